From an optimization exercise on the open Yosys and OpenROAD flow, aimed at small area; shortcuts taken in it are not production practice. At most, simulation tests tie the RTL to the original design; equivalence was not proved. Runs are listed by start time; runs that overlapped did not see each other's results, and the first one shown may already differ from the original design. The series may have gaps, and a smaller design here may also do less where the tests do not look. No functional check of the RTL was part of runs 1, 3 and 4. The clock port is modelled as an ideal driver; clocking choices that lean on that would not hold on a real chip.

===== run.sh =====
#!/bin/bash
# synth_recipe.tcl (not shown) runs the flow's synth.tcl, then flattens the netlist and writes it again
# the make line also repeats each setting of config.mk as NAME=value (left out here)
make -C /OpenROAD-flow-scripts/flow DESIGN_CONFIG=/design/flow/config.mk WORK_HOME=/design/flow/orfs CLKGATE_MAP_FILE= SYNTH_SCRIPT=/design/flow/synth_recipe.tcl finish

===== config.mk =====
export PLATFORM = sky130hd
export DESIGN_NAME = main
export DESIGN_NICKNAME = main
export VERILOG_FILES = /design/flow/design.v
export SDC_FILE = /design/flow/constraint.sdc
export NUM_CORES = 4
export LEC_CHECK = 0
export CAP_MARGIN = 20
export CORE_MARGIN = 2
export CORE_UTILIZATION = 40
export SLEW_MARGIN = 20

===== constraint.sdc =====
create_clock -name core_clock -period 13.0 [get_ports {clk}]
set_input_delay 2.6000 -clock core_clock [delete_from_list [all_inputs] [get_ports {clk}]]
set_output_delay 2.6000 -clock core_clock [all_outputs]
set_load 0.01 [all_outputs]

===== design.v =====
module decot(numero0,leds);
    output reg [6:0]leds;      
    input [3:0]numero0;
    always@(*)begin
        case(numero0)
            14'd0 : leds = 7'b1000000;
            14'd1 : leds = 7'b1111001;
            14'd2 : leds = 7'b0100100;
            14'd3 : leds = 7'b0110000;
            14'd4 : leds = 7'b0011001;
            14'd5 : leds = 7'b0010010;
            14'd6 : leds = 7'b0000010;
            14'd7 : leds = 7'b1111000;
            14'd8 : leds = 7'b0000000;
            14'd9 : leds = 7'b0010000;
            default : leds = 7'b1111111;
        endcase
    end  
endmodule
module separa( numero , numero0 , numero1 , numero2 , numero3);  
    input [13:0]numero;      
    output reg [3:0]numero0;
    output reg [3:0]numero1;
    output reg [3:0]numero2;
    output reg [3:0]numero3;
    reg [13:0]aux;
    always@(*)begin
        numero3 = numero/1000;
        aux = numero%1000;
        numero2 = aux/100;
        aux = aux%100;
        numero1 = aux/10;
        aux= aux%10;
        numero0 = aux;
    end
endmodule
module tecladinho(clk,rst,memlinha,memcoluna,num2,num);
    output reg [1:4]memcoluna;
    input [1:4]memlinha;
    output reg [13:0]num;
    output reg [13:0]num2;
    input clk;
    input rst;
    reg clk2;
    reg [1:0] count;
    parameter SCAN_HALF = 2'd3;
    wire scan = (count==SCAN_HALF) && !clk2;
    always@(posedge clk)begin
        if(rst)begin
            clk2<=1'b0;
            count<=2'd0;
        end
        else if(count==SCAN_HALF)begin
            clk2<=~clk2;
            count<=2'd0;
        end
        else begin
            count<=count+1'b1;
        end
    end
    always@(posedge clk)begin
        if(rst)
            memcoluna<=4'b0111;
        else if(scan)begin
            if(memcoluna==4'b0111)
                memcoluna<=4'b1011;
            else if(memcoluna==4'b1011)
                memcoluna<=4'b1101;
            else if(memcoluna==4'b1101)
                memcoluna<=4'b0111;
        end
    end
    always@(posedge clk)begin
        if(rst)begin
            num<=14'd0;
            num2<=14'd0;
        end
        else if(scan)begin
            if(memcoluna==4'b0111)begin
                if(memlinha==4'b0111)begin
                    num<=(num*10+1)%10000;
                end
                else if(memlinha==4'b1011)begin
                    num<=(num*10+4)%10000;
                end
                else if(memlinha==4'b1101)begin
                    num<=(num*10+7)%10000;
                end
            end
            else if(memcoluna==4'b1011)begin
                if(memlinha==4'b0111)begin
                    num<=(num*10+2)%10000;
                end
                else if(memlinha==4'b1011)begin
                    num<=(num*10+5)%10000;
                end
                else if(memlinha==4'b1101)begin
                    num<=(num*10+8)%10000;
                end
                else if(memlinha==4'b1110)begin
                    num<=(num*10)%10000;
                end
            end
            else if(memcoluna==4'b1101)begin
                if(memlinha==4'b0111)begin
                    num<=(num*10+3)%10000;
                end
                else if(memlinha==4'b1011)begin
                    num<=(num*10+6)%10000;
                end
                else if(memlinha==4'b1101)begin
                    num<=(num*10+9)%10000;
                end
                else if(memlinha==4'b1110)begin
                    num2<=num;
                end
            end
        end
    end
endmodule
module main( clk , rst , enable , funcao , reset , para , filete1 , filete2 , filete3 , filete4 , membpeg ,membsai,fio1,fio2,fio3,fio4);
    input clk;  
    input rst;  
    input funcao;  
    input enable;  
    input reset;  
    input para;  
    input [1:4]membpeg;  
    parameter CONF = 4'b0000, CRON = 4'b0001, TEMP = 4'b0010, PARAR = 4'b0011;
    parameter PULSE_MAX = 7'd99;
    output  [6:0]filete1;
    output  [6:0]filete2;
    output  [6:0]filete3;
    output  [6:0]filete4;
    output  [6:0]fio1;
    output  [6:0]fio2;
    output  [6:0]fio3;
    output  [6:0]fio4;
    output  [1:4]membsai;
    reg [3:0]estado;
    reg [13:0]counter,counterAux;
    reg [6:0] pulsos,pulsosAux;
    reg [13:0]numero;
    wire [13:0]pegui;
    wire [3:0]n0;
    wire [3:0]n1;
    wire [3:0]n2;
    wire [3:0]n3;
    wire [3:0]mempegfilt;
    reg flag;
    reg flag2;
    wire [13:0]pegui2;
    wire [3:0]m0,m1,m2,m3;
	tecladinho tec(clk,rst,membpeg,membsai,pegui,pegui2);
	separa princ(counter,n0,n1,n2,n3);
	separa dois(pegui2,m0,m1,m2,m3);
	decot dois0(m0,fio1);
	decot dois1(m1,fio2);
	decot dois2(m2,fio3);
	decot dois3(m3,fio4);
	decot dig0(n0,filete1);
	decot dig1(n1,filete2);
	decot dig2(n2,filete3);
	decot dig3(n3,filete4);
    always@ (posedge clk) begin
      if (rst) begin
        estado <= CONF;
        flag2 <= 1'b1;
      end else begin
				if(reset == 0)begin
					if( (estado == CRON) || (estado == PARAR && funcao == 0))begin
						if(estado == PARAR)
							estado <= CRON;
					end
					else if( (estado == TEMP) || (estado == PARAR && funcao == 1))begin
						if(estado == PARAR)
							estado <= TEMP;              
					end  
				end
        if (!para && flag2) begin  
            if(  (estado == CRON) || (estado == TEMP) )begin
                estado <= PARAR;
            end
            else if(estado == PARAR) begin
                estado <= funcao + 1'd1;  
            end			
        end
       if(!para && flag2)
		flag2<=0;
		else if(para && !flag2)
			flag2<=1;
        case(estado)
            CONF: begin
                if( enable==1 && funcao == 0)begin
                    estado <= CRON;
                end
                else if(enable == 1 && funcao == 1 )begin
                    estado <= TEMP;
                end
            end
            TEMP:begin
                if(enable==1'd0) begin
                    estado <= CONF;
                end
            end
            CRON:begin
                if(enable==1'd0)begin
                    estado<=CONF;
                end
            end
            PARAR:begin
                if(enable==1'd0)begin
                    estado<=CONF;
                end
            end 
        endcase
      end
    end
    always@ (posedge clk ) begin
      if (rst) begin
        counter <= 14'd0;
        pulsos <= 7'd0;
        counterAux <= 14'd0;
        flag <= 1'b1;
        pulsosAux <= 7'd0;
      end else begin
        if(!reset)begin
            if( (estado == CRON) || (estado == PARAR && funcao == 0))begin
                pulsos <= 7'd0;
                counter <= 14'd0;
                pulsosAux <= 7'd0;
                counterAux <= 14'd0;
            end
            else if( (estado == TEMP) || (estado == PARAR && funcao == 1))begin        
                pulsos <= 7'd0;
                counter <= pegui;
                pulsosAux <= 7'd0;
                counterAux <= 14'd0;      
            end  
        end
        if (!para && flag) begin
            if(  (estado == CRON) || (estado == TEMP) )begin
                counterAux <= counter;
                pulsosAux <= pulsos;
            end
            else if(estado == PARAR) begin
                counter <= counterAux;
                pulsos <= pulsosAux;
            end
        end
   	if(!para && flag)
		flag<=0;
		else if(para && !flag)
			flag<=1;
        case(estado)
            CONF: begin
				counter <=pegui;
                if(enable==1'd1 && funcao==1'd1)begin
                    counter <= pegui;
                    pulsos <= 7'd0;
                end
                else if(enable==1'd1 && funcao==1'd0)begin
                    counter <= 14'd0;
                    pulsos <= 7'd0;
                end
            end
            TEMP:begin
				if(counter != 0)begin
					if(pulsos == PULSE_MAX) begin
						pulsos <= 7'd0;
						if(counter > 0)begin
							counter <= counter - 1'd1;
						end
					end
					else
						pulsos <= pulsos + 1'd1;
				end
            end
            CRON: begin
				if(counter != pegui) begin
					if(pulsos == PULSE_MAX) begin
							pulsos <= 7'd0;
							if(counter < pegui )begin
								counter <= counter+1'd1;
							end
					end
					else
						pulsos <= pulsos + 1'd1;
				end
            end
            PARAR:begin
                if(funcao == 0 && counterAux != pegui) begin
                    if(pulsosAux == PULSE_MAX) begin
                        pulsosAux <= 7'd0;
                        if(counterAux < pegui)begin
                            counterAux <= counterAux +1'd1;
                        end
                    end
                    else
                        pulsosAux <= pulsosAux + 1'd1;
                end
                if(funcao == 1 && counterAux != 0) begin  
                    if(pulsosAux == PULSE_MAX) begin
                        pulsosAux <= 7'd0;
                        if(counterAux > 0)begin
                            counterAux <= counterAux - 1'd1;
                        end
                    end
                        else
                            pulsosAux <= pulsosAux + 1'd1;    
                end
            end
        endcase
      end
    end
    endmodule

==> results by group, run 1 <==
Clock tree
  • Clock latency on the worst-skew pair: between 0.3 and 0.4 ns
  • CTS sink cnt: 82
  • CTS tree: done
  • Maximum buffer depth of the clock tree: 2
  • H-Tree Level Count: 3
  • Cts hold-fix bufs: 0
  • CTS Buf Count: 9
  • Root buffer cell: clkbuf_16
  • Reg clk slew, reported paths: 0.07 ns

Drt
  • Vias: roughly 20,000
  • Post-DRT Antenna Nets: 0
  • Post-DR wirelength/cell: around 18 µm
  • DRC: 0
  • Initial detailed-routing violation count: 1,520
  • Routed WL: between 50 and 60 mm
  • Via density: 6.27
  • First drt pass iteration count: 8

Timing
  • Final WS setup: 0.445 ns
  • Slew @ Worst Pin: 1.10 ns
  • Fmax: 79.7 MHz
  • Max-slew headroom: ~26%
  • Min cycle time layout: about 13 ns
  • Fin crit share: 96.6%
  • Final setup viols: 0
  • Setup_tns: 0 ns
  • Final count of hold timing violations: 0
  • Final Skew: between 0.009 and 0.01 ns
  • Max-slew violation count: 0

Critical path
  • Reg-to-reg slack, setup: 2.13 ns
  • Startpoint types: flip-flop
  • CP Capture Type: output port
  • Crit path from: counter[8]
  • CP Class: reg2out
  • Reg2reg start: tec.num[0]
  • Max FO, Critical Path: 9
  • WP data arrival: a little under 10 ns
  • CP required: around 10 ns
  • Most frequent CP cell: nor2_1
  • CP max stage delay: 0.60 ns
  • Slowest CP cell: or4b_4

Layout
  • Nets: ~2,700
  • # fillers: ~4,300
  • Area Growth Syn to Fin: 13.5%
  • # diodes: 0
  • Most common cell after layout, fill and taps aside: nor2_1
  • Fraction of layout cells with a size suffix above 1: about 12%
  • Non-Filler Instances: 3,133
  • Most frequent cells in the layout: nor2_1 (259), nand2_1 (223), a21oi_1 (163)

Global route
  • First-pass GRT wire length: roughly 91 mm
  • GRT Total Usage: about a quarter
  • Met1 usage: ~33%
  • Initial antenna violation count: 0
  • Vias in the first global route: 17,800
  • Met3 usage: 1.97%
  • Top Usage Layer GRT: met2
  • Grt total ovfl: 0
  • Largest net degree at the start of global routing: 84
  • Met2 global-route usage: between 30 and 40%

Die
  • # rows: 76
  • IO Count: 70
  • Initial cell density of the core: about two fifths
  • Die Y-Extent: 212 µm
  • Die area: roughly 0.045 mm²
  • Die width: ~210 µm
  • Core area: around 0.043 mm²

Yosys
  • Total of warnings raised by yosys: 4
  • Number of synthesized flops with an enable pin: 0
  • Sequential area share after synthesis: approximately a tenth
  • Avg Cell Area, Syn: between 6 and 7 µm²
  • Post-synth cell types: 127
  • Most used DFF post-synth: dfxtp_1
  • Largest family of logic cells by synthesized area: compound AO/OA/AOI/OAI gates
  • Syn nets: 2,638
  • Post-Synth Adder-Cell Area: under 10%
  • Compound-Gate Fraction of Synth Area: between 30 and 40%
  • Synth Cell Area: ~0.017 mm²
  • Cells after synthesis: 2,515
  • Proportion of synthesized area in mux cells: 5.28%
  • Synth Area in XOR/XNOR: just over 6%
  • Post-Synth Simple-Gate Area: 28.5%
  • Post-synth ARST share: 0%
  • Seq cells post-synth: 82

Placed design
  • Pre-CTS WS: -0.104 ns
  • Inst Count DP: 3,096
  • Routability-driven placement congestion ratio: approximately 0.93
  • Port bufs: 68
  • Post-detail-place hpwl: about 42 mm

Min path
  • Hold Crit Start: tec.count[0]
  • Worst min path class: reg2reg

Run status
  • Outcome: no timing/DRC/antenna violations

Run
  • Maximum capacitance violations: 0
## final timing paths
path | endpoint | cells after the start
worst max register to register | tec.num[7] | 33
worst min-delay path | tec.count[0] | 1
worst min register to register | tec.count[0] | 1
worst max-delay path | filete1[0] | 36
## synth_stat cells (12+ instances only)
cell type	number	share of area (%)
a21oi_1	165	4.8
nand3_1	77	2.2
or4_1	12	0.52
nor3_1	96	2.8
and3_1	30	1.1
o21a_1	21	0.91
xor2_1	29	1.5
a21o_1	34	1.5
o211ai_1	40	1.7
buf_2	12	0.35
and2_1	34	1.2
nand2_1	226	4.9
xnor2_1	83	4.2
o21ai_0	130	3.8
a221oi_1	24	1.2
a211oi_1	57	2.5
nand2b_1	23	0.83
nand4_1	33	1.2
mux2i_1	75	4.3
nor2_1	263	5.7
dfxtp_1	82	9.5
ha_1	112	8.1
o22ai_1	34	1.2
nor2b_1	24	0.87
a211o_1	13	0.66
o21ai_1	28	0.81
clkbuf_1	123	2.7
mux2_2	13	0.85
o221ai_1	16	0.81
o31ai_1	22	0.96
or2_2	18	0.65
inv_1	93	2.0
nor4_1	38	1.4
a31oi_1	57	2.1
or3_1	29	1.1
a22oi_1	33	1.4
nor3b_1	12	0.52
## per-layer routing
layer  wire (µm)  vias up  share of wire (%)
met2       25700      629                 46
li1            -     9621                  -
met1       26000     9304                 47
met4        1130        0                2.0
met3        2850       80                5.1
met5           0        -                  0
## critical path: cells and delay by family, from the launching register on
family	cells	cell delay (ns)
buf+inv	3	0.75
fa+ha+maj	2	0.53
compound gates	15	3.64
mux	1	0.26
xor+xnor	2	0.39
flops	1	0.31
simple gates	13	3.70
## what timing repair did
action / CTS / global route
buffers inserted: 6 / 13
cloned: 0 / 2
gates resized for setup: 23 / 76
hold endpoints to repair: 0 / 0
pin swaps: 3 / 16
endpoints found under the setup margin: 19 / 28
## stage by stage
step	util [%]	instance area [µm²]	hold WS, ns
2_1_floorplan	-	17300	0.404
6_report	45.7	19600	0.426
5_1_grt	45.7	19600	0.468
3_3_place_gp	43.5	18700	0.412
3_5_place_dp	43.5	18700	0.424
4_1_cts	44.6	19100	0.433
## sequential cells by signal (all words and copies together), names as in the netlist
register / flops
counterAux: 14
counter: 14
tec.num2: 14
tec.num: 14
pulsosAux: 7
pulsos: 7
estado: 4
tec.memcoluna: 3
tec.count: 2
flag: 1
flag2: 1
tec.clk2: 1
## kinds of logic after synthesis
| family | count (synthesis) |
|---|---|
| buffers and inverters | 256 |
| muxes | 89 |
| AOI/OAI and AO/OA | 871 |
| xor gates and xnor gates | 116 |
| adders and majority gates | 119 |
| other | 1 |
| DFF | 82 |
| and+or+nand+nor | 981 |
## area by class of cell
class | instances | area [µm²] | share of cell area (%)
sequential | 82 | 1650 | 8.40
clock inverter | 4 | 50.0 | 0.255
clock buffer | 12 | 256 | 1.31
tap | 585 | 732 | 3.74
timing repair buffer | 166 | 1420 | 7.25
multi-input combinational | 2179 | 15100 | 77.0
inverter | 105 | 397 | 2.02
Power of run 1 is not shown: the default activity estimate is doubtful for this run.
==> run 2: changes to the inputs <==
==> design.v (replaced) <==
module decot(numero0, leds);
    input  [3:0] numero0;
    output [6:0] leds;
    wire [3:0] n = numero0;
    assign leds[0] = (~n[0] & ~n[1] & n[2]) | (n[0] & ~n[1] & ~n[2] & ~n[3]);
    assign leds[1] = (n[0] & ~n[1] & n[2]) | (~n[0] & n[1] & n[2]);
    assign leds[2] = ~n[0] & n[1] & ~n[2];
    assign leds[3] = (~n[0] & ~n[1] & n[2]) | (n[0] & n[1] & n[2]) | (n[0] & ~n[1] & ~n[2] & ~n[3]);
    assign leds[4] = n[0] | (~n[1] & n[2]);
    assign leds[5] = (n[0] & n[1]) | (n[1] & ~n[2]) | (n[0] & ~n[2] & ~n[3]);
    assign leds[6] = (n[0] & n[1] & n[2]) | (~n[1] & ~n[2] & ~n[3]);
endmodule
module separa(numero, up, passo);
    input  [15:0] numero;
    input         up;
    output [15:0] passo;
    wire [3:0] d0 = numero[3:0], d1 = numero[7:4], d2 = numero[11:8], d3 = numero[15:12];
    wire w0 = up ? (d0 == 4'd9) : (d0 == 4'd0);
    wire w1 = up ? (d1 == 4'd9) : (d1 == 4'd0);
    wire w2 = up ? (d2 == 4'd9) : (d2 == 4'd0);
    wire c1 = w0, c2 = w0 & w1, c3 = w0 & w1 & w2;
    function [3:0] dig(input [3:0] d, input u, input w);
        dig = w ? (u ? 4'd0 : 4'd9) : (u ? d + 4'd1 : d - 4'd1);
    endfunction
    assign passo[3:0]   = dig(d0, up, w0);
    assign passo[7:4]   = c1 ? dig(d1, up, w1) : d1;
    assign passo[11:8]  = c2 ? dig(d2, up, w2) : d2;
    assign passo[15:12] = c3 ? (up ? d3 + 4'd1 : d3 - 4'd1) : d3;
endmodule
module tecladinho(clk, rst, memlinha, memcoluna, num2, num);
    input clk;
    input rst;
    input [1:4] memlinha;
    output [1:4] memcoluna;
    output reg [15:0] num;
    output reg [15:0] num2;
    reg [2:0] count;
    wire scan = (count == 3'd3);
    always @(posedge clk) begin
        if (rst) count <= 3'd0;
        else     count <= count + 3'd1;
    end
    reg [1:3] col;
    assign memcoluna = {col, 1'b1};
    always @(posedge clk) begin
        if (rst)       col <= 3'b011;
        else if (scan) col <= {col[3], col[1:2]};
    end
    wire r1 = (memlinha == 4'b0111), r2 = (memlinha == 4'b1011);
    wire r3 = (memlinha == 4'b1101), r4 = (memlinha == 4'b1110);
    wire k1 = ~col[1], k2 = ~col[2], k3 = ~col[3];
    wire dig = (r1 | r2 | r3) | (r4 & k2);
    reg [3:0] d;
    always @(*) begin
        d = 4'd0;
        case (1'b1)
            r1: d = k1 ? 4'd1 : k2 ? 4'd2 : 4'd3;
            r2: d = k1 ? 4'd4 : k2 ? 4'd5 : 4'd6;
            r3: d = k1 ? 4'd7 : k2 ? 4'd8 : 4'd9;
            default: d = 4'd0;
        endcase
    end
    wire kin = scan & dig;
    wire latch = scan & k3 & r4;
    always @(posedge clk) begin
        if (rst) begin
            num  <= 16'd0;
            num2 <= 16'd0;
        end else begin
            if (kin)   num  <= {num[11:0], d};
            if (latch) num2 <= num;
        end
    end
endmodule
module main(clk, rst, enable, funcao, reset, para, filete1, filete2, filete3, filete4, membpeg, membsai, fio1, fio2, fio3, fio4);
    input clk;
    input rst;
    input funcao;
    input enable;
    input reset;
    input para;
    input [1:4] membpeg;
    output [6:0] filete1;
    output [6:0] filete2;
    output [6:0] filete3;
    output [6:0] filete4;
    output [6:0] fio1;
    output [6:0] fio2;
    output [6:0] fio3;
    output [6:0] fio4;
    output [1:4] membsai;
    localparam CONF = 2'd0, CRON = 2'd1, TEMP = 2'd2, PARAR = 2'd3;
    wire [15:0] num;    
    wire [15:0] tgt;    
    tecladinho tec(clk, rst, membpeg, membsai, tgt, num);
    reg  [1:0]  estado;
    reg         flag;     
    reg  [15:0] shown;    
    reg  [15:0] run;      
    reg  [6:0]  pulsos;   
    wire conf = (estado == CONF);
    wire cron = (estado == CRON);
    wire temp = (estado == TEMP);
    wire par  = (estado == PARAR);
    wire go   = cron | temp;
    wire press = ~para & flag;
    wire up    = cron | (par & ~funcao);
    wire eqt  = (run == tgt);
    wire ltt  = (run < tgt);
    wire zero = (run == 16'd0);
    wire active = up ? ~eqt : ~zero;
    wire tick   = (pulsos == 7'd99);
    wire stp    = tick & (up ? ltt : ~zero);
    wire [15:0] passo;
    separa st(run, up, passo);
    wire zsel = conf ? (enable & ~funcao) : up;
    wire [15:0] ld = zsel ? 16'd0 : tgt;
    wire [15:0] nat = stp ? passo : (~reset ? ld : run);
    wire [6:0]  pinc = tick ? 7'd0 : pulsos + 7'd1;
    always @(posedge clk) begin
        flag <= para;
        if (conf) begin
            run    <= ld;
            pulsos <= 7'd0;
        end else if (press) begin
            run    <= run;
            pulsos <= pulsos;
        end else if (go) begin
            run    <= nat;
            pulsos <= active ? pinc : (~reset ? 7'd0 : pulsos);
        end else begin
            run    <= ~reset ? ld : (stp ? passo : run);
            pulsos <= ~reset ? 7'd0 : (active ? pinc : pulsos);
        end
    end
    always @(posedge clk) begin
        if (rst) begin
            shown  <= 16'd0;
            estado <= CONF;
        end else begin
            if (conf)
                shown <= ld;
            else if (go)
                shown <= nat;
            else if (press)
                shown <= run;
            else if (~reset)
                shown <= ld;
            if (conf)
                estado <= enable ? (funcao ? TEMP : CRON) : CONF;
            else if (~enable)
                estado <= CONF;
            else if (go)
                estado <= press ? PARAR : estado;
            else if (~reset | press)
                estado <= funcao ? TEMP : CRON;
        end
    end
    decot dig0(shown[3:0],   filete1);
    decot dig1(shown[7:4],   filete2);
    decot dig2(shown[11:8],  filete3);
    decot dig3(shown[15:12], filete4);
    decot dois0(num[3:0],   fio1);
    decot dois1(num[7:4],   fio2);
    decot dois2(num[11:8],  fio3);
    decot dois3(num[15:12], fio4);
endmodule
==> run 2 against run 1 <==
Against the previous run:
- still clean
- sequential share of layout area is 15 points higher
- global-route usage is 1.8 points lower
- flip-flop and latch count is 2 lower
- clock skew is 0.0027 ns higher
- clock-buffer cell count is 1 lower
- final cell count is 66% lower
- synthesized cell count is 67% lower
- non-clock buffer count is 87 lower
- area after synthesis is 63% lower
- setup slack better by 6.6 ns
- die area is 62% lower
- largest cell class unchanged
==> results by group, run 2 <==
Yosys
  • Post-synth cell types: 78
  • Total of warnings raised by yosys: 3
  • Seq cells post-synth: 80
  • Number of synthesized flops with an enable pin: 16
  • Sequential area share after synthesis: roughly 28%
  • Avg Cell Area, Syn: between 7 and 8 µm²
  • Yosys top cell by area: dfxtp_1
  • Commonest cells in the netlist: nor2_1 (112), dfxtp_1 (64), nand2_1 (64)
  • Post-synth ARST share: 0%
  • Most used DFF post-synth: dfxtp_1
  • Syn nets: 864
  • Cells after synthesis: 820
  • Synth Cell Area: around 0.0063 mm²
  • Most frequent cell after synthesis: nor2_1
  • Share of the synthesized area in the top cell type: 20.2%
  • Synth area leaders: dfxtp_1 (20%), edfxtp_1 (7.6%), nor2_1 (6.6%)

Timing
  • Max-slew violation count: 0
  • Final Skew: approximately 0.012 ns
  • Fin crit share: 45.6%
  • Final count of hold timing violations: 0
  • Hold Worst Slack: ~0.43 ns
  • Final setup viols: 0
  • Slew @ Worst Pin: between 1 and 1.5 ns
  • Fmax: between 150 and 200 MHz
  • RSZ-0062 raised after global routing: false
  • Setup_tns: 0 ns
  • Max-slew headroom: 28.6%
  • Min cycle time layout: between 5 and 6 ns

Die
  • Die width: between 100 and 150 µm
  • Initial cell density of the core: 41.3%
  • Core area: between 0.015 and 0.02 mm²
  • IO Count: 70
  • Die Y-Extent: approximately 130 µm
  • # rows: between 40 and 50
  • Die area: about 0.017 mm²

Global route
  • Largest net degree at the start of global routing: 48
  • First-pass GRT wire length: between 20 and 30 mm
  • GRT Total Usage: approximately 22%
  • Vias in the first global route: roughly 5,800
  • Grt total ovfl: 0
  • Initial antenna violation count: 0

Layout
  • Area Growth Syn to Fin: 17.0%
  • # diodes: 0
  • Most common cell after layout, fill and taps aside: nor2_1
  • Fraction of layout cells with a size suffix above 1: 6.75%
  • Most frequent cells in the layout: nor2_1 (112), clkdlybuf4s50_1 (68), nand2_1 (64), dfxtp_1 (64), a21oi_1 (52)
  • Nets: approximately 880

Drt
  • Post-DRT Antenna Nets: 0
  • Vias: between 6,000 and 7,000
  • Post-DR wirelength/cell: ~17 µm
  • Initial detailed-routing violation count: 476
  • First drt pass iteration count: 5
  • Routed WL: around 18 mm
  • DRC: 0
  • Via density: 5.85

Placed design
  • Port bufs: roughly 70
  • Routability-driven placement congestion ratio: roughly 0.92
  • Post-detail-place hpwl: between 10 and 15 mm

Clock tree
  • H-Tree Level Count: 3
  • CTS tree: done
  • Maximum buffer depth of the clock tree: 2
  • Post-CTS sizing: 0
  • Reg clk slew, reported paths: ~0.06 ns
  • CTS Buf Count: 9
  • Cts hold-fix bufs: 0
  • Root buffer cell: clkbuf_16
  • Clock latency on the worst-skew pair: roughly 0.35 ns
  • CTS sink cnt: 80
  • Postcts setup bufs: 0

Critical path
  • WP data arrival: approximately 5.8 ns
  • CP Class: in2reg
  • CP required: ~13 ns
  • Startpoint types: primary input
  • CP Capture Type: flip-flop
  • R2R depth: 8
  • Max FO, Critical Path: 23

Min path
  • Worst min path class: reg2reg
  • WHS Path Cells: 1

Run
  • Maximum capacitance violations: 0

Run status
  • Outcome: no timing/DRC/antenna violations
## run 2: cell type report
class / count / area (µm²)
tap: 211 / 264
timing repair buffer: 79 / 767
clock inverter: 5 / 38.8
inverter: 36 / 135
multi-input combinational: 634 / 4180
fill: 1512 / 7910
clock buffer: 11 / 264
sequential: 80 / 1760
## run 2: through the flow
stage	cell area, µm²	setup WS (ns)	instances	utilization [%]
2_1_floorplan	6330	8.09	820	-
3_3_place_gp	7090	6.85	1039	46.3
3_5_place_dp	7090	6.71	1039	46.3
4_1_cts	7400	7.08	1055	48.3
5_1_grt	7410	6.72	1056	48.4
6_report	7410	7.07	1056	48.4
## run 2: worst paths after layout
| check | startpoint | endpoint | slack [ns] |
|---|---|---|---|
| worst min register to register | tec.count[0] | tec.count[0] | 0.43 |
| worst min-delay path | tec.count[0] | tec.count[0] | 0.43 |
| worst max register to register | run[13] | run[14] | 9.08 |
| worst max-delay path | funcao | run[14] | 7.07 |
## run 2: cells by family after synthesis
logic type               Yosys count  share of synthesized area, %
AND/OR/NAND/NOR                  303                          22.8
AO/OA/AOI/OAI                    230                          25.4
buffers and inverters            106                          6.60
flip-flops                        80                          27.8
multiplexers                      42                          6.76
adder cells (fa/ha/maj)           34                          7.19
XOR/XNOR                          24                          3.32
other                              1                        0.0592
## run 2: metal layers
layer | vias up | GRT usage (%) | part of all wire (%)
li1 | 3011 | - | -
met1 | 2916 | 30.7 | 46
met2 | 227 | 35.1 | 45
met3 | 24 | 3.49 | 7.5
met4 | 0 | 7.97 | 2.0
met5 | - | 0 | 0
## run 2: critical path: stages
cell             delay, ns
clkdlybuf4s50_1       0.49
or2b_1                0.31
nand2_2               0.24
inv_2                 0.24
o211ai_1              0.23
o31a_1                0.83
nand2_1               0.15
o21ai_0               0.18
nand2_1               0.53
Power of run 2 is not shown: the default activity estimate is doubtful for this run.
==> run 3: changes to the inputs <==
--- a/design.v
+++ b/design.v
@@ -2,30 +2,34 @@
     input  [3:0] numero0;
     output [6:0] leds;
     wire [3:0] n = numero0;
-    assign leds[0] = (~n[0] & ~n[1] & n[2]) | (n[0] & ~n[1] & ~n[2] & ~n[3]);
-    assign leds[1] = (n[0] & ~n[1] & n[2]) | (~n[0] & n[1] & n[2]);
-    assign leds[2] = ~n[0] & n[1] & ~n[2];
-    assign leds[3] = (~n[0] & ~n[1] & n[2]) | (n[0] & n[1] & n[2]) | (n[0] & ~n[1] & ~n[2] & ~n[3]);
-    assign leds[4] = n[0] | (~n[1] & n[2]);
-    assign leds[5] = (n[0] & n[1]) | (n[1] & ~n[2]) | (n[0] & ~n[2] & ~n[3]);
-    assign leds[6] = (n[0] & n[1] & n[2]) | (~n[1] & ~n[2] & ~n[3]);
+    assign leds[0] = ((n[0] & ~n[1] & ~n[3]));
+    assign leds[1] = ((n[1] & n[2]));
+    assign leds[2] = ((~n[0] & n[1] & ~n[2] & ~n[3]));
+    assign leds[3] = ((n[0] & ~n[1]));
+    assign leds[4] = ~((~n[0] & ~n[2]) | (n[0] & n[1] & n[2]));
+    assign leds[5] = ((n[0] & ~n[1] & ~n[2]) | (n[1] & ~n[2] & ~n[3]));
+    assign leds[6] = ((~n[1] & ~n[2]));
 endmodule
 module separa(numero, up, passo);
     input  [15:0] numero;
     input         up;
     output [15:0] passo;
-    wire [3:0] d0 = numero[3:0], d1 = numero[7:4], d2 = numero[11:8], d3 = numero[15:12];
-    wire w0 = up ? (d0 == 4'd9) : (d0 == 4'd0);
-    wire w1 = up ? (d1 == 4'd9) : (d1 == 4'd0);
-    wire w2 = up ? (d2 == 4'd9) : (d2 == 4'd0);
-    wire c1 = w0, c2 = w0 & w1, c3 = w0 & w1 & w2;
-    function [3:0] dig(input [3:0] d, input u, input w);
-        dig = w ? (u ? 4'd0 : 4'd9) : (u ? d + 4'd1 : d - 4'd1);
+    function [4:0] tg(input [3:0] d, input up);
+        begin
+            tg[0] = ~((~d[1] & d[2] & ~up) | (~d[1] & d[3] & ~up) | (d[0] & d[1] & ~d[3] & up));
+            tg[1] = ((~d[1] & d[2]) | (~d[1] & d[3]) | (~d[0] & ~up) | (d[0] & up));
+            tg[2] = ((~d[1] & d[2] & ~up) | (~d[1] & d[3] & ~up) | (d[0] & d[1] & ~d[3] & up));
+            tg[3] = ~((~d[0] & d[1]) | (~d[1] & d[2]) | (d[0] & ~d[2] & ~d[3]) | (d[1] & ~up) | (~d[1] & up));
+            tg[4] = ((~d[0] & ~d[1] & ~up) | (d[0] & d[1] & d[3] & up));
+        end
     endfunction
-    assign passo[3:0]   = dig(d0, up, w0);
-    assign passo[7:4]   = c1 ? dig(d1, up, w1) : d1;
-    assign passo[11:8]  = c2 ? dig(d2, up, w2) : d2;
-    assign passo[15:12] = c3 ? (up ? d3 + 4'd1 : d3 - 4'd1) : d3;
+    wire [4:0] t0 = tg(numero[3:0], up), t1 = tg(numero[7:4], up);
+    wire [4:0] t2 = tg(numero[11:8], up), t3 = tg(numero[15:12], up);
+    wire c1 = t0[4], c2 = c1 & t1[4], c3 = c2 & t2[4];
+    assign passo[3:0]   = numero[3:0]   ^ t0[3:0];
+    assign passo[7:4]   = numero[7:4]   ^ (t1[3:0] & {4{c1}});
+    assign passo[11:8]  = numero[11:8]  ^ (t2[3:0] & {4{c2}});
+    assign passo[15:12] = numero[15:12] ^ (t3[3:0] & {4{c3}});
 endmodule
 module tecladinho(clk, rst, memlinha, memcoluna, num2, num);
     input clk;
@@ -48,20 +52,10 @@
     end
     wire r1 = (memlinha == 4'b0111), r2 = (memlinha == 4'b1011);
     wire r3 = (memlinha == 4'b1101), r4 = (memlinha == 4'b1110);
-    wire k1 = ~col[1], k2 = ~col[2], k3 = ~col[3];
-    wire dig = (r1 | r2 | r3) | (r4 & k2);
-    reg [3:0] d;
-    always @(*) begin
-        d = 4'd0;
-        case (1'b1)
-            r1: d = k1 ? 4'd1 : k2 ? 4'd2 : 4'd3;
-            r2: d = k1 ? 4'd4 : k2 ? 4'd5 : 4'd6;
-            r3: d = k1 ? 4'd7 : k2 ? 4'd8 : 4'd9;
-            default: d = 4'd0;
-        endcase
-    end
+    wire dig = r1 | r2 | r3 | (r4 & ~col[2]);
+    wire [3:0] d = {r3, r2, col[1] & ~r4, col[2] & ~r4};
     wire kin = scan & dig;
-    wire latch = scan & k3 & r4;
+    wire latch = scan & ~col[3] & r4;
     always @(posedge clk) begin
         if (rst) begin
             num  <= 16'd0;
@@ -100,37 +94,44 @@
     reg  [6:0]  pulsos;   
     wire conf = (estado == CONF);
     wire cron = (estado == CRON);
-    wire temp = (estado == TEMP);
     wire par  = (estado == PARAR);
-    wire go   = cron | temp;
+    wire go   = ~conf & ~par;
     wire press = ~para & flag;
     wire up    = cron | (par & ~funcao);
-    wire eqt  = (run == tgt);
-    wire ltt  = (run < tgt);
-    wire zero = (run == 16'd0);
-    wire active = up ? ~eqt : ~zero;
-    wire tick   = (pulsos == 7'd99);
-    wire stp    = tick & (up ? ltt : ~zero);
+    wire [15:0] x = run ^ tgt;
+    wire [16:0] l;
+    assign l[0] = 1'b0;
+    genvar i;
+    generate for (i = 0; i < 16; i = i + 1) begin : cmp
+        assign l[i+1] = x[i] ? tgt[i] : l[i];
+    end endgenerate
+    wire ltt  = l[16];
+    wire neq  = |x;
+    wire nz   = |run;
+    wire active = up ? neq : nz;
+    localparam [6:0] P_START = 7'b0010001;
+    wire tick = pulsos[6] & ~pulsos[5] & pulsos[3] & ~pulsos[2] & ~pulsos[1];
+    wire [6:0] padv = tick ? P_START : {pulsos[5:0], pulsos[6] ^ pulsos[0]};
+    wire stp    = tick & (up ? ltt : nz);
     wire [15:0] passo;
     separa st(run, up, passo);
     wire zsel = conf ? (enable & ~funcao) : up;
     wire [15:0] ld = zsel ? 16'd0 : tgt;
     wire [15:0] nat = stp ? passo : (~reset ? ld : run);
-    wire [6:0]  pinc = tick ? 7'd0 : pulsos + 7'd1;
     always @(posedge clk) begin
         flag <= para;
         if (conf) begin
             run    <= ld;
-            pulsos <= 7'd0;
+            pulsos <= P_START;
         end else if (press) begin
             run    <= run;
             pulsos <= pulsos;
         end else if (go) begin
             run    <= nat;
-            pulsos <= active ? pinc : (~reset ? 7'd0 : pulsos);
+            pulsos <= active ? padv : (~reset ? P_START : pulsos);
         end else begin
             run    <= ~reset ? ld : (stp ? passo : run);
-            pulsos <= ~reset ? 7'd0 : (active ? pinc : pulsos);
+            pulsos <= ~reset ? P_START : (active ? padv : pulsos);
         end
     end
     always @(posedge clk) begin
--- a/config.mk
+++ b/config.mk
@@ -5,6 +5,7 @@
 export SDC_FILE = /design/flow/constraint.sdc
 export NUM_CORES = 4
 export LEC_CHECK = 0
+export ABC_AREA = 1
 export CAP_MARGIN = 20
 export CORE_MARGIN = 2
 export CORE_UTILIZATION = 40
==> run 3 against run 2 <==
Against the previous run:
- still clean on timing, DRC and antenna
- final cell count up 8.6%
- area after synthesis down 9.8%
- non-clock buffer count decreased by 4
- fmax increased by 6.5%
- via count fell by 3.1%
- flip-flop and latch count stayed put
- highest routed layer unchanged
==> results by group, run 3 <==
Yosys
  • Compound-Gate Fraction of Synth Area: 20.4%
  • Synth Area in XOR/XNOR: between 1.5 and 2%
  • Yosys top cell by area: dfxtp_1
  • Synth area leaders: dfxtp_1 (22%), nand2_1 (17%), edfxtp_1 (8.4%)
  • Share of the synthesized area in the top cell type: between 20% and 30%
  • Synth Cell Area: 0.00571 mm²
  • Total of warnings raised by yosys: 3
  • Post-synth ARST share: 0%
  • Post-Synth Simple-Gate Area: 32.3%
  • Seq cells post-synth: 80
  • Commonest cells in the netlist: nand2_1 (258), inv_1 (123), o21ai_0 (89)
  • Sequential area share after synthesis: just over 30%
  • Syn nets: a little over 900
  • Post-Synth Adder-Cell Area: between 1 and 1.5%
  • Most used DFF post-synth: dfxtp_1
  • Avg Cell Area, Syn: 6.23 µm²
  • Proportion of synthesized area in mux cells: 0%
  • Post-synth cell types: 42
  • Largest family of logic cells by synthesized area: simple AND/OR/NAND/NOR gates
  • Cells after synthesis: roughly 920
  • Most frequent cell after synthesis: nand2_1
  • Number of synthesized flops with an enable pin: 16

Timing
  • Max-slew headroom: 38.7%
  • Max-slew violation count: 0
  • Slew @ Worst Pin: approximately 0.9 ns
  • Fin crit share: 42.8%
  • Final Skew: ~0.0098 ns
  • Setup_tns: 0 ns
  • RSZ-0062 raised after global routing: false
  • Final setup viols: 0
  • Fmax: around 180 MHz
  • Final WS setup: 7.43 ns
  • Final count of hold timing violations: 0
  • Hold Worst Slack: 0.425 ns
  • Min cycle time layout: between 5 and 6 ns

Critical path
  • Max FO, Critical Path: 26
  • Cell Chain, Critical Path: clkdlybuf4s50_1 > clkinv_1 > nor2_1 > clkinv_1 > a21oi_1 > o21ai_1 > buf_4
  • Slowest CP cell: clkdlybuf4s50_1
  • Most frequent CP cell: clkinv_1
  • R2R depth: 13
  • Reg-to-reg slack, setup: about 9.9 ns
  • CP required: approximately 13 ns
  • Startpoint types: primary input
  • Reg2reg start: estado[0]
  • CP Capture Type: flip-flop
  • CP Class: in2reg
  • RR Endpoint: run[9]
  • CP max stage delay: 0.84 ns
  • WP data arrival: ~5.7 ns

Clock tree
  • CTS sink cnt: 80
  • CTS Buf Count: 9
  • CTS tree: done
  • Post-CTS sizing: 0
  • Maximum buffer depth of the clock tree: 2
  • Clock latency on the worst-skew pair: roughly 0.35 ns
  • Postcts setup bufs: 0
  • H-Tree Level Count: 3
  • Reg clk slew, reported paths: approximately 0.060 ns
  • Cts hold-fix bufs: 0
  • Root buffer cell: clkbuf_16

Global route
  • Vias in the first global route: about 5,400
  • Grt total ovfl: 0
  • Initial antenna violation count: 0
  • First-pass GRT wire length: around 28 mm
  • Largest net degree at the start of global routing: slightly below 50
  • GRT Total Usage: between 20% and 30%

Die
  • # rows: 43
  • Initial cell density of the core: between 40% and 50%
  • IO Count: 70
  • Die area: 0.0152 mm²
  • Die width: between 100 and 150 µm
  • Die Y-Extent: about 120 µm
  • Core area: roughly 0.014 mm²

Drt
  • Routed WL: 17.2 mm
  • Initial detailed-routing violation count: between 600 and 700
  • Post-DRT Antenna Nets: 0
  • First drt pass iteration count: 6
  • Post-DR wirelength/cell: 15.0 µm
  • DRC: 0
  • Via density: 5.22
  • Vias: between 5,000 and 6,000

Placed design
  • Routability-driven placement congestion ratio: between 0.9 and 1
  • Pre-CTS WS: 6.82 ns
  • Port bufs: 68
  • Post-detail-place hpwl: roughly 12 mm

Layout
  • # diodes: 0
  • Nets: approximately 980
  • Most common cell after layout, fill and taps aside: nand2_1
  • Area Growth Syn to Fin: 17.4%
  • Most frequent cells in the layout: nand2_1 (258), inv_1 (123), o21ai_0 (88), nor2_1 (88), clkdlybuf4s50_1 (68)
  • Footprint of the multi-input gates: about 0.0032 mm²
  • Fraction of layout cells with a size suffix above 1: 6.00%
  • # fillers: around 1,400
  • Sequential cell area: between 0.0015 and 0.002 mm²

Run status
  • Outcome: no timing/DRC/antenna violations

Run
  • Maximum capacitance violations: 0

Min path
  • WHS Path Cells: 1
  • Worst Hold End: tec.count[0]
  • Hold Crit Start: tec.count[0]
  • Worst min path class: reg2reg
==> run 3: cell types whose count changed after synthesis, moves of 12 or more <==
cell	before	now
and2_1	12	0
nand2_1	64	258
mux2i_1	39	0
nand2b_1	12	0
nor2_1	112	88
clkbuf_1	60	24
nand3_1	23	41
nor3_1	29	15
o21ai_0	41	89
a21oi_1	52	67
ha_1	30	6
a21o_1	13	0
inv_1	35	123
nand3_2	0	12
==> run 3: kinds of logic (layout without fill, tap and decap cells) <==
family | after synthesis | count (layout)
DFF | 80 | 80
xor gates and xnor gates | 11 | 11
adders and majority gates | 6 | 6
other | 1 | 1
and+or+nand+nor | 435 | 435
buffers and inverters | 177 | 227
AOI/OAI and AO/OA | 207 | 207
==> run 3: layout make-up <==
type	instances	share of cell area, %
Timing Repair Buffer	75	11.0
Tap cell	180	3.36
Inverter	136	7.69
Clock buffer	14	3.94
Clock inverter	2	0.205
Sequential cell	80	26.3
Multi-Input combinational cell	660	47.5
==> run 3: per-layer routing <==
layer  track usage (%)  wire [µm]  vias up  share of wire (%)
li1                  -          -     3052                  -
met1              32.1       7820     2663                 45
met2              36.7       7490      216                 44
met3              4.15       1150       56                6.7
met4              10.7        753        0                4.4
met5                 0          0        -                  0
==> run 3: metrics by stage <==
stage / utilization, % / instance area [µm²] / std cells
2_1_floorplan: - / 5710 / 917
3_3_place_gp: 46.0 / 6410 / 1130
3_5_place_dp: 46.0 / 6410 / 1130
4_1_cts: 48.0 / 6690 / 1146
5_1_grt: 48.1 / 6700 / 1147
6_report: 48.1 / 6700 / 1147
==> run 3: worst max-delay path by stage <==
stage	start	end	slack [ns]	cells past startpoint
2_1_floorplan	funcao	run[0]	7.81	12
3_3_place_gp	reset	shown[14]	6.95	6
3_5_place_dp	reset	shown[5]	6.82	6
4_1_cts	reset	shown[5]	7.18	6
5_1_grt	reset	run[7]	7.19	7
6_report	reset	run[7]	7.43	7
==> run 3: worst max-delay path: cells and delay by family <==
family / cells / cell delay (ns)
AOI/OAI and AO/OA: 2 / 0.38
buffers and inverters: 4 / 2.16
and+or+nand+nor: 1 / 0.49
Power of run 3 is not shown: the default activity estimate is doubtful for this run.
==> run 4: changes to the inputs <==
==> flow/run.sh (new file) <==
#!/bin/bash
# The standard layout (standard.sh, ORFS), with three settings changed through
# the environment: ports buffered with the smallest buffer, clock tree without
# dummy loads, and power recovery (downsizing off the critical paths) after global
# routing. make's full output goes to standard.log; each ORFS step logs under orfs/logs.
export BUFFER_PORTS_ARGS="-buffer_cell sky130_fd_sc_hd__buf_1"
export CTS_ARGS="-sink_clustering_enable -repair_clock_nets -dont_use_dummy_load -buf_list sky130_fd_sc_hd__clkbuf_8"
export RECOVER_POWER=100
bash standard.sh > standard.log 2>&1
==> standard.sh (new file) <==
#!/bin/bash
# synth_recipe.tcl (not shown) runs the flow's synth.tcl, then flattens the netlist and writes it again
# the make line also repeats each setting of config.mk as NAME=value (left out here)
make -C /OpenROAD-flow-scripts/flow DESIGN_CONFIG=/design/flow/config.mk WORK_HOME=/design/flow/orfs CLKGATE_MAP_FILE= SYNTH_SCRIPT=/design/flow/synth_recipe.tcl "${@:-finish}"
removed: run.sh
==> run 4 against run 3 <==
Against the previous run:
- the layout now fails its checks (max-capacitance violations, max-slew violations)
- first-iteration DRC count fell by 20%
- critical endpoint is now run[0]
- synthesized cell count did not move
- fmax fell by 5.0%
- hold slack got worse by 0.0015 ns
- flip-flop and latch count did not move
- sequential share of layout area rose by 2.8 points
- wire length fell by 2.8%
- final cell count fell by 0.61%
- core utilization fell by 4.7 points
- global-route usage fell by 1.3 points
==> results by group, run 4 <==
Placed design
  • Port bufs: 68
  • Inst Count DP: around 1,100
  • Post-detail-place hpwl: about 12 mm
  • Routability-driven placement congestion ratio: 0.972

Timing
  • Final Skew: ~0.026 ns
  • Setup_tns: 0 ns
  • Min cycle time layout: ~5.9 ns
  • Max-slew headroom: -11.7%
  • Fin crit share: 45.1%
  • Final setup viols: 0
  • RSZ-0062 raised after global routing: false
  • Max-slew violation count: 48
  • Final count of hold timing violations: 0
  • Slew @ Worst Pin: approximately 1.7 ns
  • Fmax: between 150 and 200 MHz

Drt
  • Initial detailed-routing violation count: 500
  • Routed WL: roughly 17 mm
  • First drt pass iteration count: 5
  • DRC: 0
  • Post-DR wirelength/cell: between 10 and 15 µm
  • Vias: between 5,000 and 6,000
  • Via density: slightly above 5
  • Post-DRT Antenna Nets: 0

Die
  • Die area: between 0.015 and 0.02 mm²
  • # rows: 43
  • IO Count: 70
  • Die width: around 120 µm
  • Core area: 0.0139 mm²
  • Initial cell density of the core: 41.0%
  • Die Y-Extent: around 120 µm

Yosys
  • Share of the synthesized area in the top cell type: ~22%
  • Synth area leaders: dfxtp_1 (22%), nand2_1 (17%), edfxtp_1 (8.4%)
  • Post-synth cell types: between 40 and 50
  • Synth Cell Area: around 0.0057 mm²
  • Syn nets: between 900 and 1,000
  • Cells after synthesis: about 920
  • Sequential area share after synthesis: 30.9%
  • Total of warnings raised by yosys: 3
  • Post-synth ARST share: 0%
  • Most frequent cell after synthesis: nand2_1
  • Seq cells post-synth: 80
  • Commonest cells in the netlist: nand2_1 (258), inv_1 (123), o21ai_0 (89)
  • Number of synthesized flops with an enable pin: 16
  • Most used DFF post-synth: dfxtp_1
  • Yosys top cell by area: dfxtp_1
  • Avg Cell Area, Syn: just over 6 µm²

Global route
  • Grt total ovfl: 0
  • Largest net degree at the start of global routing: 48
  • Met2 global-route usage: a little under two fifths
  • Initial antenna violation count: 0
  • Vias in the first global route: ~5,300
  • GRT Total Usage: 22.4%
  • Met3 usage: about 3.0%
  • Top Usage Layer GRT: met2
  • Met1 usage: between 20% and 30%
  • First-pass GRT wire length: 26.7 mm

Layout
  • # diodes: 0
  • Most frequent cells in the layout: nand2_1 (260), inv_1 (125), o21ai_0 (90)
  • Non-Filler Instances: around 1,100
  • Most common cell after layout, fill and taps aside: nand2_1
  • Area Growth Syn to Fin: 6.03%
  • Fraction of layout cells with a size suffix above 1: 3.96%
  • Nets: 978

Clock tree
  • Root buffer cell: clkbuf_8
  • CTS Buf Count: 9
  • Clock latency on the worst-skew pair: ~0.36 ns
  • H-Tree Level Count: 3
  • Reg clk slew, reported paths: approximately 0.06 ns
  • CTS tree: done
  • CTS sink cnt: 80
  • Maximum buffer depth of the clock tree: 2
  • Post-CTS sizing: 0
  • Cts hold-fix bufs: 0
  • Postcts setup bufs: 0

Run status
  • Outcome: failed layout checks
  • SO Faults: max-capacitance violations, max-slew violations

Min path
  • Worst min path class: reg2reg

Critical path
  • WP data arrival: 5.77 ns
  • CP Capture Type: flip-flop
  • Max FO, Critical Path: 26
  • CP required: approximately 13 ns
  • CP Class: in2reg
  • Startpoint types: primary input

Run
  • Maximum capacitance violations: 1
run 4: worst paths after layout:
| path | from | cells after the start | slack (ns) | end |
|---|---|---|---|---|
| setup / recovery | reset | 8 | 7.14 | run[0] |
| hold / removal | tec.count[0] | 1 | 0.42 | tec.count[0] |
| setup reg to reg | estado[1] | 13 | 9.00 | run[0] |
| hold reg to reg | tec.count[0] | 1 | 0.42 | tec.count[0] |
run 4: cell type report:
type / instances / area [µm²]
timing repair buffer: 75 / 297
multi-input combinational: 660 / 3130
clock buffer: 9 / 124
sequential: 80 / 1760
fill: 1530 / 7880
tap: 180 / 225
inverter: 136 / 515
run 4: critical path, cell delays in order:
cell and delay, ns:
buf_1 0.06, clkbuf_1 0.62, clkinv_1 0.74, nor2_1 0.53, clkinv_1 0.39, a21oi_1 0.20, o21ai_0 0.09, clkbuf_1 0.51
run 4: cell families after synthesis:
group | Yosys count | synth area share [%]
and+or+nand+nor | 435 | 32.3
AOI/OAI and AO/OA | 207 | 20.4
adders and majority gates | 6 | 1.31
DFF | 80 | 30.9
xor gates and xnor gates | 11 | 1.69
other | 1 | 0.0657
buffers and inverters | 177 | 13.4
run 4: metrics by stage:
step                instance area, µm²  worst slack, ns  util [%]  hold WS [ns]
floorplan                         5710             7.81         -         0.399
global placement                  6000             7.68      43.0         0.413
detailed placement                6000             7.53      43.0         0.418
CTS                               6120             7.90      43.9         0.427
global route                      6050             6.79      43.4         0.466
finish                            6050             7.14      43.4         0.424
run 4: layer usage:
metal | vias up | share of wire, %
met3 | 57 | 4.8
met2 | 184 | 45
met5 | - | 0
met4 | 0 | 4.1
li1 | 3047 | -
met1 | 2639 | 46
Power of run 4 is not shown: the default activity estimate is doubtful for this run.
==> run 5: changes to the inputs <==
--- a/design.v
+++ b/design.v
@@ -26,10 +26,7 @@
     wire [4:0] t0 = tg(numero[3:0], up), t1 = tg(numero[7:4], up);
     wire [4:0] t2 = tg(numero[11:8], up), t3 = tg(numero[15:12], up);
     wire c1 = t0[4], c2 = c1 & t1[4], c3 = c2 & t2[4];
-    assign passo[3:0]   = numero[3:0]   ^ t0[3:0];
-    assign passo[7:4]   = numero[7:4]   ^ (t1[3:0] & {4{c1}});
-    assign passo[11:8]  = numero[11:8]  ^ (t2[3:0] & {4{c2}});
-    assign passo[15:12] = numero[15:12] ^ (t3[3:0] & {4{c3}});
+    assign passo = numero ^ {t3[3:0] & {4{c3}}, t2[3:0] & {4{c2}}, t1[3:0] & {4{c1}}, t0[3:0]};
 endmodule
 module tecladinho(clk, rst, memlinha, memcoluna, num2, num);
     input clk;
@@ -54,16 +51,13 @@
     wire r3 = (memlinha == 4'b1101), r4 = (memlinha == 4'b1110);
     wire dig = r1 | r2 | r3 | (r4 & ~col[2]);
     wire [3:0] d = {r3, r2, col[1] & ~r4, col[2] & ~r4};
-    wire kin = scan & dig;
-    wire latch = scan & ~col[3] & r4;
+    wire kin   = ~rst & scan & dig;
+    wire latch = ~rst & scan & ~col[3] & r4;
+    wire hnum  = ~rst & ~kin;
+    wire htgt  = ~rst & ~latch;
     always @(posedge clk) begin
-        if (rst) begin
-            num  <= 16'd0;
-            num2 <= 16'd0;
-        end else begin
-            if (kin)   num  <= {num[11:0], d};
-            if (latch) num2 <= num;
-        end
+        num  <= ({16{kin}} & {num[11:0], d}) | ({16{hnum}} & num);
+        num2 <= ({16{latch}} & num) | ({16{htgt}} & num2);
     end
 endmodule
 module main(clk, rst, enable, funcao, reset, para, filete1, filete2, filete3, filete4, membpeg, membsai, fio1, fio2, fio3, fio4);
@@ -111,51 +105,40 @@
     wire active = up ? neq : nz;
     localparam [6:0] P_START = 7'b0010001;
     wire tick = pulsos[6] & ~pulsos[5] & pulsos[3] & ~pulsos[2] & ~pulsos[1];
-    wire [6:0] padv = tick ? P_START : {pulsos[5:0], pulsos[6] ^ pulsos[0]};
-    wire stp    = tick & (up ? ltt : nz);
+    wire stp  = tick & (up ? ltt : nz);
     wire [15:0] passo;
     separa st(run, up, passo);
     wire zsel = conf ? (enable & ~funcao) : up;
-    wire [15:0] ld = zsel ? 16'd0 : tgt;
-    wire [15:0] nat = stp ? passo : (~reset ? ld : run);
+    wire hp  = ~conf & press;             
+    wire rL  = conf | (~hp & ~reset & (par | ~stp));
+    wire rP  = ~conf & ~press & stp & (go | reset);
+    wire rR  = ~rL & ~rP;
+    wire sL  = ~rst & (conf | (~reset & (par ? ~press : ~stp)));
+    wire sP  = ~rst & go & stp;
+    wire sR  = ~rst & ((go & ~stp & reset) | (par & press));
+    wire sH  = ~rst & par & ~press & reset;
+    wire pA  = ~hp & ~conf & active & (go | reset);
+    wire pS  = conf | (~hp & ~reset & (par | ~active)) | (pA & tick);
+    wire pV  = pA & ~tick;
+    wire pH  = ~pS & ~pA;
+    wire [6:0] pshift = {pulsos[5:0], pulsos[6] ^ pulsos[0]};
     always @(posedge clk) begin
-        flag <= para;
-        if (conf) begin
-            run    <= ld;
-            pulsos <= P_START;
-        end else if (press) begin
-            run    <= run;
-            pulsos <= pulsos;
-        end else if (go) begin
-            run    <= nat;
-            pulsos <= active ? padv : (~reset ? P_START : pulsos);
-        end else begin
-            run    <= ~reset ? ld : (stp ? passo : run);
-            pulsos <= ~reset ? P_START : (active ? padv : pulsos);
-        end
+        flag   <= para;
+        run    <= ({16{rL & ~zsel}} & tgt) | ({16{rP}} & passo) | ({16{rR}} & run);
+        shown  <= ({16{sL & ~zsel}} & tgt) | ({16{sP}} & passo) | ({16{sR}} & run) | ({16{sH}} & shown);
+        pulsos <= ({7{pS}} & P_START) | ({7{pV}} & pshift) | ({7{pH}} & pulsos);
     end
     always @(posedge clk) begin
-        if (rst) begin
-            shown  <= 16'd0;
+        if (rst)
             estado <= CONF;
-        end else begin
-            if (conf)
-                shown <= ld;
-            else if (go)
-                shown <= nat;
-            else if (press)
-                shown <= run;
-            else if (~reset)
-                shown <= ld;
-            if (conf)
-                estado <= enable ? (funcao ? TEMP : CRON) : CONF;
-            else if (~enable)
-                estado <= CONF;
-            else if (go)
-                estado <= press ? PARAR : estado;
-            else if (~reset | press)
-                estado <= funcao ? TEMP : CRON;
-        end
+        else if (conf)
+            estado <= enable ? (funcao ? TEMP : CRON) : CONF;
+        else if (~enable)
+            estado <= CONF;
+        else if (go)
+            estado <= press ? PARAR : estado;
+        else if (~reset | press)
+            estado <= funcao ? TEMP : CRON;
     end
     decot dig0(shown[3:0],   filete1);
     decot dig1(shown[7:4],   filete2);
==> run.sh (new file) <==
#!/bin/bash
# synth_recipe.tcl (not shown) runs the flow's synth.tcl, then flattens the netlist and writes it again
# the make line also repeats each setting of config.mk as NAME=value (left out here)
make -C /OpenROAD-flow-scripts/flow DESIGN_CONFIG=/design/flow/config.mk WORK_HOME=/design/flow/orfs CLKGATE_MAP_FILE= SYNTH_SCRIPT=/design/flow/synth_recipe.tcl finish
removed: flow/run.sh
removed: standard.sh
==> run 5 against run 4 <==
Against the previous run:
- now clean on timing, DRC and antenna
- global-route usage is 1.0 points lower
- critical path depth grew 1
- hold slack got worse by 0.0053 ns
- highest routed layer unchanged
- critical endpoint is now shown[2]
- setup slack improved by 0.57 ns
- area after synthesis decreased by 13%
- wire length decreased by 20%
- non-clock buffer count fell by 4
- core utilization is 6.6 points higher
==> results by group, run 5 <==
Run status
  • Outcome: no timing/DRC/antenna violations

Drt
  • Via density: 5.14
  • Post-DR wirelength/cell: between 10 and 15 µm
  • Post-DRT Antenna Nets: 0
  • Initial detailed-routing violation count: roughly 270
  • Vias: slightly below 5,000
  • Routed WL: 13.4 mm
  • First drt pass iteration count: 5
  • DRC: 0

Critical path
  • WP data arrival: roughly 5.6 ns
  • Reg2reg start: estado[0]
  • CP required: about 13 ns
  • CP Class: in2reg
  • Reg-to-reg slack, setup: between 9 and 10 ns
  • R2R depth: 9
  • RR Endpoint: shown[2]
  • Max FO, Critical Path: 19
  • Startpoint types: primary input
  • CP Capture Type: flip-flop

Yosys
  • Synth area leaders: dfxtp_1 (32%), nand2_1 (10%), inv_1 (9.0%)
  • Total of warnings raised by yosys: 3
  • Synth Cell Area: just under 0.005 mm²
  • Most used DFF post-synth: dfxtp_1
  • Post-synth ARST share: 0%
  • Post-synth cell types: 41
  • Sequential area share after synthesis: 32.2%
  • Share of the synthesized area in the top cell type: 32.2%
  • Cells after synthesis: roughly 750
  • Avg Cell Area, Syn: between 6 and 7 µm²
  • Commonest cells in the netlist: nand2_1 (132), inv_1 (119), dfxtp_1 (80), nand3_1 (80), nor2_1 (79)
  • Most frequent cell after synthesis: nand2_1
  • Syn nets: ~760
  • Yosys top cell by area: dfxtp_1
  • Seq cells post-synth: 80
  • Number of synthesized flops with an enable pin: 0

Global route
  • GRT Total Usage: 21.3%
  • Vias in the first global route: approximately 5,000
  • Largest net degree at the start of global routing: 24
  • Initial antenna violation count: 0
  • First-pass GRT wire length: around 23 mm
  • Grt total ovfl: 0

Timing
  • Fmax: between 150 and 200 MHz
  • Final setup viols: 0
  • Final Skew: 0.00634 ns
  • Min cycle time layout: about 5.3 ns
  • Fin crit share: roughly two fifths
  • RSZ-0062 raised after global routing: false
  • Setup_tns: 0 ns
  • Max-slew headroom: between 30% and 40%
  • Slew @ Worst Pin: around 1.0 ns
  • Final count of hold timing violations: 0
  • Max-slew violation count: 0

Clock tree
  • Reg clk slew, reported paths: roughly 0.060 ns
  • CTS Buf Count: 9
  • H-Tree Level Count: 3
  • Cts hold-fix bufs: 0
  • Postcts setup bufs: 0
  • Post-CTS sizing: 0
  • Maximum buffer depth of the clock tree: 2
  • Clock latency on the worst-skew pair: 0.34 ns
  • CTS sink cnt: 80
  • Root buffer cell: clkbuf_16
  • CTS tree: done

Layout
  • Fraction of layout cells with a size suffix above 1: under 10%
  • Nets: between 800 and 900
  • # diodes: 0
  • Area Growth Syn to Fin: 21.6%
  • # fillers: around 1,300
  • Most common cell after layout, fill and taps aside: nand2_1
  • Util after Layout: around 50%
  • Most frequent cells in the layout: nand2_1 (132), inv_1 (119), nand3_1 (80), dfxtp_1 (80), nor2_1 (79)

Min path
  • Worst min path class: reg2reg
  • Worst Hold End: tec.count[0]
  • WHS Path Cells: 1
  • Hold Crit Start: tec.count[0]

Placed design
  • Routability-driven placement congestion ratio: slightly below 1
  • Post-detail-place hpwl: 10.1 mm
  • Port bufs: approximately 70

Die
  • IO Count: 70
  • Initial cell density of the core: between 40 and 50%
  • Core area: 0.0121 mm²
  • Die Y-Extent: 115 µm
  • Die area: 0.0133 mm²
  • Die width: 115 µm
  • # rows: 40

Run
  • Maximum capacitance violations: 0
## run 5: cell types whose count changed in the layout (fill, tap and decap cells not counted), sizes merged, moves of 49 or more
| cell | delta |
|---|---|
| nand2 | -120 |
| buf | -68 |
| clkdlybuf4s50 | +68 |
| a21oi | -59 |
| nand3 | +49 |
| o21ai | -49 |
## run 5: worst max path at each step
stage / from / to / slack [ns] / cells past startpoint
after floorplan: funcao / shown[10] / 8.96 / 9
after global placement: funcao / shown[0] / 7.45 / 9
after detailed placement: funcao / shown[11] / 7.39 / 9
after CTS: funcao / shown[2] / 7.75 / 9
after global routing: funcao / shown[12] / 7.41 / 9
final: funcao / shown[2] / 7.71 / 9
## run 5: kinds of logic (layout without fill, tap and decap cells)
| family | count (synthesis) | after routing | share of synthesized area, % |
|---|---|---|---|
| simple gates | 371 | 371 | 36.8 |
| buf+inv | 168 | 221 | 14.1 |
| compound gates | 107 | 107 | 12.8 |
| flops | 80 | 80 | 32.2 |
| xor+xnor | 14 | 14 | 2.47 |
| fa+ha+maj | 6 | 6 | 1.51 |
| other cells | 1 | 1 | 0.0755 |
## run 5: area by class of cell
class	instances	area [µm²]	share of cell area, %
multi-input combinational	499	2670	44.3
inverter	134	508	8.41
sequential	80	1600	26.5
clock inverter	7	119	1.97
timing repair buffer	71	703	11.6
clock buffer	9	225	3.73
tap	168	210	3.48
## run 5: worst max-delay path, cell delays in order
cell and delay, ns:
clkdlybuf4s50_1 0.51, inv_2 0.06, a21oi_4 0.29, inv_4 0.16
a21oi_2 0.84, inv_2 0.03, nor2_1 0.79, nand3_1 0.18
nand3_1 0.11
## run 5: stage by stage
step                cells  setup slack, ns  hold slack [ns]  cell area [µm²]
global placement      952             7.45            0.399             5700
global route          968             7.41            0.440             6040
CTS                   968             7.75            0.420             6040
finish                968             7.71            0.418             6040
detailed placement    952             7.39            0.407             5700
floorplan             747             8.96            0.390             4970
## run 5: layer usage
layer / vias to the layer above / global-route usage [%] / part of all wire [%]
met3: 24 / 4.08 / 6.4
met2: 168 / 33.7 / 44
li1: 2545 / - / -
met5: - / 0 / 0
met4: 0 / 7.87 / 1.8
met1: 2236 / 29.1 / 48
Power of run 5 is not shown: the default activity estimate is doubtful for this run.
==> run 6: changes to the inputs <==
==> flow/run.sh (new file) <==
#!/bin/bash
# The standard layout (standard.sh, ORFS) with two settings changed through
# the environment: ports buffered with the smallest buffer, and a clock tree of
# clkbuf_8 without dummy loads. make's full output goes to standard.log; each
# ORFS step writes its own log under orfs/logs.
export BUFFER_PORTS_ARGS="-buffer_cell sky130_fd_sc_hd__buf_1"
export CTS_ARGS="-sink_clustering_enable -repair_clock_nets -dont_use_dummy_load -buf_list sky130_fd_sc_hd__clkbuf_8"
bash standard.sh > standard.log 2>&1
==> standard.sh (new file) <==
#!/bin/bash
# synth_recipe.tcl (not shown) runs the flow's synth.tcl, then flattens the netlist and writes it again
# the make line also repeats each setting of config.mk as NAME=value (left out here)
make -C /OpenROAD-flow-scripts/flow DESIGN_CONFIG=/design/flow/config.mk WORK_HOME=/design/flow/orfs CLKGATE_MAP_FILE= SYNTH_SCRIPT=/design/flow/synth_recipe.tcl "${@:-finish}"
removed: run.sh
==> run 6 against run 5 <==
Against the previous run:
- fmax up 5.6%
- final area fell by 11%
- critical path depth unchanged
- clock-buffer cell count unchanged
- critical path type unchanged
==> results by group, run 6 <==
Run status
  • Outcome: no timing/DRC/antenna violations

Layout
  • Most common cell after layout, fill and taps aside: nand2_1
  • Fraction of layout cells with a size suffix above 1: 8.32%
  • # diodes: 0
  • # fillers: around 1,300
  • Most frequent cells in the layout: nand2_1 (132), inv_1 (119), nand3_1 (80), dfxtp_1 (80), nor2_1 (79)
  • Area Growth Syn to Fin: 8.56%
  • Nets: just over 800

Clock tree
  • Cts hold-fix bufs: 0
  • Maximum buffer depth of the clock tree: 2
  • H-Tree Level Count: 3
  • Clock latency on the worst-skew pair: between 0.3 and 0.4 ns
  • Root buffer cell: clkbuf_8
  • Reg clk slew, reported paths: 0.09 ns
  • Postcts setup bufs: 0
  • CTS sink cnt: 80
  • CTS tree: done
  • Post-CTS sizing: 0
  • CTS Buf Count: 9

Global route
  • GRT Total Usage: 19.7%
  • Grt total ovfl: 0
  • Vias in the first global route: roughly 4,500
  • Initial antenna violation count: 0
  • Largest net degree at the start of global routing: 24
  • First-pass GRT wire length: 21.3 mm

Critical path
  • R2R depth: 9
  • CP Capture Type: flip-flop
  • Delay-heaviest family, CP: compound AO/OA/AOI/OAI gates
  • CP max stage delay: 0.86 ns
  • WP data arrival: between 5 and 6 ns
  • CP Class: in2reg
  • Reg-to-reg slack, setup: 9.50 ns
  • Max FO, Critical Path: 19
  • RR Endpoint: shown[6]
  • Number of buffers and inverters on the critical path: 4
  • Slowest CP cell: a21oi_2
  • Reg2reg start: estado[0]
  • Cell Chain, Critical Path: buf_1 > inv_2 > a21oi_4 > inv_4 > a21oi_2 > inv_2 > nor2_1 > nand3_1 > nand3_1
  • CP required: about 13 ns
  • Startpoint types: primary input

Drt
  • Routed WL: between 10 and 15 mm
  • Post-DR wirelength/cell: between 10 and 15 µm
  • DRC: 0
  • Post-DRT Antenna Nets: 0
  • Initial detailed-routing violation count: roughly 300
  • Via density: around 5.1
  • First drt pass iteration count: 7
  • Vias: 4,883

Placed design
  • Routability-driven placement congestion ratio: about 0.92
  • Post-detail-place hpwl: 10.1 mm
  • Port bufs: a little under 70

Yosys
  • Cells after synthesis: approximately 750
  • Synth area leaders: dfxtp_1 (32%), nand2_1 (10%), inv_1 (9.0%)
  • Sequential area share after synthesis: between 30% and 40%
  • Total of warnings raised by yosys: 3
  • Yosys top cell by area: dfxtp_1
  • Post-synth ARST share: 0%
  • Avg Cell Area, Syn: ~6.7 µm²
  • Commonest cells in the netlist: nand2_1 (132), inv_1 (119), dfxtp_1 (80), nand3_1 (80), nor2_1 (79)
  • Most frequent cell after synthesis: nand2_1
  • Synth Cell Area: ~0.0050 mm²
  • Number of synthesized flops with an enable pin: 0
  • Syn nets: approximately 760
  • Post-synth cell types: 41
  • Seq cells post-synth: 80
  • Most used DFF post-synth: dfxtp_1
  • Share of the synthesized area in the top cell type: about a third

Min path
  • Worst Hold End: tec.count[0]
  • Worst min path class: reg2reg
  • WHS Path Cells: 1
  • Hold Crit Start: tec.count[0]

Timing
  • Final setup viols: 0
  • RSZ-0062 raised after global routing: false
  • Slew @ Worst Pin: 1.07 ns
  • Fin crit share: 38.5%
  • Fmax: around 200 MHz
  • Final count of hold timing violations: 0
  • Max-slew headroom: approximately 28%
  • Setup_tns: 0 ns
  • Min cycle time layout: ~5.0 ns
  • Final Skew: roughly 0.021 ns
  • Max-slew violation count: 0

Die
  • Initial cell density of the core: between 40% and 50%
  • IO Count: 70
  • Core area: about 0.012 mm²
  • Die width: approximately 120 µm
  • # rows: 40
  • Die area: ~0.013 mm²
  • Die Y-Extent: between 100 and 150 µm

Run
  • Maximum capacitance violations: 0
[run 6: cell counts after synthesis]
No cell type changed its count.
[run 6: cell families (layout without fill, tap and decap cells)]
| family | count (synthesis) | count (layout) | synth area share, % |
|---|---|---|---|
| AOI/OAI and AO/OA | 107 | 107 | 12.8 |
| other | 1 | 1 | 0.0755 |
| adders and majority gates | 6 | 6 | 1.51 |
| buffers and inverters | 168 | 214 | 14.1 |
| xor gates and xnor gates | 14 | 14 | 2.47 |
| and+or+nand+nor | 371 | 371 | 36.8 |
| DFF | 80 | 80 | 32.2 |
[run 6: routing by layer]
metal | GRT usage, % | wire length (µm) | vias up
li1 | - | - | 2530
met5 | 0 | 0 | -
met4 | 5.86 | 114 | 0
met1 | 28.2 | 6470 | 2192
met3 | 3.09 | 760 | 8
met2 | 30.7 | 5650 | 153
[run 6: metrics by stage]
stage / worst slack [ns] / hold slack (ns) / cell area, µm² / utilization [%] / instances
floorplan: 8.96 / 0.390 / 4970 / - / 747
global placement: 7.82 / 0.401 / 5270 / 43.7 / 952
detailed placement: 7.72 / 0.410 / 5270 / 43.7 / 952
CTS: 8.08 / 0.425 / 5400 / 44.7 / 961
global route: 7.75 / 0.446 / 5400 / 44.7 / 961
finish: 7.99 / 0.423 / 5400 / 44.7 / 961
[run 6: layout make-up]
type | instances | area [µm²] | share of cell area, %
clock buffer | 9 | 124 | 2.30
timing repair buffer | 71 | 278 | 5.15
inverter | 134 | 508 | 9.42
tap | 168 | 210 | 3.90
multi-input combinational | 499 | 2670 | 49.6
sequential | 80 | 1600 | 29.7
[run 6: how the worst max path moves through the flow]
stage,endpoint,startpoint,slack (ns),depth (start not counted)
after floorplan,shown[10],funcao,8.96,9
after global routing,shown[3],funcao,7.75,9
after CTS,shown[6],funcao,8.08,9
after detailed placement,shown[6],funcao,7.72,9
final,shown[6],funcao,7.99,9
after global placement,shown[11],funcao,7.82,9
Power of run 6 is not shown: the default activity estimate is doubtful for this run.
==> run 7: changes to the inputs <==
--- a/config.mk
+++ b/config.mk
@@ -5,7 +5,7 @@
 export SDC_FILE = /design/flow/constraint.sdc
 export NUM_CORES = 4
 export LEC_CHECK = 0
-export ABC_AREA = 1
+export ABC_AREA = 0
 export CAP_MARGIN = 20
 export CORE_MARGIN = 2
 export CORE_UTILIZATION = 40
==> run 7 against run 6 <==
Against the previous run:
- critical path type unchanged
- highest routed layer unchanged
- non-clock buffer count increased by 2
- core utilization up 0.094 points
- clock skew increased by 0.0065 ns
- die area is 0.54% higher
- global-route usage rose by 1.6 points
==> results by group, run 7 <==
Clock tree
  • Reg clk slew, reported paths: ~0.09 ns
  • Post-CTS sizing: 0
  • Root buffer cell: clkbuf_8
  • CTS Buf Count: 9
  • H-Tree Level Count: 3
  • CTS sink cnt: 80
  • Clock latency on the worst-skew pair: about 0.38 ns
  • CTS tree: done
  • Maximum buffer depth of the clock tree: 2
  • Cts hold-fix bufs: 0
  • Postcts setup bufs: 0

Yosys
  • Syn nets: about 650
  • Post-synth cell types: 68
  • Commonest cells in the netlist: dfxtp_1 (80), nand2_1 (59), nor2_1 (47)
  • Seq cells post-synth: 80
  • Synth Cell Area: roughly 0.0050 mm²
  • Most frequent cell after synthesis: dfxtp_1
  • Synth area leaders: dfxtp_1 (32%), a221o_1 (6.4%), nand2b_1 (4.8%)
  • Share of the synthesized area in the top cell type: about a third
  • Most used DFF post-synth: dfxtp_1
  • Yosys top cell by area: dfxtp_1
  • Cells after synthesis: 638
  • Total of warnings raised by yosys: 3
  • Post-synth ARST share: 0%
  • Avg Cell Area, Syn: between 7 and 8 µm²
  • Sequential area share after synthesis: about 32%
  • Number of synthesized flops with an enable pin: 0

Layout
  • # diodes: 0
  • Area Growth Syn to Fin: 8.64%
  • Most common cell after layout, fill and taps aside: dfxtp_1
  • Fraction of layout cells with a size suffix above 1: under 10%
  • Nets: just under 700
  • Most frequent cells in the layout: dfxtp_1 (80), buf_1 (68), nand2_1 (59)
  • # fillers: approximately 1,300

Min path
  • Worst Hold End: tec.count[0]
  • Worst min path class: reg2reg
  • WHS Path Cells: 1
  • Hold Crit Start: tec.count[0]

Drt
  • Routed length on met1: roughly 6.4 mm
  • Vias: just under 5,000
  • Via density: 5.79
  • First drt pass iteration count: 5
  • DRC: 0
  • Initial detailed-routing violation count: approximately 270
  • Top Metal Used: met4
  • Post-DRT Antenna Nets: 0
  • Routed WL: between 10 and 15 mm
  • Post-DR wirelength/cell: 16.2 µm
  • Routed length on met3: approximately 750 µm
  • Met2 WL: a little over 6 mm

Global route
  • Vias in the first global route: ~4,500
  • Largest net degree at the start of global routing: 47
  • First-pass GRT wire length: approximately 23 mm
  • Initial antenna violation count: 0
  • Grt total ovfl: 0
  • GRT Total Usage: 21.3%

Timing
  • Fin crit share: roughly two fifths
  • RSZ-0062 raised after global routing: false
  • Final count of hold timing violations: 0
  • Final setup viols: 0
  • Min cycle time layout: slightly above 5 ns
  • Slew @ Worst Pin: between 1 and 1.5 ns
  • Max-slew violation count: 0
  • Final Skew: roughly 0.028 ns
  • Fmax: 196 MHz
  • Setup_tns: 0 ns
  • Max-slew headroom: between 20% and 30%

Critical path
  • Slowest CP cell: nor3b_4
  • RR Endpoint: shown[3]
  • R2R depth: 7
  • Reg2reg start: estado[0]
  • CP Class: in2reg
  • Delay-heaviest family, CP: simple AND/OR/NAND/NOR gates
  • CP required: 13.30 ns
  • WP data arrival: 5.40 ns
  • Max FO, Critical Path: 15
  • Startpoint types: primary input
  • Reg-to-reg slack, setup: roughly 9.7 ns
  • Number of buffers and inverters on the critical path: 1
  • CP max stage delay: 0.81 ns
  • CP Capture Type: flip-flop
  • Cell Chain, Critical Path: buf_1 > nand2b_2 > nand2_1 > o2111a_1 > or3_1 > nor3b_4 > a221o_1

Die
  • Initial cell density of the core: about 41%
  • Die Y-Extent: approximately 120 µm
  • Die width: 116 µm
  • IO Count: 70
  • Die area: 0.0134 mm²
  • Core area: between 0.01 and 0.015 mm²
  • # rows: 40

Run status
  • Outcome: no timing/DRC/antenna violations

Placed design
  • Post-detail-place hpwl: between 9 and 10 mm
  • Routability-driven placement congestion ratio: roughly 0.93
  • Port bufs: ~70

Run
  • Maximum capacitance violations: 0
==> run 7: layout make-up <==
type	instances	area [µm²]	share of cell area, %
timing repair buffer	73	293	5.39
multi-input combinational	470	3050	56.2
sequential	80	1600	29.5
clock buffer	9	124	2.28
inverter	40	150	2.77
tap	168	210	3.87
==> run 7: cell families (layout without fill, tap and decap cells) <==
kind of cell	Yosys count	in the layout	synth area share [%]
other	1	1	0.0750
flip-flops	80	80	32.0
buffers and inverters	88	122	7.39
AND/OR/NAND/NOR	261	261	28.2
adder cells (fa/ha/maj)	9	9	2.10
AO/OA/AOI/OAI	189	189	28.1
XOR/XNOR	8	8	1.40
multiplexers	2	2	0.651
==> run 7: per-layer routing <==
metal,up-vias,GRT usage (%)
met4,0,10.7
met1,2286,28.5
met5,-,0
li1,2393,-
met3,37,4.13
met2,150,32.9
==> run 7: worst register-to-register path: stages, from the launching register on <==
cell	delay [ns]
dfxtp_1	0.34
ha_1	0.32
nand2b_2	0.22
nand2_1	0.35
o2111a_1	0.33
or3_1	0.62
nor3b_4	0.81
a221o_1	0.27
==> run 7: stage by stage <==
stage	instances	area, µm²	setup slack [ns]	hold WS [ns]	utilization, %
finish	840	5430	7.90	0.429	44.8
floorplan	638	5000	8.31	0.390	-
CTS	840	5430	7.99	0.431	44.8
global placement	831	5290	7.37	0.399	43.7
detailed placement	831	5310	7.60	0.417	43.8
global route	840	5430	7.75	0.465	44.8
==> run 7: worst max-delay path by stage <==
stage,start,end,slack (ns),cells past startpoint
4_1_cts,funcao,shown[3],7.99,7
5_1_grt,funcao,shown[7],7.75,7
3_5_place_dp,funcao,shown[2],7.60,7
3_3_place_gp,funcao,shown[1],7.37,7
2_1_floorplan,funcao,shown[15],8.31,8
6_report,funcao,shown[3],7.90,7
Power of run 7 is not shown: the default activity estimate is doubtful for this run.
==> run 8: changes to the inputs <==
==> flow/run.sh (replaced) <==
#!/bin/bash
# The standard layout (standard.sh, ORFS) with these changes, made through
# the environment:
#  - after floorplan, the combinational logic is resynthesised for area with
#    OpenROAD's restructure (flow/restructure.tcl; ABC's log in rmp/abc.log);
#  - ports are buffered with the smallest buffer;
#  - the clock tree uses clkbuf_8 and no dummy loads.
# make's full output goes to standard.log; each ORFS step writes its own log
# under orfs/logs.
export POST_FLOORPLAN_TCL="$PWD/flow/restructure.tcl"
export FLOW_RMP_DIR="$PWD/rmp"
export BUFFER_PORTS_ARGS="-buffer_cell sky130_fd_sc_hd__buf_1"
export CTS_ARGS="-sink_clustering_enable -repair_clock_nets -dont_use_dummy_load -buf_list sky130_fd_sc_hd__clkbuf_8"
bash standard.sh > standard.log 2>&1
==> flow/restructure.tcl (new file) <==
# Sourced by ORFS at the end of floorplan (POST_FLOORPLAN_TCL): area-oriented
# resynthesis of the combinational logic between the registers (OpenROAD's
# restructure, which runs ABC). Registers, ports and the clock are untouched.
set tielo [join $::env(TIELO_CELL_AND_PORT) /]
set tiehi [join $::env(TIEHI_CELL_AND_PORT) /]
file mkdir $::env(FLOW_RMP_DIR)
report_design_area
restructure -target area -liberty_file [lindex $::env(LIB_FILES) 0] \
  -tielo_port $tielo -tiehi_port $tiehi \
  -work_dir $::env(FLOW_RMP_DIR) -abc_logfile $::env(FLOW_RMP_DIR)/abc.log
report_design_area
--- a/config.mk
+++ b/config.mk
@@ -5,7 +5,7 @@
 export SDC_FILE = /design/flow/constraint.sdc
 export NUM_CORES = 4
 export LEC_CHECK = 0
-export ABC_AREA = 0
+export ABC_AREA = 1
 export CAP_MARGIN = 20
 export CORE_MARGIN = 2
 export CORE_UTILIZATION = 40
==> run 8 against run 7 <==
Against the previous run:
- still clean
- setup slack worse by 0.43 ns
- sequential share of layout area rose by 5.1 points
- first-iteration DRC count rose by 76%
- clock-buffer cell count is the same
- clock skew down 0.0025 ns
- register-to-register slack worse by 0.60 ns
- via count fell by 12%
- highest routed layer unchanged
==> results by group, run 8 <==
Die
  • Die width: around 120 µm
  • Die area: between 0.01 and 0.015 mm²
  • Die Y-Extent: approximately 120 µm
  • Initial cell density of the core: between 40 and 50%
  • IO Count: 70
  • # rows: 40
  • Core area: 0.0121 mm²

Placed design
  • Post-detail-place hpwl: approximately 9.0 mm
  • Routability-driven placement congestion ratio: approximately 0.91
  • Port bufs: between 60 and 70

Timing
  • Max-slew headroom: 28.8%
  • Min cycle time layout: around 5.5 ns
  • Final Skew: between 0.02 and 0.03 ns
  • Fin crit share: between 40% and 50%
  • Fmax: between 150 and 200 MHz
  • Slew @ Worst Pin: about 1.1 ns
  • RSZ-0062 raised after global routing: false
  • Setup_tns: 0 ns
  • Final count of hold timing violations: 0
  • Final setup viols: 0
  • Max-slew violation count: 0

Critical path
  • CP required: ~13 ns
  • R2R depth: 22
  • CP Class: in2reg
  • WP data arrival: slightly below 6 ns
  • Startpoint types: primary input
  • Reg2reg start: run[1]
  • Max FO, Critical Path: 17
  • CP Capture Type: flip-flop
  • Reg-to-reg slack, setup: ~9.1 ns
  • Crit path from: funcao
  • RR Endpoint: run[4]

Global route
  • Largest net degree at the start of global routing: 33
  • Vias in the first global route: 3,837
  • First-pass GRT wire length: approximately 19 mm
  • Initial antenna violation count: 0
  • GRT Total Usage: approximately 18%
  • Grt total ovfl: 0

Yosys
  • Cells after synthesis: between 700 and 800
  • Post-synth cell types: between 40 and 50
  • Synth area leaders: dfxtp_1 (32%), nand2_1 (10%), inv_1 (9.0%)
  • Synth Cell Area: approximately 0.005 mm²
  • Seq cells post-synth: 80
  • Post-synth ARST share: 0%
  • Number of synthesized flops with an enable pin: 0
  • Sequential area share after synthesis: around 32%
  • Share of the synthesized area in the top cell type: between 30 and 40%
  • Total of warnings raised by yosys: 3
  • Yosys top cell by area: dfxtp_1
  • Avg Cell Area, Syn: about 6.7 µm²
  • Syn nets: roughly 760
  • Most used DFF post-synth: dfxtp_1
  • Most frequent cell after synthesis: nand2_1
  • Commonest cells in the netlist: nand2_1 (132), inv_1 (119), dfxtp_1 (80), nand3_1 (80), nor2_1 (79)

Clock tree
  • Postcts setup bufs: 0
  • Root buffer cell: clkbuf_8
  • CTS Buf Count: 9
  • Post-CTS sizing: 0
  • Clock latency on the worst-skew pair: between 0.3 and 0.4 ns
  • CTS sink cnt: 80
  • Maximum buffer depth of the clock tree: 2
  • Reg clk slew, reported paths: ~0.07 ns
  • CTS tree: done
  • H-Tree Level Count: 3
  • Cts hold-fix bufs: 0

Drt
  • DRC: 0
  • Vias: between 4,000 and 5,000
  • First drt pass iteration count: 8
  • Routed WL: ~12 mm
  • Initial detailed-routing violation count: roughly 470
  • Via density: roughly 5.5
  • Post-DR wirelength/cell: 15.3 µm
  • Post-DRT Antenna Nets: 0

Layout
  • # diodes: 0
  • Most common cell after layout, fill and taps aside: clkinv_1
  • Nets: 615
  • Fraction of layout cells with a size suffix above 1: under 10%
  • Most frequent cells in the layout: clkinv_1 (108), nor2_1 (89), dfxtp_1 (80)
  • Area Growth Syn to Fin: -6.87%

Min path
  • WHS Path Cells: 1
  • Worst Hold End: tec.count[0]
  • Hold Crit Start: tec.count[0]
  • Worst min path class: reg2reg

Run status
  • Outcome: no timing/DRC/antenna violations

Run
  • Maximum capacitance violations: 0
==> run 8: changes by cell type after synthesis, moves of 28 or more <==
cell | previous run | this run
a221o_1 | 32 | 0
nand2b_1 | 38 | 0
nand2_1 | 59 | 132
nand4_1 | 6 | 34
nand3_1 | 9 | 80
nor2_1 | 47 | 79
inv_1 | 38 | 119
==> run 8: logic make-up (layout without fill, tap and decap cells) <==
group	count (synthesis)	in the layout	share of synthesized area (%)
buf+inv	168	190	14.1
xor+xnor	14	7	2.47
compound gates	107	176	12.8
fa+ha+maj	6	0	1.51
simple gates	371	148	36.8
flops	80	80	32.2
other cells	1	2	0.0755
==> run 8: area by class of cell <==
type,instances,area [µm²]
tap,168,210
sequential,80,1600
timing repair buffer,73,300
fill,1269,7430
inverter,108,405
clock buffer,9,124
multi-input combinational,333,1990
==> run 8: critical path, stage by stage <==
cell      delay [ns]
buf_1           0.13
clkinv_1        0.09
o21ai_0         0.16
buf_4           0.21
clkinv_1        0.31
nor3_1          0.35
nand4_1         0.17
o211ai_1        0.22
nor2_1          0.11
o21a_1          0.41
nor2_1          0.66
buf_6           0.23
a222oi_1        0.08
clkinv_1        0.08
==> run 8: metrics by stage <==
stage / hold WS, ns / area, µm² / worst slack (ns) / instances / utilization (%)
after floorplan: 0.390 / 4970 / 8.96 / 747 / -
after global placement: 0.410 / 4480 / 7.08 / 760 / 37.2
after detailed placement: 0.429 / 4500 / 7.20 / 762 / 37.3
after CTS: 0.445 / 4630 / 7.56 / 771 / 38.4
after global routing: 0.463 / 4630 / 7.24 / 771 / 38.4
final: 0.441 / 4630 / 7.47 / 771 / 38.4
==> run 8: worst max path at each step <==
stage,to
detailed placement,run[7]
global placement,run[15]
global route,run[4]
CTS,run[4]
floorplan,shown[10]
finish,run[4]
==> run 8: routing by layer <==
metal	vias up	routed length [µm]	track usage [%]	part of all wire (%)
li1	2099	-	-	-
met1	1963	5450	24.6	46
met2	199	5280	28.4	45
met3	15	939	3.09	7.9
met4	0	159	6.27	1.3
met5	-	0	0	0
Power of run 8 is not shown: the default activity estimate is doubtful for this run.
==> run 9: changes to the inputs <==
--- a/design.v
+++ b/design.v
@@ -41,11 +41,12 @@
         if (rst) count <= 3'd0;
         else     count <= count + 3'd1;
     end
-    reg [1:3] col;
+    reg [1:0] c;
+    wire [1:3] col = {c[1] | c[0], ~c[0], ~c[1]};
     assign memcoluna = {col, 1'b1};
     always @(posedge clk) begin
-        if (rst)       col <= 3'b011;
-        else if (scan) col <= {col[3], col[1:2]};
+        if (rst)       c <= 2'd0;
+        else if (scan) c <= {c[0], ~c[0] & ~c[1]};
     end
     wire r1 = (memlinha == 4'b0111), r2 = (memlinha == 4'b1011);
     wire r3 = (memlinha == 4'b1101), r4 = (memlinha == 4'b1110);
==> flow/run.sh (replaced) <==
#!/bin/bash
# The standard layout (standard.sh, ORFS) with these changes, made through
# the environment:
#  - after floorplan, the combinational logic is resynthesised for area with
#    OpenROAD's restructure (flow/restructure.tcl; ABC's log in rmp/abc.log);
#  - ports are buffered with the smallest buffer;
#  - the clock tree uses a clkbuf_8 root, clkbuf_4 buffers and no dummy loads.
# make's full output goes to standard.log; each ORFS step writes its own log
# under orfs/logs.
export POST_FLOORPLAN_TCL="$PWD/flow/restructure.tcl"
export FLOW_RMP_DIR="$PWD/rmp"
export BUFFER_PORTS_ARGS="-buffer_cell sky130_fd_sc_hd__buf_1"
export CTS_ARGS="-sink_clustering_enable -repair_clock_nets -dont_use_dummy_load -root_buf sky130_fd_sc_hd__clkbuf_8 -buf_list sky130_fd_sc_hd__clkbuf_4"
bash standard.sh > standard.log 2>&1
==> flow/restructure.tcl (replaced) <==
# Sourced by ORFS at the end of floorplan (POST_FLOORPLAN_TCL): area-oriented
# resynthesis (two passes) of the combinational logic between the registers
# (OpenROAD's restructure, which runs ABC). Registers, ports and the clock are
# untouched. A later pass can delete a tie cell that drives an output port
# directly (it sees a constant output), so such tie cells are put back.

# output ports driven directly by a tie cell: {net pin master}
proc my_port_ties {} {
  set res {}
  foreach bt [[ord::get_db_block] getBTerms] {
    if {[$bt getIoType] ne "OUTPUT"} { continue }
    set net [$bt getNet]
    if {$net eq "NULL"} { continue }
    foreach it [$net getITerms] {
      set m [[$it getInst] getMaster]
      if {[string match *conb* [$m getName]]} {
        lappend res [list [$net getName] [[$it getMTerm] getName] [$m getName]]
      }
    }
  }
  return $res
}

# give a tie cell back to each such port that lost its driver
proc my_restore_ties {ties} {
  set block [ord::get_db_block]
  set db [ord::get_db]
  foreach t $ties {
    lassign $t netname pin mname
    set net [$block findNet $netname]
    set driven 0
    foreach it [$net getITerms] {
      if {[$it isOutputSignal]} { set driven 1 }
    }
    if {$driven} { continue }
    set i 0
    while {[$block findInst my_tie_$i] ne "NULL"} { incr i }
    set inst [odb::dbInst_create $block [$db findMaster $mname] my_tie_$i]
    [$inst findITerm $pin] connect $net
    puts "restored tie cell $mname/$pin on $netname"
  }
}

set tielo [join $::env(TIELO_CELL_AND_PORT) /]
set tiehi [join $::env(TIEHI_CELL_AND_PORT) /]
file mkdir $::env(FLOW_RMP_DIR)
report_design_area
set ties {}
foreach pass {1 2} {
  restructure -target area -liberty_file [lindex $::env(LIB_FILES) 0] \
    -tielo_port $tielo -tiehi_port $tiehi \
    -work_dir $::env(FLOW_RMP_DIR) -abc_logfile $::env(FLOW_RMP_DIR)/abc$pass.log
  my_restore_ties $ties
  set ties [my_port_ties]
  report_design_area
}
--- a/config.mk
+++ b/config.mk
@@ -8,5 +8,5 @@
 export ABC_AREA = 1
 export CAP_MARGIN = 20
 export CORE_MARGIN = 2
-export CORE_UTILIZATION = 40
+export CORE_UTILIZATION = 60
 export SLEW_MARGIN = 20
==> run 9 against run 8 <==
Against the previous run:
- critical path depth up 1
- die area down 33%
- sequential share of layout area up 1.0 points
- register-to-register slack better by 0.31 ns
- setup slack better by 0.36 ns
- flip-flop and latch count down 1
- clock-buffer cell count unchanged
==> results by group, run 9 <==
Drt
  • Initial detailed-routing violation count: 321
  • DRC: 0
  • Via density: 6.21
  • Vias: about 4,200
  • Post-DRT Antenna Nets: 0
  • Post-DR wirelength/cell: between 15 and 20 µm
  • First drt pass iteration count: 9
  • Routed WL: about 11 mm

Placed design
  • Post-detail-place hpwl: between 8 and 9 mm
  • Pre-CTS WS: roughly 7.3 ns
  • Inst Count DP: between 600 and 700
  • Routability-driven placement congestion ratio: between 0.8 and 0.9
  • Port bufs: ~70

Yosys
  • Post-synth cell types: 40
  • Seq cells post-synth: just under 80
  • Sequential area share after synthesis: roughly 32%
  • Most frequent cell after synthesis: nand2_1
  • Number of synthesized flops with an enable pin: 0
  • Synth Cell Area: a little under 0.005 mm²
  • Avg Cell Area, Syn: between 6 and 7 µm²
  • Commonest cells in the netlist: nand2_1 (138), inv_1 (129), nand3_1 (91)
  • Most used DFF post-synth: dfxtp_1
  • Cells after synthesis: between 700 and 800
  • Post-synth ARST share: 0%
  • Total of warnings raised by yosys: 3
  • Share of the synthesized area in the top cell type: 32.3%
  • Yosys top cell by area: dfxtp_1
  • Syn nets: 764
  • Synth area leaders: dfxtp_1 (32%), nand2_1 (11%), inv_1 (9.9%)

Critical path
  • Startpoint types: primary input
  • WP data arrival: around 5.4 ns
  • Max FO, Critical Path: 14
  • Reg-to-reg slack, setup: ~9.4 ns
  • CP Capture Type: flip-flop
  • CP Class: in2reg
  • R2R depth: 19
  • CP required: 13.22 ns

Timing
  • Final setup viols: 0
  • Final count of hold timing violations: 0
  • Fmax: just under 200 MHz
  • Final Skew: 0.0138 ns
  • Fin crit share: between 30% and 40%
  • Setup_tns: 0 ns
  • Max-slew headroom: between 20% and 30%
  • Max-slew violation count: 0
  • Slew @ Worst Pin: 1.07 ns
  • RSZ-0062 raised after global routing: false
  • Final WS setup: 7.83 ns
  • Min cycle time layout: 5.17 ns

Global route
  • GRT Total Usage: 25.8%
  • Vias in the first global route: 3,778
  • First-pass GRT wire length: between 15 and 20 mm
  • Initial antenna violation count: 0
  • Largest net degree at the start of global routing: 18
  • Grt total ovfl: 0

Run
  • Maximum capacitance violations: 0

Clock tree
  • Clock latency on the worst-skew pair: between 0.3 and 0.4 ns
  • Postcts setup bufs: 0
  • H-Tree Level Count: 3
  • Reg clk slew, reported paths: 0.07 ns
  • CTS sink cnt: approximately 80
  • Cts hold-fix bufs: 0
  • CTS Buf Count: 9
  • Maximum buffer depth of the clock tree: 2
  • Post-CTS sizing: 0
  • CTS tree: done
  • Root buffer cell: clkbuf_8

Die
  • Die width: roughly 94 µm
  • Initial cell density of the core: a little over three fifths
  • # rows: 32
  • Die area: 0.00890 mm²
  • Die Y-Extent: about 94 µm
  • Core area: 0.00781 mm²
  • IO Count: 70

Layout
  • Sequential cell area: about 0.0016 mm²
  • Nets: 590
  • Footprint of the multi-input gates: around 0.0019 mm²
  • # diodes: 0
  • Area Growth Syn to Fin: -9.35%
  • Fraction of layout cells with a size suffix above 1: 2.60%
  • Most common cell after layout, fill and taps aside: clkinv_1
  • Non-Filler Instances: just under 700
  • # fillers: ~790
  • Most frequent cells in the layout: clkinv_1 (109), dfxtp_1 (79), nor2_1 (72)

Min path
  • Worst min path class: reg2reg
  • WHS Path Cells: 1

Run status
  • Outcome: no timing/DRC/antenna violations
==> run 9: stage by stage <==
step / util [%] / cell area (µm²) / hold slack, ns
after CTS: 56.8 / 4430 / 0.449
final: 56.9 / 4440 / 0.441
after global routing: 56.9 / 4440 / 0.485
after floorplan: - / 4900 / 0.390
after global placement: 55.1 / 4300 / 0.421
after detailed placement: 55.2 / 4310 / 0.431
==> run 9: critical path, stage by stage <==
cell and delay, ns:
buf_1 0.14, clkinv_1 0.09, o21ai_0 0.14, buf_4 0.23
nor3_1 0.09, a21boi_0 0.49, clkinv_1 0.19, o21ai_0 0.14
o21bai_1 0.26, or3_1 0.27, nor2_1 0.08, o21ai_0 0.08
o22ai_1 0.12, a222oi_1 0.33, clkinv_1 0.11
==> run 9: layout make-up <==
type	count	area share (%)
timing repair buffer	69	5.92
sequential	79	35.6
inverter	109	9.22
multi-input combinational	312	43.6
clock buffer	9	2.79
tap	102	2.87
==> run 9: per-layer routing <==
metal	track usage [%]	wire length (µm)
met5	0	0
met1	35.3	5160
met2	40.5	5030
met4	11.7	294
met3	3.35	685
==> run 9: path summary, 6_finish.rpt <==
kind / start / end
max: funcao / run[15]
min: tec.count[0] / tec.count[0]
max reg2reg: tec.num2[3] / run[11]
min reg2reg: tec.count[0] / tec.count[0]
==> run 9: logic make-up after synthesis <==
kind of cell,Yosys count,share of synthesized area (%)
and+or+nand+nor,366,35.2
other,1,0.0766
AOI/OAI and AO/OA,104,13.0
DFF,79,32.3
xor gates and xnor gates,18,3.22
buffers and inverters,174,14.7
adders and majority gates,6,1.53
Power of run 9 is not shown: the default activity estimate is doubtful for this run.
==> run 10: changes to the inputs <==
==> flow/run.sh (replaced) <==
#!/bin/bash
# The standard layout (standard.sh, ORFS) with these changes, made through
# the environment:
#  - after floorplan, the combinational logic is resynthesised for area with
#    OpenROAD's restructure (flow/restructure.tcl; ABC's log in rmp/abc.log);
#  - ports are buffered with the smallest buffer;
#  - the clock tree uses a clkbuf_8 root, clkbuf_4 buffers below it and no
#    dummy loads.
# make's full output goes to standard.log; each ORFS step writes its own log
# under orfs/logs.
export POST_FLOORPLAN_TCL="$PWD/flow/restructure.tcl"
export FLOW_RMP_DIR="$PWD/rmp"
export BUFFER_PORTS_ARGS="-buffer_cell sky130_fd_sc_hd__buf_1"
export CTS_ARGS="-sink_clustering_enable -repair_clock_nets -dont_use_dummy_load -root_buf sky130_fd_sc_hd__clkbuf_8 -tree_buf sky130_fd_sc_hd__clkbuf_4 -buf_list sky130_fd_sc_hd__clkbuf_4"
bash standard.sh > standard.log 2>&1
==> run 10 against run 9 <==
Against the previous run:
- setup slack did not move
- critical path depth did not move
- die area did not move
- final cell count did not move
- critical path type unchanged
- still clean on timing, DRC and antenna
- fmax did not move
- final area did not move
- global-route usage did not move
==> results by group, run 10 <==
Yosys
  • Syn nets: approximately 760
  • Synth area leaders: dfxtp_1 (32%), nand2_1 (11%), inv_1 (9.9%)
  • Seq cells post-synth: 79
  • Sequential area share after synthesis: 32.3%
  • Yosys top cell by area: dfxtp_1
  • Synth Cell Area: 0.00490 mm²
  • Post-synth ARST share: 0%
  • Total of warnings raised by yosys: 3
  • Number of synthesized flops with an enable pin: 0
  • Post-synth cell types: 40
  • Commonest cells in the netlist: nand2_1 (138), inv_1 (129), nand3_1 (91)
  • Cells after synthesis: between 700 and 800
  • Avg Cell Area, Syn: about 6.5 µm²
  • Most frequent cell after synthesis: nand2_1
  • Most used DFF post-synth: dfxtp_1
  • Share of the synthesized area in the top cell type: approximately 32%

Critical path
  • CP Capture Type: flip-flop
  • Delay-heaviest family, CP: compound AO/OA/AOI/OAI gates
  • Max FO, Critical Path: 14
  • Number of buffers and inverters on the critical path: 5
  • CP max stage delay: slightly below 0.5 ns
  • CP required: 13.22 ns
  • CP Class: in2reg
  • WP data arrival: ~5.4 ns
  • Cell Chain, Critical Path: buf_1 > clkinv_1 > o21ai_0 > buf_4 > nor3_1 > a21boi_0 > clkinv_1 > o21ai_0 > o21bai_1 > or3_1 > nor2_1 > o21ai_0 > o22ai_1 > a222oi_1 > clkinv_1
  • Slowest CP cell: a21boi_0
  • Startpoint types: primary input

Clock tree
  • CTS tree: done
  • Cts hold-fix bufs: 0
  • Postcts setup bufs: 0
  • Reg clk slew, reported paths: around 0.070 ns
  • Clock latency on the worst-skew pair: between 0.3 and 0.4 ns
  • Maximum buffer depth of the clock tree: 2
  • H-Tree Level Count: 3
  • CTS Buf Count: 9
  • Root buffer cell: clkbuf_8
  • CTS sink cnt: 79
  • Post-CTS sizing: 0

Timing
  • Min cycle time layout: 5.17 ns
  • Final setup viols: 0
  • Final count of hold timing violations: 0
  • Final Skew: ~0.014 ns
  • Fin crit share: between 30% and 40%
  • Final WS setup: about 7.8 ns
  • Slew @ Worst Pin: ~1.1 ns
  • Max-slew headroom: about 28%
  • Fmax: 193 MHz
  • Setup_tns: 0 ns
  • RSZ-0062 raised after global routing: false
  • Max-slew violation count: 0

Drt
  • Initial detailed-routing violation count: 321
  • Routed WL: between 10 and 15 mm
  • Post-DR wirelength/cell: between 15 and 20 µm
  • Vias: about 4,200
  • Routed length on met1: between 5 and 6 mm
  • First drt pass iteration count: 9
  • Post-DRT Antenna Nets: 0
  • Top Metal Used: met4
  • Met2 WL: ~5.0 mm
  • Via density: roughly 6.2
  • Routed length on met3: ~690 µm
  • DRC: 0

Global route
  • Initial antenna violation count: 0
  • First-pass GRT wire length: roughly 18 mm
  • Vias in the first global route: ~3,800
  • GRT Total Usage: between 20% and 30%
  • Largest net degree at the start of global routing: 18
  • Grt total ovfl: 0

Layout
  • # fillers: a little under 800
  • Most frequent cells in the layout: clkinv_1 (109), dfxtp_1 (79), nor2_1 (72)
  • Most common cell after layout, fill and taps aside: clkinv_1
  • Area Growth Syn to Fin: -9.35%
  • # diodes: 0
  • Util after Layout: 56.9%
  • Nets: between 500 and 600
  • Fraction of layout cells with a size suffix above 1: roughly 2.6%
  • Final instance area: 0.00444 mm²

Placed design
  • Routability-driven placement congestion ratio: just under 0.9
  • Port bufs: 68
  • Post-detail-place hpwl: a little over 8 mm
  • Placed Area: 0.00431 mm²
  • Pre-CTS WS: 7.35 ns

Min path
  • Worst min path class: reg2reg

Die
  • Die area: a little under 0.009 mm²
  • Core area: just under 0.008 mm²
  • Die Y-Extent: around 94 µm
  • IO Count: 70
  • # rows: 32
  • Die width: around 94 µm
  • Initial cell density of the core: between 60% and 70%

Run
  • Maximum capacitance violations: 0

Run status
  • Outcome: no timing/DRC/antenna violations
[run 10: cell counts after synthesis]
Identical to the previous run, type by type.
[run 10: worst reg2reg max path: stages, from the launching register on]
cell and delay, ns:
dfxtp_1 0.39, clkinv_1 0.12, o22ai_1 0.21, nor2_1 0.08
o21a_1 0.17, nor2_1 0.08, nor2_1 0.05, nor2_1 0.09
nor2_1 0.05, o21a_1 0.16, nor2_1 0.08, nor2_1 0.05
nor2_1 0.11, nor2_1 0.05, a21oi_1 0.12, o211ai_1 0.16
nor2_2 0.64, nor2_2 0.33, a222oi_1 0.46, clkinv_1 0.10
[run 10: per-stage QoR]
step,std cells,hold WS (ns)
2_1_floorplan,748,0.390
5_1_grt,680,0.485
4_1_cts,680,0.449
3_3_place_gp,671,0.421
6_report,680,0.441
3_5_place_dp,671,0.431
[run 10: per-layer routing]
metal | GRT usage, % | vias up
met1 | 35.3 | 1986
li1 | - | 2037
met3 | 3.35 | 27
met5 | 0 | -
met4 | 11.7 | 0
met2 | 40.5 | 176
[run 10: logic make-up after synthesis]
kind of cell	share of synthesized area (%)
AND/OR/NAND/NOR	35.2
buffers and inverters	14.7
AO/OA/AOI/OAI	13.0
flip-flops	32.3
XOR/XNOR	3.22
adder cells (fa/ha/maj)	1.53
other	0.0766
[run 10: area by class of cell]
type                       count  area, µm²  area share, %
clock buffer                   9        124           2.79
inverter                     109        409           9.22
multi-input combinational    312       1930           43.6
sequential                    79       1580           35.6
tap                          102        128           2.87
timing repair buffer          69        263           5.92
[run 10: path summary, 6_finish.rpt]
check / start / to / slack, ns / cells past startpoint
max reg2reg: tec.num2[3] / run[11] / 9.37 / 19
min reg2reg: tec.count[0] / tec.count[0] / 0.44 / 1
max: funcao / run[15] / 7.83 / 15
min: tec.count[0] / tec.count[0] / 0.44 / 1
Power of run 10 is not shown: the default activity estimate is doubtful for this run.
==> run 11: changes to the inputs <==
==> flow/run.sh (replaced) <==
#!/bin/bash
# The standard layout (standard.sh, ORFS) with these changes, made through
# the environment:
#  - after floorplan, the combinational logic is resynthesised for area with
#    OpenROAD's restructure (flow/restructure.tcl; ABC's log in rmp/abc.log);
#  - ports are buffered with the smallest buffer;
#  - the clock tree uses clkbuf_4 and no dummy loads.
# make's full output goes to standard.log; each ORFS step writes its own log
# under orfs/logs.
export POST_FLOORPLAN_TCL="$PWD/flow/restructure.tcl"
export FLOW_RMP_DIR="$PWD/rmp"
export BUFFER_PORTS_ARGS="-buffer_cell sky130_fd_sc_hd__buf_1"
export CTS_ARGS="-sink_clustering_enable -repair_clock_nets -dont_use_dummy_load -buf_list sky130_fd_sc_hd__clkbuf_4"
bash standard.sh > standard.log 2>&1
--- a/config.mk
+++ b/config.mk
@@ -8,5 +8,5 @@
 export ABC_AREA = 1
 export CAP_MARGIN = 20
 export CORE_MARGIN = 2
-export CORE_UTILIZATION = 60
+export CORE_UTILIZATION = 80
 export SLEW_MARGIN = 20
==> run 11 against run 10 <==
Against the previous run:
- fmax grew 0.29%
- final cell count fell by 3.8%
- global-route usage rose by 6.4 points
- register-to-register slack worse by 0.21 ns
- wire length is 5.6% lower
- sequential share of layout area rose by 0.77 points
- first-iteration DRC count is 74% higher
- hold slack improved by 0.0057 ns
- flip-flop and latch count is the same
- non-clock buffer count rose by 1
- setup slack improved by 0.015 ns
- largest cell class unchanged
==> results by group, run 11 <==
Min path
  • Worst min path class: reg2reg
  • Worst Hold End: tec.count[0]
  • WHS Path Cells: 1
  • Hold Crit Start: tec.count[0]

Clock tree
  • CTS tree: done
  • CTS Buf Count: 9
  • Reg clk slew, reported paths: ~0.12 ns
  • Maximum buffer depth of the clock tree: 2
  • Clock latency on the worst-skew pair: 0.42 ns
  • Root buffer cell: clkbuf_4
  • CTS sink cnt: approximately 80
  • Post-CTS sizing: 0
  • Cts hold-fix bufs: 0
  • Postcts setup bufs: 0
  • H-Tree Level Count: 3

Global route
  • Grt total ovfl: 0
  • Vias in the first global route: approximately 3,700
  • Initial antenna violation count: 0
  • Largest net degree at the start of global routing: 18
  • First-pass GRT wire length: 16.8 mm
  • GRT Total Usage: ~32%

Yosys
  • Commonest cells in the netlist: nand2_1 (138), inv_1 (129), nand3_1 (91)
  • Most frequent cell after synthesis: nand2_1
  • Proportion of synthesized area in mux cells: 0%
  • Number of synthesized flops with an enable pin: 0
  • Post-synth ARST share: 0%
  • Most used DFF post-synth: dfxtp_1
  • Largest family of logic cells by synthesized area: simple AND/OR/NAND/NOR gates
  • Post-Synth Simple-Gate Area: roughly a third
  • Synth Area in XOR/XNOR: under 10%
  • Synth Cell Area: ~0.005 mm²
  • Post-Synth Adder-Cell Area: roughly 1.5%
  • Avg Cell Area, Syn: ~6.5 µm²
  • Yosys top cell by area: dfxtp_1
  • Synth area leaders: dfxtp_1 (32%), nand2_1 (11%), inv_1 (9.9%)
  • Total of warnings raised by yosys: 3
  • Seq cells post-synth: just under 80
  • Share of the synthesized area in the top cell type: 32.3%
  • Compound-Gate Fraction of Synth Area: about an eighth
  • Sequential area share after synthesis: roughly a third
  • Post-synth cell types: 40
  • Syn nets: around 760
  • Cells after synthesis: 748

Critical path
  • Reg-to-reg slack, setup: between 9 and 10 ns
  • Startpoint types: primary input
  • Max FO, Critical Path: 17
  • CP required: ~13 ns
  • CP Capture Type: flip-flop
  • Reg2reg start: run[5]
  • R2R depth: 18
  • RR Endpoint: run[4]
  • WP data arrival: around 5.5 ns
  • CP Class: in2reg

Timing
  • Max-slew violation count: 0
  • Setup_tns: 0 ns
  • Final setup viols: 0
  • Final count of hold timing violations: 0
  • Fmax: 194 MHz
  • Max-slew headroom: between 20% and 30%
  • Fin crit share: between 30% and 40%
  • RSZ-0062 raised after global routing: false
  • Slew @ Worst Pin: between 1 and 1.5 ns
  • Min cycle time layout: 5.16 ns
  • Final Skew: about 0.021 ns

Placed design
  • Port bufs: between 60 and 70
  • Post-detail-place hpwl: slightly below 8 mm
  • Routability-driven placement congestion ratio: 0.931

Die
  • # rows: 28
  • Initial cell density of the core: between 80 and 90%
  • Die width: 82.2 µm
  • IO Count: 70
  • Die area: ~0.0068 mm²
  • Core area: around 0.006 mm²
  • Die Y-Extent: 82.2 µm

Drt
  • First drt pass iteration count: 7
  • Routed WL: between 10 and 15 mm
  • DRC: 0
  • Initial detailed-routing violation count: roughly 560
  • Post-DR wirelength/cell: around 16 µm
  • Post-DRT Antenna Nets: 0
  • Vias: between 4,000 and 5,000
  • Via density: about 6.4

Layout
  • Most common cell after layout, fill and taps aside: clkinv_1
  • Fraction of layout cells with a size suffix above 1: between 2 and 3%
  • # diodes: 0
  • Nets: just under 600
  • Area Growth Syn to Fin: -11.3%
  • Most frequent cells in the layout: clkinv_1 (109), dfxtp_1 (79), nor2_1 (73)
  • # fillers: 475

Run status
  • Outcome: no timing/DRC/antenna violations

Run
  • Maximum capacitance violations: 0
run 11: area by class of cell:
| class | count | area, µm² | share of cell area [%] |
|---|---|---|---|
| inverter | 109 | 409 | 9.42 |
| tap | 75 | 93.8 | 2.16 |
| multi-input combinational | 312 | 1920 | 44.3 |
| clock buffer | 9 | 67.6 | 1.55 |
| timing repair buffer | 70 | 270 | 6.22 |
| sequential | 79 | 1580 | 36.4 |
run 11: how the worst max path moves through the flow:
| stage | startpoint | endpoint | slack, ns | cells past startpoint |
|---|---|---|---|---|
| 6_report | funcao | run[4] | 7.84 | 11 |
| 5_1_grt | funcao | run[5] | 7.73 | 11 |
| 4_1_cts | funcao | run[9] | 7.83 | 12 |
| 3_5_place_dp | funcao | run[9] | 7.41 | 12 |
| 3_3_place_gp | funcao | run[4] | 7.55 | 11 |
| 2_1_floorplan | funcao | shown[10] | 8.83 | 10 |
run 11: cells by family (layout without fill, tap and decap cells):
logic type / after synthesis / after routing
compound gates: 104 / 177
xor+xnor: 18 / 6
fa+ha+maj: 6 / 0
buf+inv: 174 / 188
flops: 79 / 79
other cells: 1 / 2
simple gates: 366 / 127
run 11: per-layer routing:
metal	GRT usage, %	wire (µm)	vias up
met4	12.3	147	0
li1	-	-	2035
met3	5.33	962	20
met5	0	0	-
met1	42.5	4550	1892
met2	52.4	4890	242
run 11: critical path: stages:
cell and delay (ns):
buf_1 0.13, clkinv_1 0.09, o21ai_0 0.14, buf_4 0.22
nand3_1 0.11, or4_1 0.46, o211ai_1 0.18, nor2_2 0.23
nor2_1 0.93, a222oi_1 0.32, clkinv_1 0.09
run 11: through the flow:
step / setup slack, ns / cell area, µm² / util [%] / cells / hold WS (ns)
4_1_cts: 7.83 / 4340 / 73.2 / 654 / 0.451
2_1_floorplan: 8.83 / 4900 / - / 748 / 0.390
3_3_place_gp: 7.55 / 4270 / 72.1 / 645 / 0.417
6_report: 7.84 / 4350 / 73.4 / 654 / 0.446
5_1_grt: 7.73 / 4350 / 73.4 / 654 / 0.494
3_5_place_dp: 7.41 / 4270 / 72.1 / 645 / 0.422
Power of run 11 is not shown: the default activity estimate is doubtful for this run.
==> run 12: changes to the inputs <==
==> flow/run.sh (replaced) <==
#!/bin/bash
# The standard layout (standard.sh, ORFS) with these changes, made through
# the environment:
#  - after floorplan, the combinational logic is resynthesised for area with
#    OpenROAD's restructure (flow/restructure.tcl; ABC's log in rmp/abc.log);
#  - ports are buffered with the smallest buffer;
#  - the clock tree uses clkbuf_4 and no dummy loads; a clock buffer whose
#    loads would see a high slew becomes a clkbuf_8 (flow/clock_leaves.tcl).
# make's full output goes to standard.log; each ORFS step writes its own log
# under orfs/logs.
export POST_FLOORPLAN_TCL="$PWD/flow/restructure.tcl"
export FLOW_RMP_DIR="$PWD/rmp"
export POST_CTS_TCL="$PWD/flow/clock_leaves.tcl"
export BUFFER_PORTS_ARGS="-buffer_cell sky130_fd_sc_hd__buf_1"
export CTS_ARGS="-sink_clustering_enable -repair_clock_nets -dont_use_dummy_load -buf_list sky130_fd_sc_hd__clkbuf_4"
bash standard.sh > standard.log 2>&1
==> flow/clock_leaves.tcl (new file) <==
set_propagated_clock [all_clocks]
estimate_parasitics -placement
set swapped 0
foreach c [get_cells clkbuf_*] {
  set out [get_pins -of_objects $c -filter "direction==output"]
  set worst 0
  foreach p [get_pins -of_objects [get_nets -of_objects $out] -filter "direction==input"] {
    set s [get_property $p slew_max]
    if {$s > $worst} { set worst $s }
  }
  if {$worst > 0.110} {
    puts "clock buffer [get_name $c]: slew [format %.3f $worst] ns at its loads, now clkbuf_8"
    replace_cell $c sky130_fd_sc_hd__clkbuf_8
    incr swapped
  }
}
if {$swapped} {
  detailed_placement
  check_placement -verbose
  estimate_parasitics -placement
}
==> run 12 against run 11 <==
Against the previous run:
- register-to-register slack about the same
- largest cell class unchanged
- clock skew up 0.0043 ns
- final area up 0.14%
- critical path type unchanged
- wire length down 0.34%
- fmax up 0.28%
- core utilization up 0.11 points
- final cell count unchanged
==> results by group, run 12 <==
Die
  • Initial cell density of the core: between 80% and 90%
  • IO Count: 70
  • Die width: around 80 µm
  • Die area: roughly 0.0068 mm²
  • Core area: 0.00592 mm²
  • # rows: 28
  • Die Y-Extent: between 80 and 90 µm

Timing
  • Max-slew violation count: 0
  • Max-slew headroom: roughly 22%
  • RSZ-0062 raised after global routing: false
  • Slew @ Worst Pin: 1.17 ns
  • Setup_tns: 0 ns
  • Fin crit share: between 30 and 40%
  • Min cycle time layout: between 5 and 6 ns
  • Hold Worst Slack: around 0.44 ns
  • Final setup viols: 0
  • Fmax: 194 MHz
  • Final Skew: 0.0257 ns
  • Final count of hold timing violations: 0

Layout
  • Non-Filler Instances: between 600 and 700
  • Fraction of layout cells with a size suffix above 1: about 2.6%
  • # fillers: ~470
  • Most common cell after layout, fill and taps aside: clkinv_1
  • Nets: a little under 600
  • Util after Layout: 73.5%
  • Area Growth Syn to Fin: -11.1%
  • # diodes: 0
  • Most frequent cells in the layout: clkinv_1 (109), dfxtp_1 (79), nor2_1 (73)

Yosys
  • Total of warnings raised by yosys: 3
  • Number of synthesized flops with an enable pin: 0
  • Most frequent cell after synthesis: nand2_1
  • Share of the synthesized area in the top cell type: between 30% and 40%
  • Synth area leaders: dfxtp_1 (32%), nand2_1 (11%), inv_1 (9.9%)
  • Post-synth cell types: 40
  • Yosys top cell by area: dfxtp_1
  • Avg Cell Area, Syn: about 6.5 µm²
  • Seq cells post-synth: 79
  • Commonest cells in the netlist: nand2_1 (138), inv_1 (129), nand3_1 (91)
  • Sequential area share after synthesis: ~32%
  • Syn nets: 764
  • Post-synth ARST share: 0%
  • Cells after synthesis: ~750
  • Most used DFF post-synth: dfxtp_1
  • Synth Cell Area: about 0.0049 mm²

Critical path
  • Max FO, Critical Path: 17
  • Crit path from: funcao
  • CP Capture Type: flip-flop
  • CP Class: in2reg
  • Startpoint types: primary input
  • R2R depth: 20
  • RR Endpoint: run[4]
  • Reg2reg start: run[0]
  • Reg-to-reg slack, setup: approximately 9.2 ns
  • CP required: roughly 13 ns
  • WP data arrival: approximately 5.5 ns

Clock tree
  • CTS sink cnt: 79
  • Clock latency on the worst-skew pair: around 0.42 ns
  • CTS tree: done
  • Reg clk slew, reported paths: roughly 0.10 ns

Global route
  • Initial antenna violation count: 0
  • Vias in the first global route: about 3,700
  • GRT Total Usage: between 30% and 40%
  • Grt total ovfl: 0
  • First-pass GRT wire length: approximately 17 mm
  • Largest net degree at the start of global routing: 18

Drt
  • Vias: roughly 4,200
  • Via density: ~6.4
  • DRC: 0
  • Initial detailed-routing violation count: approximately 560
  • Post-DR wirelength/cell: about 16 µm
  • First drt pass iteration count: 9
  • Post-DRT Antenna Nets: 0
  • Routed WL: between 10 and 15 mm

Run status
  • Outcome: no timing/DRC/antenna violations

Min path
  • Worst min path class: reg2reg
  • Worst Hold End: tec.count[0]
  • WHS Path Cells: 1
  • Hold Crit Start: tec.count[0]

Placed design
  • Routability-driven placement congestion ratio: 0.931
  • Inst Count DP: 645
  • Port bufs: between 60 and 70
  • Post-detail-place hpwl: about 7.7 mm

Run
  • Maximum capacitance violations: 0
run 12: cell type report, clock buffers not listed:
type / instances / area [µm²] / area share (%)
flip-flops and latches: 79 / 1580 / 36.3
inverters: 109 / 409 / 9.40
multi-input cells: 312 / 1920 / 44.2
well taps: 75 / 93.8 / 2.16
repair buffers: 70 / 270 / 6.21
run 12: logic make-up (layout without fill, tap and decap cells):
group | after synthesis | count (layout) | share of synthesized area [%]
xor+xnor | 18 | 6 | 3.22
other cells | 1 | 2 | 0.0766
compound gates | 104 | 177 | 13.0
buf+inv | 174 | 188 | 14.7
simple gates | 366 | 127 | 35.2
flops | 79 | 79 | 32.3
fa+ha+maj | 6 | 0 | 1.53
run 12: worst max path at each step:
stage                     end  slack (ns)
global placement       run[4]        7.55
finish                 run[4]        7.86
global route           run[5]        7.74
floorplan           shown[10]        8.83
detailed placement     run[9]        7.41
run 12: worst max-delay path, stage by stage:
cell,delay (ns)
buf_1,0.13
clkinv_1,0.09
o21ai_0,0.14
buf_4,0.23
nand3_1,0.11
or4_1,0.46
o211ai_1,0.18
nor2_2,0.23
nor2_1,0.93
a222oi_1,0.32
clkinv_1,0.09
run 12: stage by stage:
stage	worst slack [ns]	cell area [µm²]
after floorplan	8.83	4900
after global placement	7.55	4270
after detailed placement	7.41	4270
after global routing	7.74	4350
final	7.86	4350
run 12: per-layer routing:
layer  GRT usage (%)  share of wire [%]  up-vias
met5               0                  0        -
met4            12.3                1.7        0
li1                -                  -     2036
met3            5.33                9.8       22
met2            52.4                 47      259
met1            42.5                 42     1864
Power of run 12 is not shown: the default activity estimate is doubtful for this run.
==> run 13: changes to the inputs <==
==> flow/abc.history (new file) <==
source /tmp/rt/rmp/main0ord_abc_script.tcl
source /tmp/rt/rmp/main1ord_abc_script.tcl
source /tmp/rt/rmp/main2ord_abc_script.tcl
--- a/flow/restructure.tcl
+++ b/flow/restructure.tcl
@@ -2,7 +2,8 @@
 # resynthesis (two passes) of the combinational logic between the registers
 # (OpenROAD's restructure, which runs ABC). Registers, ports and the clock are
 # untouched. A later pass can delete a tie cell that drives an output port
-# directly (it sees a constant output), so such tie cells are put back.
+# directly (it sees a constant output), so such tie cells are put back, and
+# tie cells left driving nothing are removed.
 
 # output ports driven directly by a tie cell: {net pin master}
 proc my_port_ties {} {
@@ -54,3 +55,22 @@
   set ties [my_port_ties]
   report_design_area
 }
+
+# a tie cell whose output drives nothing is left over by a pass: remove it
+foreach inst [[ord::get_db_block] getInsts] {
+  if {![string match *conb* [[$inst getMaster] getName]]} { continue }
+  set used 0
+  set nets {}
+  foreach it [$inst getITerms] {
+    set net [$it getNet]
+    if {$net eq "NULL"} { continue }
+    lappend nets $net
+    if {[llength [$net getITerms]] > 1 || [llength [$net getBTerms]] > 0} { set used 1 }
+  }
+  if {!$used} {
+    puts "removed unused tie cell [$inst getName]"
+    odb::dbInst_destroy $inst
+    foreach net $nets { odb::dbNet_destroy $net }
+  }
+}
+report_design_area
==> run 13 against run 12 <==
Against the previous run:
- final cell count shrank 0.31%
- hold slack gained 0.024 ns
- core utilization grew 0.11 points
- wire length grew 2.6%
- synthesized cell count is the same
- register-to-register slack gained 0.16 ns
- final area grew 0.14%
- first-iteration DRC count grew 9.5%
- die area is the same
- global-route usage shrank 0.14 points
==> results by group, run 13 <==
Placed design
  • Post-detail-place hpwl: about 7.9 mm
  • Pre-CTS WS: between 7 and 8 ns
  • Routability-driven placement congestion ratio: around 0.97
  • Port bufs: ~70

Clock tree
  • CTS sink cnt: 79
  • Clock latency on the worst-skew pair: between 0.4 and 0.5 ns
  • CTS tree: done
  • Reg clk slew, reported paths: roughly 0.09 ns

Critical path
  • RR Endpoint: run[1]
  • Reg-to-reg slack, setup: between 9 and 10 ns
  • Crit path from: funcao
  • Max FO, Critical Path: 14
  • Reg2reg start: run[0]
  • CP Capture Type: flip-flop
  • CP Class: in2reg
  • CP required: between 10 and 15 ns
  • R2R depth: 21
  • Startpoint types: primary input
  • WP data arrival: between 5 and 6 ns
  • Crit path capture: run[15]

Yosys
  • Yosys top cell by area: dfxtp_1
  • Post-synth cell types: 40
  • Syn nets: 764
  • Commonest cells in the netlist: nand2_1 (138), inv_1 (129), nand3_1 (91)
  • Synth Cell Area: 0.00490 mm²
  • Total of warnings raised by yosys: 3
  • Share of the synthesized area in the top cell type: between 30% and 40%
  • Most used DFF post-synth: dfxtp_1
  • Cells after synthesis: 748
  • Post-synth ARST share: 0%
  • Most frequent cell after synthesis: nand2_1
  • Synth area leaders: dfxtp_1 (32%), nand2_1 (11%), inv_1 (9.9%)
  • Sequential area share after synthesis: ~32%
  • Avg Cell Area, Syn: between 6 and 7 µm²
  • Number of synthesized flops with an enable pin: 0
  • Seq cells post-synth: just under 80

Timing
  • RSZ-0062 raised after global routing: false
  • Fin crit share: about two fifths
  • Hold Worst Slack: ~0.46 ns
  • Final count of hold timing violations: 0
  • Fmax: 201 MHz
  • Max-slew violation count: 0
  • Final WS setup: around 8 ns
  • Min cycle time layout: between 4 and 5 ns
  • Final Skew: approximately 0.034 ns
  • Max-slew headroom: 31.1%
  • Slew @ Worst Pin: 1.03 ns
  • Final setup viols: 0
  • Setup_tns: 0 ns

Die
  • Die area: just under 0.007 mm²
  • Initial cell density of the core: between 80% and 90%
  • # rows: 28
  • Die width: a little over 80 µm
  • IO Count: 70
  • Die Y-Extent: 82.2 µm
  • Core area: around 0.0059 mm²

Drt
  • First drt pass iteration count: 6
  • Routed WL: 10.8 mm
  • Post-DRT Antenna Nets: 0
  • Via density: approximately 6.5
  • Initial detailed-routing violation count: slightly above 600
  • Vias: ~4,200
  • DRC: 0
  • Post-DR wirelength/cell: around 17 µm

Min path
  • Worst min path class: reg2reg

Global route
  • Largest net degree at the start of global routing: 18
  • Initial antenna violation count: 0
  • Vias in the first global route: about 3,600
  • GRT Total Usage: 32.0%
  • First-pass GRT wire length: about 17 mm
  • Grt total ovfl: 0

Layout
  • Nets: 589
  • # diodes: 0
  • Fraction of layout cells with a size suffix above 1: about 2.6%
  • Area Growth Syn to Fin: -11.0%
  • Most frequent cells in the layout: clkinv_1 (109), dfxtp_1 (79), nor2_1 (72)
  • Most common cell after layout, fill and taps aside: clkinv_1

Run status
  • Outcome: no timing/DRC/antenna violations

Run
  • Maximum capacitance violations: 0
==> run 13: how the worst min path moves through the flow <==
stage | startpoint | end | cells after the start | slack (ns)
after global placement | tec.count[0] | tec.count[0] | 1 | 0.42
final | tec.count[0] | tec.count[0] | 1 | 0.46
after detailed placement | tec.count[0] | tec.count[0] | 1 | 0.44
after global routing | tec.count[0] | tec.count[0] | 1 | 0.48
after floorplan | tec.count[0] | tec.count[0] | 1 | 0.39
==> run 13: cell families after synthesis <==
| logic type | synth area share [%] |
|---|---|
| and+or+nand+nor | 35.2 |
| adders and majority gates | 1.53 |
| AOI/OAI and AO/OA | 13.0 |
| DFF | 32.3 |
| other | 0.0766 |
| buffers and inverters | 14.7 |
| xor gates and xnor gates | 3.22 |
==> run 13: final cells by class, clock buffers not listed <==
cell class              instances  area (µm²)
multi-input cells             311        1930
inverters                     109         409
repair buffers                 69         263
well taps                      75        93.8
flip-flops and latches         79        1580
fillers                       497        1560
==> run 13: metal layers <==
layer  wire [µm]  GRT usage (%)  vias to the layer above
met4         133           10.7                        0
met5           0              0                        -
met1        4550           42.1                     1936
met2        5130           52.3                      253
li1            -              -                     2036
met3         974           6.52                       14
==> run 13: metrics by stage <==
| step | cells | area [µm²] | utilization, % |
|---|---|---|---|
| global placement | 643 | 4270 | 72.1 |
| floorplan | 748 | 4900 | - |
| detailed placement | 643 | 4270 | 72.1 |
| finish | 652 | 4360 | 73.6 |
| global route | 652 | 4360 | 73.6 |
==> run 13: critical path, stage by stage <==
cell and delay (ns):
buf_1 0.13, clkinv_1 0.09, o21ai_0 0.14, buf_4 0.23, nor3_1 0.10, a21boi_0 0.38, clkinv_1 0.18, o21ai_0 0.13
o21bai_1 0.29, or3_1 0.26, nor2_1 0.08, o21ai_0 0.08, o22ai_1 0.12, a222oi_1 0.34, clkinv_1 0.11
Power of run 13 is not shown: the default activity estimate is doubtful for this run.

-- port drivers added, routing unchanged --
Ports are ideal in the flow. The routed layouts listed here were re-timed in OpenROAD. Step 1 assumes that a clkbuf_16 drives the clock port and a buf_2 every other input. Step 2 moves the port delays by t, midway between the first and last clock arrival at a register: inputs arrive t later, outputs are due t later. That takes back most of the time a late clock gives input paths. Three values: no drivers, after step 1, after step 2; two values: the first two.
run	t (ns)	slack for setup (ns)	latest minus earliest clock arrival (ns)
run 1	0.400	0.445 / 0.398 / 0.798	0.009 / 0.010
run 2	0.384	7.070 / 7.085 / 6.701	0.012 / 0.012
run 3	0.387	7.433 / 7.455 / 7.068	0.010 / 0.010
run 4	0.388	7.142 / 7.156 / 6.769	0.028 / 0.027
run 5	0.379	7.710 / 7.721 / 7.343	0.006 / 0.007
run 6	0.366	7.992 / 7.994 / 7.628	0.022 / 0.022
run 7	0.403	7.898 / 7.900 / 7.497	0.027 / 0.027
run 8	0.366	7.470 / 7.478 / 7.112	0.026 / 0.025
run 9	0.373	7.826 / 7.836 / 7.463	0.014 / 0.014
run 10	0.373	7.826 / 7.836 / 7.463	0.014 / 0.014
run 11	0.440	7.841 / 7.849 / 7.409	0.021 / 0.021
run 12	0.436	7.856 / 7.863 / 7.427	0.026 / 0.026
run 13	0.420	8.016 / 8.021 / 7.601	0.033 / 0.033
The setup slack of run 11, which loses most, moves by +0.008 ns with the drivers and by -0.432 ns with both steps.
